This is an optimization exercise on Yosys and OpenROAD, whose aim is small area, not a production implementation.
Function was checked by simulation only, so behaviour that the tests miss may differ from the original.
The runs stand in the order in which they began. Some may have run side by side, so a run need not build on the results above it, and the first need not be the original design.
Some runs may be left out. An edit can pass the tests and still lose a function that they never use.
Power figures rest on the tool's default switching activity, not on a simulated workload.

<file path="flow/design.v">
module ALU
(
    srcA_i,
    srcB_i,
    ALUctrl_i,
    ALUresult_o,
    NZCV_o
);
    input  [32-1:0] srcA_i;       
    input  [32-1:0] srcB_i;       
    input  [ 4-1:0] ALUctrl_i;    
    output [32-1:0] ALUresult_o;  
    output [ 4-1:0] NZCV_o;       
    reg    [33-1:0] result;  
    assign ALUresult_o = result[31:0];  
    assign NZCV_o[3]   = result[31];  
    assign NZCV_o[2]   = ~|result[31:0];  
    assign NZCV_o[1]   = (ALUctrl_i == 4'b0010 || ALUctrl_i == 4'b0110) ? result[32] : 1'b0;  
    assign NZCV_o[0]   = (srcA_i[31] ^ (srcA_i[31] + srcB_i[31])) & (srcB_i[31] ^ (srcA_i[31] + srcB_i[31]));  
    always @(*)
    begin
        case(ALUctrl_i) 
            4'b0000: result = srcA_i & srcB_i;                                    
            4'b0001: result = srcA_i | srcB_i;                                    
            4'b0010: result = srcA_i + srcB_i;                  
            4'b0110: result = srcA_i -{1'b1, srcB_i};                  
            4'b0111: result = ($signed(srcA_i) < $signed(srcB_i)) ? 33'd1:33'd0 ;  
            4'b1100: result = ~(srcA_i | srcB_i);                                    
            4'b1101: result = ~(srcA_i & srcB_i);                                    
            default: result = 33'd0;                               
        endcase
    end
endmodule
module ALU_Conrtoller
(
    funct_i,
    ALUop_i,
    ALUctrl_o
);
    input  [3:0] funct_i;    
    input  [1:0] ALUop_i;    
    output [3:0] ALUctrl_o;  
    reg    [2:0] ALUopcode;  
    assign ALUctrl_o = {1'b0 , ALUopcode};  
    always @(*)
    begin
        case(ALUop_i)  
            2'b00  : ALUopcode = 3'b010;  
            2'b01  : ALUopcode = 3'b110;  
            2'b10  :  
                begin
                    case(funct_i[2:0])
                        3'b000:  ALUopcode = (funct_i[3]) ? 3'b110 : 3'b010;  
                        3'b010:  ALUopcode = 3'b111;  
                        3'b110:  ALUopcode = 3'b001;  
                        3'b111:  ALUopcode = 3'b000;  
                        default: ALUopcode = 3'b000;  
                    endcase
                end
            2'b11  : ALUopcode = 3'b000;        
            default: ALUopcode = 3'b000;  
        endcase
    end
endmodule
module Controller
(
    instr_op_i,
    ALUop_o,
    RegWrite_o,
    MemWrite_o,
    MemtoReg_o,
    MemRead_o,
    ALUSrc_o,
    Branch_o,
    Jal_o,
    Jalr_o
);
    localparam OPC_OP     = 5'b01100;  
    localparam OPC_OP_IMM = 5'b00100;  
    localparam OPC_LOAD   = 5'b00000;  
    localparam OPC_STORE  = 5'b01000;  
    localparam OPC_BRANCH = 5'b11000;  
    localparam OPC_JAL    = 5'b11011;  
    localparam OPC_JALR   = 5'b11001;  
    localparam OPC_LUI    = 5'b01101;  
    localparam OPC_AUIPC  = 5'b00101;  
    localparam F3_ADDSUB = 3'b000;  
    localparam F3_SLT    = 3'b010;  
    localparam F3_SLTU   = 3'b011;  
    localparam F3_XOR    = 3'b100;  
    localparam F3_OR     = 3'b110;  
    localparam F3_AND    = 3'b111;  
    localparam F3_SLL    = 3'b001;  
    localparam F3_SR     = 3'b101;  
    input  wire [7-1:0] instr_op_i;  
    output  reg [2-1:0] ALUop_o;     
    output  reg         RegWrite_o;  
    output  reg         MemWrite_o;  
    output  reg [2-1:0] MemtoReg_o;  
    output  reg         MemRead_o;   
    output  reg         ALUSrc_o;    
    output  reg         Branch_o;    
    output  reg         Jal_o;       
    output  reg         Jalr_o;      
    always @(*)
    begin
        case (instr_op_i[6:2])  
            OPC_LOAD:  
                begin
                    RegWrite_o = 1'b1;
                    ALUSrc_o   = 1'b1;
                    MemWrite_o = 1'b0;
                    MemtoReg_o = 2'b01;
                    MemRead_o  = 1'b1;
                    Branch_o   = 1'b0;
                    Jal_o      = 1'b0;
                    Jalr_o     = 1'b0;
                    ALUop_o    = 2'b00;
                end
            OPC_STORE:  
                begin
                    RegWrite_o = 1'b0;
                    ALUSrc_o   = 1'b1;
                    MemWrite_o = 1'b1;
                    MemtoReg_o = 2'b00;
                    MemRead_o  = 1'b0;
                    Branch_o   = 1'b0;
                    Jal_o      = 1'b0;
                    Jalr_o     = 1'b0;
                    ALUop_o    = 2'b00;
                end
            OPC_BRANCH:  
                begin
                    RegWrite_o = 1'b0;
                    ALUSrc_o   = 1'b0;
                    MemWrite_o = 1'b0;
                    MemtoReg_o = 2'b00;
                    MemRead_o  = 1'b0;
                    Branch_o   = 1'b1;
                    Jal_o      = 1'b0;
                    Jalr_o     = 1'b0;
                    ALUop_o    = 2'b01;
                end
            OPC_OP:  
                begin
                    RegWrite_o = 1'b1;
                    ALUSrc_o   = 1'b0;
                    MemWrite_o = 1'b0;
                    MemtoReg_o = 2'b00;
                    MemRead_o  = 1'b0;
                    Branch_o   = 1'b0;
                    Jal_o      = 1'b0;
                    Jalr_o     = 1'b0;
                    ALUop_o    = 2'b10;
                end
            OPC_OP_IMM:  
                begin
                    RegWrite_o = 1'b1;
                    ALUSrc_o   = 1'b1;
                    MemWrite_o = 1'b0;
                    MemtoReg_o = 2'b00;
                    MemRead_o  = 1'b0;
                    Branch_o   = 1'b0;
                    Jal_o      = 1'b0;
                    Jalr_o     = 1'b0;
                    ALUop_o    = 2'b10;
                end
            OPC_JAL:  
                begin
                    RegWrite_o = 1'b1;
                    ALUSrc_o   = 1'b0;
                    MemWrite_o = 1'b0;
                    MemtoReg_o = 2'b10;
                    MemRead_o  = 1'b0;
                    Branch_o   = 1'b0;
                    Jal_o      = 1'b1;
                    Jalr_o     = 1'b0;
                    ALUop_o    = 2'b00;
                end
            OPC_JALR:  
                begin
                    RegWrite_o = 1'b1;
                    ALUSrc_o   = 1'b0;
                    MemWrite_o = 1'b0;
                    MemtoReg_o = 2'b10;
                    MemRead_o  = 1'b0;
                    Branch_o   = 1'b0;
                    Jal_o      = 1'b0;
                    Jalr_o     = 1'b1;
                    ALUop_o    = 2'b00;
                end
            OPC_AUIPC:  
                begin
                    RegWrite_o = 1'b1;
                    ALUSrc_o   = 1'b0;
                    MemWrite_o = 1'b0;
                    MemtoReg_o = 2'b11;
                    MemRead_o  = 1'b0;
                    Branch_o   = 1'b0;
                    Jal_o      = 1'b0;
                    Jalr_o     = 1'b0;
                    ALUop_o    = 2'b00;
                end
            default:  
                begin
                    RegWrite_o = 1'b0;
                    ALUSrc_o   = 1'b0;
                    MemWrite_o = 1'b0;
                    MemtoReg_o = 2'b00;
                    MemRead_o  = 1'b0;
                    Branch_o   = 1'b0;
                    Jal_o      = 1'b0;
                    Jalr_o     = 1'b0;
                    ALUop_o    = 2'b00;
                end
        endcase
    end
endmodule
module Imm_Gen
(
    instr_data_i,  
    imm_data_o     
);
    localparam OPC_OP_IMM = 5'b00100;  
    localparam OPC_LOAD   = 5'b00000;  
    localparam OPC_STORE  = 5'b01000;  
    localparam OPC_BRANCH = 5'b11000;  
    localparam OPC_JAL    = 5'b11011;  
    localparam OPC_JALR   = 5'b11001;  
    localparam OPC_LUI    = 5'b01101;  
    localparam OPC_AUIPC  = 5'b00101;  
    input      [32-1:0] instr_data_i;  
    output reg [32-1:0] imm_data_o;    
    always @(*)
    begin
        case (instr_data_i[6:2])  
            OPC_LOAD, OPC_OP_IMM, OPC_JALR:  
                imm_data_o = {{20{instr_data_i[31]}}, instr_data_i[31:20]};
            OPC_STORE:  
                imm_data_o = {{20{instr_data_i[31]}}, instr_data_i[31:25], instr_data_i[11:7]};
            OPC_BRANCH:  
                imm_data_o = {{19{instr_data_i[31]}}, instr_data_i[31], instr_data_i[7],
                              instr_data_i[30:25], instr_data_i[11:8], 1'b0};
            OPC_JAL:  
                imm_data_o = {{11{instr_data_i[31]}}, instr_data_i[31], instr_data_i[19:12],
                              instr_data_i[20], instr_data_i[30:21], 1'b0};
            OPC_LUI, OPC_AUIPC:  
                imm_data_o = {instr_data_i[31:12], 12'd0};
            default:  
                imm_data_o = 32'd0;
        endcase
    end
endmodule
module MUX_2to1
(
    select_i,  
    data0_i,   
    data1_i,   
    data_o     
);
    input           select_i;  
    input  [32-1:0] data0_i;   
    input  [32-1:0] data1_i;   
    output [32-1:0] data_o;    
    assign data_o = (select_i) ? data1_i: data0_i;
endmodule
module MUX_4to1
(
    select_i,
    data0_i,
    data1_i,
    data2_i,
    data3_i,
    data_o
);
    input  wire [ 2-1:0] select_i;  
    input  wire [32-1:0] data0_i;   
    input  wire [32-1:0] data1_i;   
    input  wire [32-1:0] data2_i;   
    input  wire [32-1:0] data3_i;   
    output reg  [32-1:0] data_o;    
    always @(*)
    begin
        case (select_i)
            2'b00:   data_o = data0_i;
            2'b01:   data_o = data1_i;
            2'b10:   data_o = data2_i;
            2'b11:   data_o = data3_i;
            default: data_o = 32'd0;  
        endcase 
    end
endmodule
module ProgramCounter
(
    clk_i,   
    rst_n,   
    load_i,  
    count_o  
);
    input  wire          clk_i;    
    input  wire          rst_n;    
    input  wire [32-1:0] load_i;   
    output reg  [32-1:0] count_o;  
    always @(posedge clk_i or negedge rst_n) 
    begin
        if(~rst_n)
            count_o <= 0;
        else
            count_o <= load_i;
    end
endmodule
module Reg_File
(
    clk_i,
    rst_n,
    RegWrite_i,
    rs1_addr_i,
    rs2_addr_i,
    rd_addr_i,
    rd_data_i,
    rs1_data_o,
    rs2_data_o
);
    input           clk_i;       
    input           rst_n;       
    input           RegWrite_i;  
    input  [ 5-1:0] rs1_addr_i;  
    input  [ 5-1:0] rs2_addr_i;  
    input  [ 5-1:0] rd_addr_i;   
    input  [32-1:0] rd_data_i;   
    output [32-1:0] rs1_data_o;  
    output [32-1:0] rs2_data_o;  
    reg signed [31:0] register [0:31];  
    assign rs1_data_o = register[rs1_addr_i];
    assign rs2_data_o = register[rs2_addr_i];
    always @(negedge rst_n or posedge clk_i) 
    begin
        if (~rst_n)  
        begin  
            register[ 0] <= 0; register[ 1] <= 0; register[ 2] <= 0; register[ 3] <= 0;
            register[ 4] <= 0; register[ 5] <= 0; register[ 6] <= 0; register[ 7] <= 0;
            register[ 8] <= 0; register[ 9] <= 0; register[10] <= 0; register[11] <= 0;
            register[12] <= 0; register[13] <= 0; register[14] <= 0; register[15] <= 0;
            register[16] <= 0; register[17] <= 0; register[18] <= 0; register[19] <= 0;
            register[20] <= 0; register[21] <= 0; register[22] <= 0; register[23] <= 0;
            register[24] <= 0; register[25] <= 0; register[26] <= 0; register[27] <= 0;
            register[28] <= 0; register[29] <= 128; register[30] <= 0; register[31] <= 0;
        end
        else
        begin
            if (RegWrite_i)  
            begin
                if(rd_addr_i != 5'd0)  
                    register[rd_addr_i] <= rd_data_i;
            end
            else 
                register[rd_addr_i] <= register[rd_addr_i];
        end
    end
endmodule
module adder
(
    srcA_i,  
    srcB_i,  
    sum_o    
);
    input  [32-1:0] srcA_i;
    input  [32-1:0] srcB_i;
    output [32-1:0] sum_o;
    assign sum_o = srcA_i + srcB_i;
endmodule
module Simple_Single_CPU
(
    clk_i,
    rst_n,
    imem_addr_o,
    imem_rdata_i,
    dmem_addr_o,
    dmem_wdata_o,
    dmem_we_o,
    dmem_re_o,
    dmem_rdata_i
);
    input         clk_i;          
    input         rst_n;          
    output [32-1:0] imem_addr_o;    
    input  [32-1:0] imem_rdata_i;   
    output [32-1:0] dmem_addr_o;    
    output [32-1:0] dmem_wdata_o;   
    output          dmem_we_o;      
    output          dmem_re_o;      
    input  [32-1:0] dmem_rdata_i;   
    wire [32-1:0] PC_next;        
    wire [32-1:0] PC_pres;        
    wire [32-1:0] instr;          
    wire [32-1:0] imm_out;        
    wire [   3:0] funct;          
    wire [   6:0] opcode;         
    wire [ 2-1:0] ALUop;          
    wire          RegWrite;       
    wire          MemWrite;       
    wire [ 2-1:0] MemtoReg;       
    wire          MemRead;        
    wire          ALUSrc;         
    wire          Branch;         
    wire          Jal;            
    wire          Jalr;           
    wire [ 5-1:0] rs1_addr;       
    wire [ 5-1:0] rs2_addr;       
    wire [ 5-1:0] rd_addr;        
    wire [32-1:0] rs1_data;       
    wire [32-1:0] rs2_data;       
    wire [32-1:0] rd_data;        
    wire [32-1:0] ALUsrcA;        
    wire [32-1:0] ALUsrcB;        
    wire [32-1:0] ALUresult;      
    wire [ 4-1:0] NZCV;           
    wire [32-1:0] PC_plusfour;    
    wire [32-1:0] PC_branch;      
    wire [32-1:0] PC_jump;        
    wire [ 4-1:0] ALUctrl;        
    wire [32-1:0] mem_data_wr;    
    wire [32-1:0] mem_data_rd;    
    wire [32-1:0] PC_target;      
    wire          target_sel;     
    ProgramCounter PC
    (
        .clk_i(clk_i),
        .rst_n(rst_n),
        .load_i(PC_next),          
        .count_o(PC_pres)          
    );
    assign imem_addr_o = PC_pres;       
    assign instr       = imem_rdata_i;  
    Imm_Gen ImmGen
    (
        .instr_data_i(instr),    
        .imm_data_o(imm_out)       
    );
    assign opcode = instr[6:0];
    Controller Control
    (
        .instr_op_i(opcode),     
        .ALUop_o(ALUop),        
        .RegWrite_o(RegWrite),     
        .MemWrite_o(MemWrite),     
        .MemtoReg_o(MemtoReg),     
        .MemRead_o(MemRead),      
        .ALUSrc_o(ALUSrc),       
        .Branch_o(Branch),       
        .Jal_o(Jal),          
        .Jalr_o(Jalr)          
    );
    assign rs1_addr = instr[19:15];
    assign rs2_addr = instr[24:20];
    assign rd_addr  = instr[11: 7];
    Reg_File RF
    (
        .clk_i(clk_i),
        .rst_n(rst_n),
        .RegWrite_i(RegWrite),     
        .rs1_addr_i(rs1_addr),     
        .rs2_addr_i(rs2_addr),     
        .rd_addr_i(rd_addr),      
        .rd_data_i(rd_data),      
        .rs1_data_o(rs1_data),     
        .rs2_data_o(rs2_data)      
    );
    MUX_2to1 MUX_ALUSrc
    (
        .data0_i(rs2_data),        
        .data1_i(imm_out),        
        .select_i(ALUSrc),      
        .data_o(ALUsrcB)          
    );
    assign ALUsrcA = rs1_data;
    ALU ALU
    (
        .srcA_i(ALUsrcA),         
        .srcB_i(ALUsrcB),         
        .ALUctrl_i(ALUctrl),      
        .ALUresult_o(ALUresult),    
        .NZCV_o(NZCV)          
    );
    assign funct = {instr[30], instr[14:12]};
    ALU_Conrtoller ALU_Conrtoller
    (
        .funct_i(funct),       
        .ALUop_i(ALUop),       
        .ALUctrl_o(ALUctrl)      
    );
    adder adder_PC_plusfour
    (
        .srcA_i(PC_pres),        
        .srcB_i(32'd4),
        .sum_o(PC_plusfour)          
    );
    assign mem_data_wr = rs2_data;
    assign dmem_addr_o  = ALUresult;     
    assign dmem_wdata_o = mem_data_wr;   
    assign dmem_re_o    = MemRead;       
    assign dmem_we_o    = MemWrite;      
    assign mem_data_rd  = dmem_rdata_i;  
    adder adder_branch_addr
    (
        .srcA_i(PC_pres),        
        .srcB_i(imm_out),        
        .sum_o(PC_branch)          
    );
    MUX_4to1 MUX_Mem_Reg
    (
        .data0_i(ALUresult),       
        .data1_i(mem_data_rd),       
        .data2_i(PC_plusfour),       
        .data3_i(PC_branch),  
        .select_i(MemtoReg),      
        .data_o(rd_data)         
    );
    assign target_sel = (Branch & NZCV[2]) | Jal;
    MUX_2to1 MUX_PC_Source
    (
        .data0_i(PC_plusfour),       
        .data1_i(PC_branch),       
        .select_i(target_sel),      
        .data_o(PC_target)         
    );
    adder adder_jalr_addr
    (
        .srcA_i(rs1_data),        
        .srcB_i(imm_out),        
        .sum_o(PC_jump)          
    );
    MUX_2to1 MUX_PC_Branch
    (
        .data0_i(PC_target),       
        .data1_i(PC_jump),       
        .select_i(Jalr),      
        .data_o(PC_next)         
    );
endmodule
</file>
<file path="flow/run.sh">
#!/bin/bash
# synth_recipe.tcl (not shown) runs the flow's synth.tcl, then flattens the netlist and writes it again
# the make line also repeats each setting of config.mk as NAME=value (left out here)
make -C /OpenROAD-flow-scripts/flow DESIGN_CONFIG=/design/flow/config.mk WORK_HOME=/design/flow/orfs CLKGATE_MAP_FILE= SYNTH_SCRIPT=/design/flow/synth_recipe.tcl finish
</file>
<file path="flow/config.mk">
export PLATFORM = sky130hd
export DESIGN_NAME = Simple_Single_CPU
export DESIGN_NICKNAME = Simple_Single_CPU
export VERILOG_FILES = /design/flow/design.v
export SDC_FILE = /design/flow/constraint.sdc
export NUM_CORES = 8
export LEC_CHECK = 0
export CAP_MARGIN = 20
export CORE_MARGIN = 2
export CORE_UTILIZATION = 25
export PLACE_DENSITY = 0.45
export SLEW_MARGIN = 20
</file>
<file path="flow/constraint.sdc">
create_clock -name core_clock -period 20.0 [get_ports {clk_i}]
set_input_delay 4.0000 -clock core_clock [delete_from_list [all_inputs] [get_ports {clk_i}]]
set_output_delay 4.0000 -clock core_clock [all_outputs]
set_load 0.01 [all_outputs]
</file>
==> results of run 1 <==
## placed cells by master, fill, tap and decap left out, types with 36 or more instances in the layout
cell type	count
a21o_1	36
inv_1	156
a21oi_1	264
clkbuf_16	132
nand2_1	1389
xor2_1	37
nand3_1	120
nand4_1	176
nor2_1	233
a22oi_1	840
o21ai_0	1146
buf_4	282
xnor2_1	40
nor3_1	97
clkdlybuf4s50_1	159
a22o_1	304
a221oi_1	302
dfrtp_1	1055
nor2_4	96
ha_1	159
nor4_1	50
diode_2	51
o21a_1	53
## synth_stat cells, types with 9 or more instances
library cell,n
and3_1,23
nor3_1,99
o32a_1,12
a211oi_1,26
a22o_1,304
o22ai_1,27
a31oi_1,25
nor4_1,50
or3_1,21
o32ai_1,12
o21bai_1,13
a22oi_1,840
o221ai_1,33
nand2b_1,35
nor2_1,330
o31ai_1,13
o21ai_0,1155
nand3_1,121
nand3b_1,9
nand2_1,1421
a221oi_1,302
ha_1,159
xnor2_1,40
dfrtp_1,1055
buf_2,23
nand4_1,176
mux2i_1,27
a21o_1,36
inv_1,156
clkbuf_1,677
o21a_1,53
a21oi_1,280
or4b_2,18
and2_1,16
o211ai_1,25
nor2b_1,25
buf_1,42
a222oi_1,32
or2_2,16
xor2_1,37
## logic make-up (layout without fill, tap and decap cells)
kind of cell    count (synthesis)  in the layout  synth area share, %
compound gates               3310           3310                 33.9
buf+inv                       908            838                 5.31
flops                        1056           1056                 40.1
simple gates                 2400           2400                 16.0
mux                            32             32                0.512
other cells                     0             51                    0
fa+ha+maj                     163            163                 3.14
xor+xnor                       77             77                 1.02
## state kept, by name, indices dropped and copies added (netlist names)
| signal | cells |
|---|---|
| PC.count_o | 32 |
| RF.register | 1024 |
## area by class of cell
cell class | count | share of cell area [%]
diodes | 51 | 0.165
clock buffers | 175 | 4.70
clock inverters | 54 | 1.06
inverters | 157 | 0.764
multi-input cells | 5982 | 48.3
flip-flops and latches | 1056 | 34.3
well taps | 3515 | 5.70
repair buffers | 452 | 5.10
## layer usage
metal  share of wire, %  wire [um]
met5              0.094        458
met4                8.9      43300
met3                 14      68200
met2                 40     193000
met1                 37     181000
## path summary, 6_finish.rpt
check / endpoint / slack [ps] / cells after the start
setup / recovery: dmem_addr_o[27] / 3020 / 23
hold reg to reg: RF.register[0][26] / 420 / 0
hold / removal: RF.register[0][26] / 420 / 0
min in group asynchronous: RF.register[20][19] / 3090 / 1
setup reg to reg: PC.count_o[13] / 12200 / 21
max in group asynchronous: PC.count_o[31] / 14100 / 4
## power breakdown
part | switching (mW) | internal, mW
clock network | 1.09 | 1.47
logic | 1.67 | 0.807
registers | 0.665 | 2.55
total | 3.43 | 4.83
## critical path, stage by stage
cell	delay, ps
clkdlybuf4s50_1	880
nand2b_1	660
nor2_4	910
buf_4	720
a22oi_1	150
nand3_1	150
nor3_1	90
a21oi_1	980
nand2_1	100
a21boi_0	220
ha_1	370
a211oi_1	410
o311ai_1	180
buf_4	200
a31oi_1	350
o21ai_0	320
a41oi_1	460
and2_1	230
o32ai_1	110
a221oi_1	320
nor2b_1	490
inv_1	80
clkdlybuf4s50_1	490
## stage by stage
step | total power, mW | hold WS, ps | setup slack (ps)
floorplan | 4.30 | 462 | 7410
global route | 8.54 | 432 | 3110
finish | 8.26 | 418 | 3020
detailed placement | 5.59 | 407 | 3540
global placement | 5.57 | 402 | 3520
CTS | 8.14 | 421 | 3500
==> run notes, run 1 <==
H-tree depth 4; Arrival @ worst endpoint 12980 ps; Netlist Area Pre-Place 0.0659 mm^2; post-synthesis sequential area ratio 40.1%; antenna violations before repair 49; Inst Count DP 11158; reg-to-reg critical path startpoint RF.register[10][1]; hold_buf cts 0; core area 0.262 mm^2; Clock Latency Late Sink 860 ps; CTS tree built; Slew @ Worst Pin 1310 ps; NumNets Final 8009; FF+latch area 0.0264 mm^2; syn_nets 8175; Detail Route Antenna Nets 0; post-DP HPWL 299 mm; EDFF count, synth 0; Post-route DRC 0; max-slew violation count 0; crit path kind in -> out; Via density 6.76; Syn. warnings 8; All-Layer GR Usage 34.9%; Req. time, crit path 16000 ps; # rows 188; top_reg_cell synth dfrtp_1; Fin Setup TNS 0 ps; PwrDens 107 mW/mm^2; fin crit share 84.9%; Initial Utilization 25.1%; Synth area leader dfrtp_1; skew final 43.7 ps; placed cell areas 0.0724 mm^2; synth top area cells dfrtp_1, a22oi_1, o21ai_0; MaxCap Viol Count 0; endpoints failing setup 0; Placer Congestion 1.00; Port Buf Inserts 161; Yosys reg bits 1056; Die W 518 um; Tmin final 16980 ps; Die ar. 0.268 mm^2; leakage power 31.9 nW; worst hold path type reg -> reg; TritonCTS buffer count 131; CTS Buffer Depth 3; Peak VDD IR 0.000112 V; share of the synthesized area in the top cell type 40.0%; final std cells w/o fill 11442; vias in the first global route 70259; first-pass GRT wire length 646 mm; DRT iter0 DRCs 14387; share of cells above drive strength 1 9.46%; Max FO, Critical Path 20; Area growth syn-to-layout 17.0%; TritonCTS Sinks 1056; startpoint types primary input; met3 Track Usage GR 15.3%; fraction of registers with async set/reset 100%; DR WL/cell 42.4 um; drt first pass iters 11; Worst-path clk slew 50 ps; final hold violation count 0; post_cts resized 0; total grt overflow 0; I/O pin count 164; largest net degree at the start of global routing 150; Mapped Avg Cell Area 8.30 um^2; CTS root buffer clkbuf_16; hold_sp RF.register[0][26]; die height 518 um; unrepaired setup endpoints after global routing false; Fillers 27857; relative slew slack 11.9%; Most Crowded Layer GR met2; status finished clean; Total Routed Length 485 mm; met2 Usage GRT 48.4%; CP endpoint kind primary output; number of distinct library cells after synthesis 100; Finished Core Util 29.4%; design area 0.0771 mm^2; Post-CTS Setup Bufs 0; met1 Track Usage GR 42.5%; footprint of the multi-input gates 0.0372 mm^2; routed via count 77309; Max Clk Rate 58.9 MHz; Syn Inst Count 7946; CP startpoint imem_rdata_i[23]
==> inputs of run 2 (changes only) <==
==> flow/design.v (replaced) <==
module Simple_Single_CPU
(
    clk_i,
    rst_n,
    imem_addr_o,
    imem_rdata_i,
    dmem_addr_o,
    dmem_wdata_o,
    dmem_we_o,
    dmem_re_o,
    dmem_rdata_i
);
    input           clk_i;
    input           rst_n;
    output [32-1:0] imem_addr_o;
    input  [32-1:0] imem_rdata_i;
    output [32-1:0] dmem_addr_o;
    output [32-1:0] dmem_wdata_o;
    output          dmem_we_o;
    output          dmem_re_o;
    input  [32-1:0] dmem_rdata_i;
    reg  [2:0] ph;       
    reg        init;     
    reg        pass2;    
    reg        flag;     
    reg        cm;       
    reg        cp;       
    reg [31:0] pc;
    reg [31:0] A;        
    reg [31:0] W;        
    wire p0   = (ph == 3'd0);
    wire last = (ph == 3'd7);
    wire [31:0] I  = imem_rdata_i;
    wire [4:0]  op = I[6:2];
    wire [2:0]  f3 = I[14:12];
    wire is_load  = (op == 5'b00000);
    wire is_opimm = (op == 5'b00100);
    wire is_auipc = (op == 5'b00101);
    wire is_store = (op == 5'b01000);
    wire is_op    = (op == 5'b01100);
    wire is_br    = (op == 5'b11000);
    wire is_jalr  = (op == 5'b11001);
    wire is_jal   = (op == 5'b11011);
    wire is_alu   = is_op | is_opimm;
    wire is_slt   = is_alu & (f3 == 3'b010);
    wire two_pass = is_load | is_store | is_br | is_slt;
    wire fin      = init | pass2 | ~two_pass;    
    reg [31:0] imm;
    always @(*) begin
        case (op)
            5'b01000: imm = {{20{I[31]}}, I[31:25], I[11:7]};
            5'b11000: imm = {{20{I[31]}}, I[7], I[30:25], I[11:8], 1'b0};
            5'b11011: imm = {{12{I[31]}}, I[19:12], I[20], I[30:21], 1'b0};
            5'b00101: imm = {I[31:12], 12'd0};
            default:  imm = {{20{I[31]}}, I[31:20]};
        endcase
    end
    wire [3:0] imm_d = imm[{ph, 2'b00} +: 4];
    wire [3:0] pc_d  = pc[{ph, 2'b00} +: 4];
    wire [3:0] rdig [0:31];
    assign rdig[0] = 4'd0;
    wire [3:0] r1 = rdig[I[19:15]];
    wire [3:0] r2 = rdig[I[24:20]];
    wire       inv   = is_alu & (((f3 == 3'b000) & I[30]) | (f3 == 3'b010));
    wire [3:0] x     = (is_auipc | is_jal | is_br) ? pc_d : r1;
    wire [3:0] b     = is_op ? r2 : imm_d;
    wire [3:0] y     = b ^ {4{inv}};
    wire       cin   = p0 ? inv : cm;
    wire [4:0] msum  = {1'b0, x} + {1'b0, y} + {4'd0, cin};
    wire       lt    = (x[3] ^ b[3]) ? x[3] : msum[3];
    wire [4:0] psum  = {1'b0, pc_d} + {2'd0, p0, 2'd0} + {4'd0, cp & ~p0};
    reg  [3:0] alu_d;
    always @(*) begin
        case (f3)
            3'b000:  alu_d = msum[3:0];
            3'b110:  alu_d = r1 | b;
            default: alu_d = r1 & b;
        endcase
    end
    wire wr1 = ~pass2 & ((is_alu & ~is_slt) | is_auipc | is_jal | is_jalr);
    wire wr2 =  pass2 & (is_load | is_slt);
    wire wr  = ~init & (wr1 | wr2);
    reg  [3:0] wd;
    always @(*) begin
        if (init)
            wd = 4'd0;
        else if (pass2)
            wd = is_load ? (p0 ? dmem_rdata_i[3:0] : W[3:0]) : {3'd0, flag & p0};
        else if (is_jal | is_jalr)
            wd = psum[3:0];
        else if (is_auipc)
            wd = msum[3:0];
        else
            wd = alu_d;
    end
    wire [3:0] wd29 = init ? {(ph == 3'd1), 3'd0} : wd;
    wire [4:0] rd   = I[11:7];
    genvar g;
    generate
        for (g = 1; g < 32; g = g + 1) begin : R
            reg  [31:0] q;
            wire        wen = init | (wr & (rd == g));
            wire [3:0]  din = (g == 29) ? wd29 : wd;
            always @(posedge clk_i)
                q <= {wen ? din : q[3:0], q[31:4]};
            assign rdig[g] = q[3:0];
        end
    endgenerate
    wire       a_m  = (~pass2 & (is_load | is_store | is_jal | is_jalr)) | (pass2 & is_br & flag);
    wire [3:0] a_in = init ? 4'd0 : (a_m ? msum[3:0] : psum[3:0]);
    wire [31:0] a_next = {a_in, A[31:4]};
    wire cap = pass2 & p0;
    always @(posedge clk_i) begin
        A  <= a_next;
        W  <= cap ? {dmem_rdata_i[3:0], dmem_rdata_i[31:4]} : {r2, W[31:4]};
        cm <= msum[4];
        cp <= psum[4];
        if (last & fin)
            pc <= a_next;
        if (~pass2) begin
            if (is_slt)
                flag <= lt;
            else
                flag <= (p0 | flag) & (r1 == r2);
        end
    end
    always @(posedge clk_i or negedge rst_n) begin
        if (~rst_n) begin
            ph    <= 3'd0;
            init  <= 1'b1;
            pass2 <= 1'b0;
        end else begin
            ph <= ph + 3'd1;
            if (last) begin
                init  <= 1'b0;
                pass2 <= ~init & ~pass2 & two_pass;
            end
        end
    end
    assign imem_addr_o  = pc;
    assign dmem_addr_o  = A;
    assign dmem_wdata_o = W;
    assign dmem_we_o    = cap & is_store;
    assign dmem_re_o    = cap & is_load;
endmodule
==> run notes, run 2 <==
status finished clean; hold_buf cts 0; Int Pwr 3.50 mW; Synth Area in Adders 0.598%; placed cell areas 0.0325 mm^2; max-slew violation count 0; All-Layer GR Usage 13.6%; # rows 125; Peak VDD IR 0.0000689 V; H-tree depth 3; post-synthesis sequential area ratio 76.1%; CP endpoint kind primary output; startpoint types primary input; reg-to-reg critical path startpoint ph[0]; Port Buf Inserts 161; Detail Route Antenna Nets 0; skew final 24.6 ps; Initial Utilization 25.2%; top_reg_cell synth dfxtp_1; PwrDens 123 mW/mm^2; Yosys reg bits 1096; Tmin final 10550 ps; slowest library cell on the worst path or4b_2; Area growth syn-to-layout 23.2%; syn_nets 2278; mux contribution to synthesized area 3.65%; sequential power share 51.0%; hold_sp R[6].q[14]; share of the synthesized area in the top cell type 72.3%; Via density 4.28; core area 0.116 mm^2; Switching Share 21.2%; number of distinct library cells after synthesis 100; synth top area cells dfxtp_1, edfxtp_1, nand3_1; Clock Power Share 45.0%; EDFF count, synth 33; Netlist Area Pre-Place 0.0293 mm^2; area share of and/or/nand/nor cells after synthesis 9.32%; relative slew slack 26.6%; Placer Congestion 0.888; share of cells above drive strength 1 11.9%; CP startpoint imem_rdata_i[2]; Req. time, crit path 16000 ps; post_cts resized 0; unrepaired setup endpoints after global routing false; first-pass GRT wire length 120 mm; DRT iter0 DRCs 1373; TritonCTS buffer count 104; endpoints failing setup 0; Overall Power 4.45 mW; Max Clk Rate 94.8 MHz; commonest non-fill, non-tap cell in the layout dfxtp_1; Max FO, Critical Path 19; largest net degree at the start of global routing 64; CTS tree built; routed via count 17169; top-count cell post-synth dfxtp_1; post-DP HPWL 57.3 mm; Post-CTS Setup Bufs 0; worst hold path type reg -> reg; most frequent CP cell clkdlybuf4s50_1; Mapped Avg Cell Area 13.3 um^2; vias in the first global route 16951; largest family of logic cells by synthesized area simple AND/OR/NAND/NOR gates; xor/xnor share of the synthesized area 0.359%; fraction of registers with async set/reset 0.456%; Slew @ Worst Pin 1100 ps; Finished Core Util 31.1%; Commonest cells post-synth dfxtp_1, nand3_1, o21ai_0; most frequent cells in the layout dfxtp_1, clkdlybuf4s50_1, nand3_1, o21ai_0, clkbuf_16; max reg flops 992; MaxCap Viol Count 0; Post-route DRC 0; leakage power 13.5 nW; CTS root buffer clkbuf_16; Compound-Gate Fraction of Synth Area 8.05%; Arrival @ worst endpoint 6550 ps; crit path kind in -> out; die height 346 um; DR WL/cell 20.7 um; Syn Inst Count 2200; NumNets Final 2476; I/O pin count 164; Comb power frac 4.0%; fin crit share 52.7%; Worst-path clk slew 60 ps; Syn. warnings 1; Die ar. 0.120 mm^2; Synth area leader dfxtp_1; crit-path cells clkdlybuf4s50_1, or4b_2, nor3_1, clkdlybuf4s50_1; total grt overflow 0; TritonCTS Sinks 1096; Clock Latency Late Sink 670 ps; Psw 0.945 mW; antenna violations before repair 8; Total Routed Length 83.0 mm; CTS Buffer Depth 3; drt first pass iters 5; Largest Register R.q; Fin Setup TNS 0 ps; final hold violation count 0; Die W 346 um; design area 0.0361 mm^2; Worst path max stage delay 900 ps
-- run 2: cell types whose count changed after synthesis, moves of 164 or more --
cell,delta
o21ai_0,-1051
nor2_1,-238
a21oi_1,-235
a22o_1,-297
a221oi_1,-300
nand2_1,-1322
nand4_1,-164
dfrtp_1,-1051
a22oi_1,-822
clkbuf_1,-643
dfxtp_1,+1058
-- run 2: cell type report --
type	instances	area [um^2]
diodes	2	5.00
fillers	11631	80100
flip-flops and latches	1096	22300
multi-input cells	984	6460
inverters	24	90.1
clock inverters	43	569
well taps	1524	1910
repair buffers	188	1780
clock buffers	146	3000
-- run 2: cell families after synthesis --
logic type	count (synthesis)
xor+xnor	12
fa+ha+maj	13
buf+inv	120
mux	89
simple gates	514
flops	1096
compound gates	356
-- run 2: final timing paths --
path                                     to  slack [ps]  cells after the start
worst max-delay path              dmem_we_o        9450                      4
worst min-delay path             R[6].q[10]         310                      0
worst max register to register  R[10].q[30]       14870                     15
worst min register to register   R[6].q[10]         310                      0
max in group asynchronous              init       16160                      1
min in group asynchronous             ph[0]        3580                      1
-- run 2: power by group through the flow --
stage / clock, mW / sequential [mW] / combinational, mW
after floorplan: 0 / 2.31 / 0.0806
after detailed placement: 0 / 2.32 / 0.179
after global routing: 2.15 / 2.27 / 0.189
after global placement: 0 / 2.32 / 0.180
after CTS: 2.06 / 2.27 / 0.179
final: 2.00 / 2.27 / 0.178
-- run 2: routing by layer --
layer	up-vias	GRT usage [%]	wire [um]	share of wire, %
met2	592	20.9	36400	44
met1	8334	18.4	38600	46
met3	149	3.84	5610	6.8
met4	10	4.51	2340	2.8
met5	-	0	72	0.087
li1	8084	-	-	-
-- run 2: worst max-delay path: cells and delay by family --
| kind | cells | cell delay [ps] |
|---|---|---|
| buf+inv | 2 | 1380 |
| simple gates | 2 | 1170 |
-- run 2: metrics by stage --
stage	setup slack [ps]	cells	hold slack, ps
after floorplan	10790	2200	310
after global placement	9480	3816	310
after detailed placement	9430	3816	312
after CTS	9440	4005	310
after global routing	9280	4005	325
final	9450	4007	314
==> inputs of run 3 (changes only) <==
--- a/flow/config.mk
+++ b/flow/config.mk
@@ -6,7 +6,9 @@
 export NUM_CORES = 8
 export LEC_CHECK = 0
+export ABC_AREA = 1
 export CAP_MARGIN = 20
 export CORE_MARGIN = 2
 export CORE_UTILIZATION = 25
+export CTS_BUF_LIST = sky130_fd_sc_hd__clkbuf_4
 export PLACE_DENSITY = 0.45
 export SLEW_MARGIN = 20
==> run notes, run 3 <==
status finished clean; post-synthesis sequential area ratio 76.1%; largest net degree at the start of global routing 41; Fin Setup TNS 0 ps; Slew @ Worst Pin 1020 ps; number of distinct library cells after synthesis 51; core area 0.116 mm^2; leakage power 15.4 nW; All-Layer GR Usage 14.2%; Overall Power 4.14 mW; H-tree depth 5; commonest non-fill, non-tap cell in the layout dfxtp_1; crit path kind in -> out; PwrDens 115 mW/mm^2; xor/xnor share of the synthesized area 0.269%; area share of and/or/nand/nor cells after synthesis 15.6%; Largest Register R.q; skew final 134 ps; hold_buf cts 0; Via density 4.04; worst hold path type reg -> reg; pre-CTS setup slack 9750 ps; fin crit share 51.1%; routed via count 19251; Req. time, crit path 16000 ps; Yosys reg bits 1096; Max FO, Critical Path 6; Hold Path Stages 0; Compound-Gate Fraction of Synth Area 2.81%; Total Routed Length 85.4 mm; Max Clk Rate 97.9 MHz; most frequent cells in the layout dfxtp_1, nand2_1, clkbuf_4, nor2_1, inv_1; Tmin final 10220 ps; Die W 346 um; vias in the first global route 19154; endpoints failing setup 0; DR WL/cell 17.9 um; Netlist Area Pre-Place 0.0293 mm^2; largest family of logic cells by synthesized area simple AND/OR/NAND/NOR gates; relative slew slack 32.0%; TritonCTS buffer count 292; NumNets Final 3162; fraction of registers with async set/reset 0.456%; Placer Congestion 0.951; Peak VDD IR 0.0000310 V; met1 WL 39.8 mm; Detail Route Antenna Nets 0; max reg flops 992; Die ar. 0.120 mm^2; setup ws final 9780 ps; top-count cell post-synth dfxtp_1; Fillers 12118; MaxCap Viol Count 0; Commonest cells post-synth dfxtp_1, nand2_1, nor2_1; CTS root buffer clkbuf_4; Mapped Avg Cell Area 11.0 um^2; top_reg_cell synth dfxtp_1; first-pass GRT wire length 124 mm; Synth Area in Adders 0.564%; Clock Latency Late Sink 1170 ps; Post-CTS Setup Bufs 0; syn_nets 2740; Post-route DRC 0; worst-case reg-to-reg path depth 18; CTS Buffer Depth 4; met3 routed WL 5.90 mm; share of cells above drive strength 1 15.1%; synth top area cells dfxtp_1, nand2_1, edfxtp_1; DR WL met2 37.3 mm; TritonCTS Sinks 1096; antenna violations before repair 2; placed cell areas 0.0327 mm^2; Synth area leader dfxtp_1; Arrival @ worst endpoint 6220 ps; CP endpoint kind primary output; EDFF count, synth 33; total grt overflow 0; drt first pass iters 5; CTS tree built; Syn. warnings 1; design area 0.0359 mm^2; # rows 125; Worst-path clk slew 60 ps; Port Buf Inserts 161; die height 346 um; DRT iter0 DRCs 1162; post-DP HPWL 59.2 mm; I/O pin count 164; Max Used Layer met4; mux contribution to synthesized area 1.08%; max-slew violation count 0; Area growth syn-to-layout 22.7%; post_cts resized 0; startpoint types primary input; share of the synthesized area in the top cell type 72.3%; unrepaired setup endpoints after global routing false; final hold violation count 0; Syn Inst Count 2662; Initial Utilization 25.2%
-- run 3: power breakdown --
| group | internal (mW) | switching (mW) |
|---|---|---|
| Combinational | 0.0502 | 0.0922 |
| Sequential | 2.24 | 0.0188 |
| Clock | 0.932 | 0.806 |
| Total | 3.22 | 0.917 |
-- run 3: worst paths after layout --
path	from	to	slack, ps
worst max-delay path	imem_rdata_i[3]	dmem_re_o	9780
max in group asynchronous	rst_n	init	16600
worst min-delay path	R[29].q[16]	R[29].q[12]	230
worst max register to register	ph[1]	R[9].q[30]	14870
worst min register to register	R[29].q[16]	R[29].q[12]	230
min in group asynchronous	rst_n	ph[1]	3050
-- run 3: cell type report --
cell class | instances | area (um^2) | area share [%]
flip-flops and latches | 1096 | 22300 | 62.0
diodes | 4 | 10.0 | 0.0278
repair buffers | 175 | 1740 | 4.83
clock inverters | 52 | 290 | 0.808
well taps | 1524 | 1910 | 5.30
clock buffers | 391 | 2940 | 8.17
inverters | 205 | 769 | 2.14
multi-input cells | 1314 | 6000 | 16.7
-- run 3: worst max-delay path, stage by stage --
cell	delay [ps]
clkdlybuf4s50_1	490
nor2_1	220
nand2_1	120
nor2_1	110
inv_1	60
nor2_1	260
inv_1	210
nor2_1	130
clkdlybuf4s50_1	600
-- run 3: cell families (layout without fill, tap and decap cells) --
logic type	Yosys count	after routing
compound gates	139	139
xor+xnor	9	9
fa+ha+maj	12	12
buf+inv	252	823
flops	1096	1096
mux	28	28
other cells	0	4
simple gates	1126	1126
-- run 3: per-layer routing --
layer,track usage (%),up-vias
met4,5.92,0
met3,4.27,141
met2,21.5,714
met5,0,-
met1,18.7,9054
li1,-,9342
-- run 3: through the flow --
stage / hold slack [ps] / instances / util (%)
after floorplan: 310 / 2662 / -
after detailed placement: 312 / 4314 / 28.1
after global placement: 310 / 4313 / 28.1
final: 235 / 4761 / 30.9
after CTS: 227 / 4757 / 30.9
after global routing: 228 / 4761 / 30.9
==> inputs of run 4 (changes only) <==
--- a/flow/config.mk
+++ b/flow/config.mk
@@ -10,5 +10,5 @@
 export CORE_MARGIN = 2
 export CORE_UTILIZATION = 25
-export CTS_BUF_LIST = sky130_fd_sc_hd__clkbuf_4
+export CTS_BUF_LIST = sky130_fd_sc_hd__clkbuf_8
 export PLACE_DENSITY = 0.45
 export SLEW_MARGIN = 20
==> run notes, run 4 <==
die height 346 um; TritonCTS Sinks 1096; core area 0.116 mm^2; Die W 346 um; CTS tree built; CTS Buffer Depth 3; flop2flop setup slack 14930 ps; share of the synthesized area in the top cell type 72.3%; most frequent CP cell nor2_1; Worst path max stage delay 590 ps; Worst path depth 9; Hold Path Stages 0; cell family with most CP delay buffers and inverters; startpoint types primary input; hold_buf cts 0; commonest non-fill, non-tap cell in the layout dfxtp_1; leakage power 15.4 nW; number of distinct library cells after synthesis 51; status finished clean; Total Routed Length 84.9 mm; Mapped Avg Cell Area 11.0 um^2; fraction of registers with async set/reset 0.456%; Fin Setup TNS 0 ps; Netlist Area Pre-Place 0.0293 mm^2; I/O pin count 164; footprint of the multi-input gates 0.00600 mm^2; drt first pass iters 5; CTS root buffer clkbuf_8; Tmin final 10230 ps; post_cts resized 0; relative slew slack 33.9%; Req. time, crit path 16000 ps; antenna violations before repair 2; CP endpoint kind primary output; sequential power share 53.6%; Clock Power Share 43.1%; Slew @ Worst Pin 990 ps; Post-CTS Setup Bufs 0; post-DP HPWL 59.2 mm; max reg flops 992; EDFF count, synth 33; crit-path cells clkdlybuf4s50_1, nor2_1, nand2_1, nor2_1, inv_1, nor2_1, inv_1, nor2_1, clkdlybuf4s50_1; Max FO, Critical Path 6; Overall Power 4.21 mW; Detail Route Antenna Nets 0; Fillers 12022; H-tree depth 4; Arrival @ worst endpoint 6230 ps; PwrDens 117 mW/mm^2; most frequent cells in the layout dfxtp_1, nand2_1, inv_1, nor2_1, clkbuf_8; syn_nets 2740; MaxCap Viol Count 0; Via density 4.02; placed cell areas 0.0327 mm^2; DR WL/cell 18.4 um; largest net degree at the start of global routing 41; # rows 125; Yosys reg bits 1096; Comb power frac 3.4%; design area 0.0361 mm^2; Critical path buffers and inverters 4; synth top area cells dfxtp_1, nand2_1, edfxtp_1; Hold WS 283 ps; top_reg_cell synth dfxtp_1; Peak VDD IR 0.0000463 V; worst hold path type reg -> reg; Psw 0.941 mW; vias in the first global route 17959; unrepaired setup endpoints after global routing false; NumNets Final 3040; Initial Utilization 25.2%; Area growth syn-to-layout 23.3%; Clock Latency Late Sink 840 ps; total grt overflow 0; routed via count 18566; post-synthesis sequential area ratio 76.1%; top-count cell post-synth dfxtp_1; max-slew violation count 0; Placer Congestion 0.951; crit path kind in -> out; Port Buf Inserts 161; DRT iter0 DRCs 1283; final hold violation count 0; share of cells above drive strength 1 10.4%; first-pass GRT wire length 122 mm; Syn. warnings 1; skew final 64.0 ps; All-Layer GR Usage 14.0%; Synth area leader dfxtp_1; Commonest cells post-synth dfxtp_1, nand2_1, nor2_1; slowest library cell on the worst path clkdlybuf4s50_1; worst-case reg-to-reg path depth 18; FF+latch area 0.0223 mm^2; endpoints failing setup 0; Switching Share 22.3%; TritonCTS buffer count 170; Max Clk Rate 97.8 MHz; Die ar. 0.120 mm^2; Worst-path clk slew 60 ps; Post-route DRC 0; Syn Inst Count 2662; Int Pwr 3.27 mW; Largest Register R.q; fin crit share 51.1%
[run 4: cell counts after synthesis]
Identical to the previous run, type by type.
[run 4: path summary, 6_finish.rpt]
| kind | start | to |
|---|---|---|
| min in group asynchronous | rst_n | ph[0] |
| worst min-delay path | R[30].q[9] | R[30].q[5] |
| max in group asynchronous | rst_n | init |
| worst max register to register | ph[1] | R[9].q[30] |
| worst min register to register | R[30].q[9] | R[30].q[5] |
| worst max-delay path | imem_rdata_i[3] | dmem_re_o |
[run 4: area by class of cell]
cell class | count | share of cell area, %
Clock buffer | 205 | 7.81
Timing Repair Buffer | 175 | 4.81
Sequential cell | 1096 | 61.7
Tap cell | 1524 | 5.28
Inverter | 205 | 2.13
Antenna cell | 1 | 0.00693
Clock inverter | 96 | 1.61
Multi-Input combinational cell | 1314 | 16.6
[run 4: power by group through the flow]
stage / clock network (mW) / registers (mW) / logic, mW
floorplan: 0 / 2.30 / 0.0555
global placement: 0 / 2.30 / 0.143
global route: 1.98 / 2.26 / 0.151
detailed placement: 0 / 2.31 / 0.142
CTS: 1.89 / 2.26 / 0.142
finish: 1.81 / 2.26 / 0.142
[run 4: metrics by stage]
step	std cells	setup WS (ps)	utilization [%]
final	4616	9770	31.1
after global routing	4616	9620	31.1
after CTS	4615	9750	31.1
after detailed placement	4314	9750	28.1
after global placement	4313	9720	28.1
after floorplan	2662	11210	-
[run 4: cells by family after synthesis]
family / share of synthesized area (%)
muxes: 1.08
AOI/OAI and AO/OA: 2.81
DFF: 76.1
buffers and inverters: 3.53
and+or+nand+nor: 15.6
xor gates and xnor gates: 0.269
adders and majority gates: 0.564
[run 4: worst reg2reg max path, stage by stage (launching register included)]
cell and delay (ps):
dfrtp_1 790, inv_1 440, ha_1 310, nand2_1 170, inv_1 290, nand2_1 140
o21ai_0 130, fa_1 500, fa_1 480, xnor2_1 370, a21oi_1 130, nand2_1 80
nand2_1 70, nand2_1 70, nand2_1 60, nand2_2 50, buf_4 580, nand3_1 180
nand2_1 130
[run 4: routing by layer]
metal	share of wire, %	track usage, %	wire length (um)	vias to the layer above
met5	0.0082	0	7	-
met4	2.9	5.28	2430	2
met3	6.9	3.67	5850	151
met2	43	21.3	36800	665
met1	47	19.0	39700	8751
li1	-	-	-	8997
==> inputs of run 5 (changes only) <==
--- a/flow/config.mk
+++ b/flow/config.mk
@@ -6,9 +6,10 @@
 export NUM_CORES = 8
 export LEC_CHECK = 0
-export ABC_AREA = 1
 export CAP_MARGIN = 20
 export CORE_MARGIN = 2
 export CORE_UTILIZATION = 25
-export CTS_BUF_LIST = sky130_fd_sc_hd__clkbuf_8
+export CTS_BUF_LIST = sky130_fd_sc_hd__clkbuf_16 sky130_fd_sc_hd__clkbuf_8 sky130_fd_sc_hd__clkbuf_4
+export CTS_CLUSTER_DIAMETER = 100
+export CTS_CLUSTER_SIZE = 24
 export PLACE_DENSITY = 0.45
 export SLEW_MARGIN = 20
==> run notes, run 5 <==
I/O pin count 164; setup ws final 9440 ps; Fillers 11770; All-Layer GR Usage 13.3%; EDFF count, synth 33; CP endpoint kind primary output; Req. time, crit path 16000 ps; routed via count 16818; fin crit share 52.8%; DR WL/cell 21.0 um; synth top area cells dfxtp_1, edfxtp_1, nand3_1; total grt overflow 0; TritonCTS Sinks 1096; Post-CTS Setup Bufs 0; worst hold path type reg -> reg; MaxCap Viol Count 0; antenna violations before repair 8; Syn Inst Count 2200; top_reg_cell synth dfxtp_1; Port Buf Inserts 161; Largest Register R.q; most frequent cells in the layout dfxtp_1, clkdlybuf4s50_1, nand3_1, o21ai_0, nand2_1; Fin Setup TNS 0 ps; Commonest cells post-synth dfxtp_1, nand3_1, o21ai_0; Slew @ Worst Pin 1100 ps; Total Routed Length 81.7 mm; PwrDens 107 mW/mm^2; CP startpoint imem_rdata_i[2]; Clock Latency Late Sink 660 ps; crit path to dmem_we_o; leakage power 12.5 nW; Placer Congestion 0.888; Max Clk Rate 94.7 MHz; vias in the first global route 16472; Mapped Avg Cell Area 13.3 um^2; Post-route DRC 0; Overall Power 3.64 mW; Initial Utilization 25.2%; Syn. warnings 1; FF+latch area 0.0223 mm^2; Tmin final 10560 ps; first-pass GRT wire length 118 mm; drt first pass iters 5; largest net degree at the start of global routing 64; max-slew violation count 0; fraction of registers with async set/reset 0.456%; footprint of the multi-input gates 0.00646 mm^2; max reg flops 992; post-synthesis sequential area ratio 76.1%; share of the synthesized area in the top cell type 72.3%; core area 0.116 mm^2; startpoint types primary input; CTS Buffer Depth 3; Crit Reg-Reg Endpoint R[10].q[30]; Synth area leader dfxtp_1; Via density 4.33; crit path kind in -> out; worst-case reg-to-reg path depth 15; Area growth syn-to-layout 16.4%; flop2flop setup slack 14840 ps; Arrival @ worst endpoint 6560 ps; reg-to-reg critical path startpoint ph[0]; DRT iter0 DRCs 1428; Peak VDD IR 0.0000765 V; CTS tree built; share of cells above drive strength 1 8.14%; top-count cell post-synth dfxtp_1; post-DP HPWL 57.3 mm; CTS root buffer clkbuf_16; hold_buf cts 0; number of distinct library cells after synthesis 100; post_cts resized 0; pre-CTS setup slack 9430 ps; Netlist Area Pre-Place 0.0293 mm^2; # rows 125; commonest non-fill, non-tap cell in the layout dfxtp_1; NumNets Final 2426; relative slew slack 26.2%; Hold WS 320 ps; final hold violation count 0; Worst-path clk slew 90 ps; die height 346 um; skew final 36.9 ps; syn_nets 2278; hold_sp R[31].q[18]; unrepaired setup endpoints after global routing false; Die ar. 0.120 mm^2; status finished clean; Max FO, Critical Path 19; TritonCTS buffer count 54; Yosys reg bits 1096; endpoints failing setup 0; H-tree depth 2; Detail Route Antenna Nets 0; Die W 346 um
[run 5: changes by cell type after synthesis, moves of 16 or more]
cell      change
a211oi_1     +32
a32oi_1      +18
and3_1       +16
buf_2        +30
inv_1       -175
mux2_2       +22
mux2i_1      +28
nand2_1     -563
nor2_1      -147
nor2b_1      +23
o21ai_0      +46
o21ai_1      +21
[run 5: area by class of cell]
cell class	instances	share of cell area [%]
flip-flops and latches	1096	65.4
multi-input cells	984	18.9
well taps	1524	5.59
repair buffers	188	5.23
clock buffers	58	4.10
clock inverters	10	0.488
inverters	24	0.264
diodes	3	0.0220
[run 5: worst min path at each step]
stage	end	cells past startpoint
final	R[31].q[14]	0
after global routing	R[24].q[12]	0
after CTS	R[6].q[10]	0
after detailed placement	R[1].q[3]	0
after global placement	R[9].q[6]	0
after floorplan	R[10].q[0]	0
[run 5: through the flow]
stage	cells	instance area [um^2]	utilization, %
global placement	3816	32500	28.0
detailed placement	3816	32500	28.0
finish	3887	34100	29.4
CTS	3884	34100	29.4
floorplan	2200	29300	-
global route	3884	34100	29.4
[run 5: kinds of logic after synthesis]
family	after synthesis	synth area share [%]
AOI/OAI and AO/OA	356	8.05
xor gates and xnor gates	12	0.359
adders and majority gates	13	0.598
buffers and inverters	120	1.96
DFF	1096	76.1
muxes	89	3.65
and+or+nand+nor	514	9.32
[run 5: routing by layer]
| metal | part of all wire (%) | vias to the layer above | wire length, um | GRT usage (%) |
|---|---|---|---|---|
| met5 | 0.19 | - | 158 | 0.520 |
| met4 | 3.4 | 12 | 2780 | 4.76 |
| met3 | 6.6 | 130 | 5400 | 3.30 |
| met2 | 43 | 544 | 35500 | 20.5 |
| met1 | 46 | 8216 | 37900 | 18.1 |
| li1 | - | 7916 | - | - |
[run 5: critical path, cell delays in order]
cell and delay [ps]:
clkdlybuf4s50_1 770, or4b_2 900, nor3_1 270, clkdlybuf4s50_1 620
[run 5: power breakdown]
part	switching (mW)	leakage, nW	internal, mW
Clock	0.670	0.764	0.524
Combinational	0.112	2.80	0.0668
Sequential	0.0234	8.92	2.24
Total	0.805	12.5	2.83
==> inputs of run 6 (changes only) <==
--- a/flow/config.mk
+++ b/flow/config.mk
@@ -11,5 +11,5 @@
 export CTS_BUF_LIST = sky130_fd_sc_hd__clkbuf_16 sky130_fd_sc_hd__clkbuf_8 sky130_fd_sc_hd__clkbuf_4
 export CTS_CLUSTER_DIAMETER = 100
-export CTS_CLUSTER_SIZE = 24
+export CTS_CLUSTER_SIZE = 30
 export PLACE_DENSITY = 0.45
 export SLEW_MARGIN = 20
==> run notes, run 6 <==
status finished clean; endpoints failing setup 0; Initial Utilization 25.2%; pre-CTS setup slack 9430 ps; Syn. warnings 1; commonest non-fill, non-tap cell in the layout dfxtp_1; fraction of registers with async set/reset 0.456%; sequential power share 64.3%; antenna violations before repair 8; Clock Latency Late Sink 670 ps; PwrDens 104 mW/mm^2; Max FO, Critical Path 19; Die W 346 um; FF+latch area 0.0223 mm^2; flop2flop setup slack 14830 ps; leakage power 12.3 nW; Post-CTS Setup Bufs 0; All-Layer GR Usage 13.3%; final hold violation count 0; top-count cell post-synth dfxtp_1; footprint of the multi-input gates 0.00646 mm^2; post-synthesis sequential area ratio 76.1%; crit path kind in -> out; max reg flops 992; Yosys reg bits 1096; # rows 125; Arrival @ worst endpoint 6560 ps; Switching Share 22.4%; vias in the first global route 16358; Synth area leader dfxtp_1; Post-route DRC 0; Placer Congestion 0.888; CTS tree built; hold endpoint R[31].q[14]; Worst-path clk slew 100 ps; top_reg_cell synth dfxtp_1; Slew @ Worst Pin 1150 ps; routed via count 16729; total grt overflow 0; hold_buf cts 0; hold_sp R[31].q[18]; CTS Buffer Depth 3; Via density 4.32; share of cells above drive strength 1 7.67%; NumNets Final 2416; CTS root buffer clkbuf_16; post-DP HPWL 57.3 mm; worst-case reg-to-reg path depth 15; reg-to-reg critical path startpoint ph[0]; synth top area cells dfxtp_1, edfxtp_1, nand3_1; number of distinct library cells after synthesis 100; drt first pass iters 5; worst hold path type reg -> reg; Fillers 11785; TritonCTS buffer count 44; unrepaired setup endpoints after global routing false; setup ws final 9440 ps; Netlist Area Pre-Place 0.0293 mm^2; Mapped Avg Cell Area 13.3 um^2; fin crit share 52.8%; startpoint types primary input; Total Routed Length 81.7 mm; EDFF count, synth 33; H-tree depth 2; relative slew slack 23.3%; max-slew violation count 0; Max Clk Rate 94.7 MHz; skew final 36.4 ps; syn_nets 2278; post_cts resized 0; first-pass GRT wire length 117 mm; Psw 0.791 mW; Largest Register R.q; most frequent cells in the layout dfxtp_1, clkdlybuf4s50_1, nand3_1, o21ai_0, nand2_1; Comb power frac 5.1%; Port Buf Inserts 161; die height 346 um; largest net degree at the start of global routing 64; CP endpoint kind primary output; Detail Route Antenna Nets 0; Int Pwr 2.73 mW; Syn Inst Count 2200; DR WL/cell 21.1 um; TritonCTS Sinks 1096; MaxCap Viol Count 0; Req. time, crit path 16000 ps; core area 0.116 mm^2; Overall Power 3.52 mW; Tmin final 10560 ps; Hold Path Stages 0; share of the synthesized area in the top cell type 72.3%; Commonest cells post-synth dfxtp_1, nand3_1, o21ai_0; Fin Setup TNS 0 ps; Die ar. 0.120 mm^2; Crit Reg-Reg Endpoint R[10].q[30]; Clock Power Share 30.6%; Hold WS 304 ps; I/O pin count 164; DRT iter0 DRCs 1292; Peak VDD IR 0.0000620 V; Area growth syn-to-layout 15.5%
run 6: metrics by stage:
| step | cells | cell area (um^2) | utilization, % |
|---|---|---|---|
| floorplan | 2200 | 29300 | - |
| global placement | 3816 | 32500 | 28.0 |
| detailed placement | 3816 | 32500 | 28.0 |
| CTS | 3872 | 33800 | 29.1 |
| global route | 3872 | 33800 | 29.1 |
| finish | 3873 | 33900 | 29.1 |
run 6: cells by family after synthesis:
family | count (synthesis) | synth area share, %
xor+xnor | 12 | 0.359
simple gates | 514 | 9.32
mux | 89 | 3.65
fa+ha+maj | 13 | 0.598
flops | 1096 | 76.1
buf+inv | 120 | 1.96
compound gates | 356 | 8.05
run 6: power groups by stage:
stage	registers (mW)	logic (mW)	clock network [mW]
global route	2.27	0.190	1.21
detailed placement	2.32	0.179	0
floorplan	2.31	0.0806	0
finish	2.27	0.178	1.08
CTS	2.27	0.179	1.13
global placement	2.32	0.180	0
run 6: how the worst max path moves through the flow:
stage	endpoint	slack (ps)	start
after floorplan	dmem_we_o	10790	imem_rdata_i[2]
final	dmem_we_o	9440	imem_rdata_i[2]
after detailed placement	dmem_we_o	9430	imem_rdata_i[2]
after CTS	dmem_we_o	9440	imem_rdata_i[2]
after global routing	dmem_we_o	9280	imem_rdata_i[2]
after global placement	dmem_we_o	9480	imem_rdata_i[2]
run 6: final cells by class:
| cell class | instances | area share [%] |
|---|---|---|
| Sequential cell | 1096 | 65.9 |
| Clock buffer | 47 | 3.36 |
| Clock inverter | 9 | 0.503 |
| Timing Repair Buffer | 188 | 5.27 |
| Inverter | 24 | 0.266 |
| Antenna cell | 1 | 0.00739 |
| Multi-Input combinational cell | 984 | 19.1 |
| Tap cell | 1524 | 5.63 |
run 6: critical path, stage by stage:
cell and delay [ps]:
clkdlybuf4s50_1 770, or4b_2 900, nor3_1 270, clkdlybuf4s50_1 620
run 6: routing by layer:
metal | wire [um] | track usage [%] | vias up
met2 | 35500 | 20.5 | 565
met4 | 2460 | 4.29 | 10
met5 | 72 | 0 | -
met1 | 37900 | 18.1 | 8151
met3 | 5760 | 3.67 | 126
li1 | - | - | 7877
==> inputs of run 7 (changes only) <==
--- a/flow/config.mk
+++ b/flow/config.mk
@@ -11,5 +11,5 @@
 export CTS_BUF_LIST = sky130_fd_sc_hd__clkbuf_16 sky130_fd_sc_hd__clkbuf_8 sky130_fd_sc_hd__clkbuf_4
 export CTS_CLUSTER_DIAMETER = 100
-export CTS_CLUSTER_SIZE = 30
+export CTS_CLUSTER_SIZE = 34
 export PLACE_DENSITY = 0.45
 export SLEW_MARGIN = 20
==> run notes, run 7 <==
commonest non-fill, non-tap cell in the layout dfxtp_1; slowest library cell on the worst path or4b_2; Placer Congestion 0.888; startpoint types primary input; DR WL/cell 21.0 um; Commonest cells post-synth dfxtp_1, nand3_1, o21ai_0; Comb power frac 5.1%; Post-route DRC 0; Die W 346 um; Detail Route Antenna Nets 0; post_cts resized 0; Synth area leader dfxtp_1; Via density 4.30; Worst path max stage delay 900 ps; Arrival @ worst endpoint 6560 ps; EDFF count, synth 33; Area growth syn-to-layout 15.1%; # rows 125; CTS tree built; All-Layer GR Usage 13.3%; DRT iter0 DRCs 1283; routed via count 16637; leakage power 12.3 nW; die height 346 um; top_reg_cell synth dfxtp_1; fraction of registers with async set/reset 0.456%; Syn Inst Count 2200; Psw 0.782 mW; relative slew slack 23.2%; Hold Path Stages 0; Syn. warnings 1; final hold violation count 0; unrepaired setup endpoints after global routing false; Total Routed Length 81.1 mm; most frequent cells in the layout dfxtp_1, clkdlybuf4s50_1, nand3_1, o21ai_0, nand2_1; status finished clean; post-synthesis sequential area ratio 76.1%; worst-case reg-to-reg path depth 15; TritonCTS Sinks 1096; CTS Buffer Depth 3; Yosys reg bits 1096; I/O pin count 164; core area 0.116 mm^2; crit-path cells clkdlybuf4s50_1, or4b_2, nor3_1, clkdlybuf4s50_1; NumNets Final 2413; first-pass GRT wire length 117 mm; Req. time, crit path 16000 ps; Max Clk Rate 94.7 MHz; sequential power share 65.0%; MaxCap Viol Count 0; Initial Utilization 25.2%; Netlist Area Pre-Place 0.0293 mm^2; fin crit share 52.8%; Peak VDD IR 0.0000629 V; total grt overflow 0; number of distinct library cells after synthesis 100; PwrDens 103 mW/mm^2; vias in the first global route 16290; setup ws final 9440 ps; Slew @ Worst Pin 1150 ps; hold_buf cts 0; top-count cell post-synth dfxtp_1; Fin Setup TNS 0 ps; Switching Share 22.4%; endpoints failing setup 0; CP endpoint kind primary output; Clock Power Share 29.9%; Tmin final 10560 ps; skew final 47.8 ps; Die ar. 0.120 mm^2; Int Pwr 2.71 mW; CTS root buffer clkbuf_16; flop2flop setup slack 14830 ps; crit path kind in -> out; max-slew violation count 0; Clock Latency Late Sink 640 ps; max reg flops 992; Worst-path clk slew 120 ps; post-DP HPWL 57.3 mm; largest net degree at the start of global routing 64; synth top area cells dfxtp_1, edfxtp_1, nand3_1; Port Buf Inserts 161; Post-CTS Setup Bufs 0; drt first pass iters 7; H-tree depth 2; pre-CTS setup slack 9430 ps; TritonCTS buffer count 41; share of cells above drive strength 1 7.55%; Max FO, Critical Path 19; share of the synthesized area in the top cell type 72.3%; Largest Register R.q; most frequent CP cell clkdlybuf4s50_1; syn_nets 2278; worst hold path type reg -> reg; Mapped Avg Cell Area 13.3 um^2; antenna violations before repair 8
[run 7: layout make-up]
cell class	instances	area, um^2
sequential	1096	22300
clock buffer	43	1040
clock inverter	10	156
tap	1524	1910
multi-input combinational	984	6460
timing repair buffer	188	1780
inverter	24	90.1
fill	11789	82500
antenna	1	2.50
[run 7: logic make-up after synthesis]
kind of cell / synth area share (%)
mux: 3.65
compound gates: 8.05
simple gates: 9.32
fa+ha+maj: 0.598
buf+inv: 1.96
xor+xnor: 0.359
flops: 76.1
[run 7: final timing paths]
path / endpoint / from
worst max-delay path: dmem_we_o / imem_rdata_i[2]
worst min-delay path: R[5].q[11] / R[5].q[15]
worst max register to register: R[24].q[30] / ph[0]
worst min register to register: R[5].q[11] / R[5].q[15]
max in group asynchronous: init / rst_n
min in group asynchronous: pass2 / rst_n
[run 7: power groups by stage]
stage	logic [mW]	clock network [mW]	registers, mW
after floorplan	0.0806	0	2.31
after global placement	0.180	0	2.32
after detailed placement	0.179	0	2.32
after CTS	0.179	1.10	2.27
after global routing	0.190	1.17	2.27
final	0.178	1.05	2.27
[run 7: stage by stage]
step	utilization [%]	area [um^2]	total power, mW	cells	hold slack [ps]
final	29.0	33700	3.49	3870	313
after global routing	29.0	33700	3.63	3869	316
after CTS	29.0	33700	3.55	3869	312
after detailed placement	28.0	32500	2.50	3816	312
after global placement	28.0	32500	2.50	3816	310
after floorplan	-	29300	2.39	2200	310
[run 7: worst max-delay path, delay by kind of cell]
kind,cells,cell delay (ps)
buffers and inverters,2,1390
and+or+nand+nor,2,1170
[run 7: metal layers]
layer | wire length [um] | share of wire, % | track usage, % | vias to the layer above
met5 | 76 | 0.094 | 0 | -
met4 | 2610 | 3.2 | 4.75 | 10
met3 | 5400 | 6.7 | 3.25 | 119
met2 | 35300 | 43 | 20.4 | 545
met1 | 37800 | 47 | 18.1 | 8086
li1 | - | - | - | 7877
==> inputs of run 8 (changes only) <==
==> flow/flow/run.sh (new file) <==
#!/bin/bash
# Standard ORFS flow (standard.sh), with two changes:
#  - the port buffers that global placement inserts are buf_1 cells;
#  - clock tree synthesis clusters up to 30 sinks within 100 um.
# Each ORFS step writes its own log under orfs/logs/; make's output is in flow.log.
set -euo pipefail
bash standard.sh \
  "BUFFER_PORTS_ARGS=-buffer_cell sky130_fd_sc_hd__buf_1" \
  "CTS_ARGS=-sink_clustering_enable -repair_clock_nets -sink_clustering_size 30 -sink_clustering_max_diameter 100 -buf_list {sky130_fd_sc_hd__clkbuf_16 sky130_fd_sc_hd__clkbuf_8 sky130_fd_sc_hd__clkbuf_4}" \
  finish > flow.log 2>&1
==> flow/standard.sh (new file) <==
#!/bin/bash
# synth_recipe.tcl (not shown) runs the flow's synth.tcl, then flattens the netlist and writes it again
# the make line also repeats each setting of config.mk as NAME=value (left out here)
make -C /OpenROAD-flow-scripts/flow DESIGN_CONFIG=/design/flow/config.mk WORK_HOME=/design/flow/orfs CLKGATE_MAP_FILE= SYNTH_SCRIPT=/design/flow/synth_recipe.tcl "${@:-finish}"
--- a/flow/config.mk
+++ b/flow/config.mk
@@ -9,7 +9,4 @@
 export CORE_MARGIN = 2
 export CORE_UTILIZATION = 25
-export CTS_BUF_LIST = sky130_fd_sc_hd__clkbuf_16 sky130_fd_sc_hd__clkbuf_8 sky130_fd_sc_hd__clkbuf_4
-export CTS_CLUSTER_DIAMETER = 100
-export CTS_CLUSTER_SIZE = 34
 export PLACE_DENSITY = 0.45
 export SLEW_MARGIN = 20
removed: flow/run.sh
==> run notes, run 8 <==
Hold WS 317 ps; unrepaired setup endpoints after global routing false; met3 routed WL 3.70 mm; Syn Inst Count 2200; footprint of the multi-input gates 0.00648 mm^2; Area growth syn-to-layout 12.0%; Mapped Avg Cell Area 13.3 um^2; H-tree depth 2; Die W 346 um; pre-CTS setup slack 10240 ps; worst hold path type reg -> reg; Post-CTS Setup Bufs 0; Port Buf Inserts 161; MaxCap Viol Count 0; synth top area cells dfxtp_1, edfxtp_1, nand3_1; # rows 125; top_reg_cell synth dfxtp_1; Yosys reg bits 1096; drt first pass iters 6; DR WL met2 35.4 mm; Initial Utilization 25.2%; reg-to-reg critical path startpoint ph[0]; top-count cell post-synth dfxtp_1; NumNets Final 2417; startpoint types primary input; core area 0.116 mm^2; Peak VDD IR 0.0000596 V; FF+latch area 0.0223 mm^2; Die ar. 0.120 mm^2; max-slew violation count 0; vias in the first global route 16205; TritonCTS buffer count 44; Arrival @ worst endpoint 5740 ps; Placer Congestion 0.864; skew final 22.5 ps; CTS root buffer clkbuf_16; hold endpoint R[7].q[11]; CP endpoint kind primary output; hold_sp R[7].q[15]; Overall Power 3.48 mW; post_cts resized 0; crit path kind in -> out; Largest Register R.q; commonest non-fill, non-tap cell in the layout dfxtp_1; Finished Core Util 28.3%; EDFF count, synth 33; Synth area leader dfxtp_1; status finished clean; first-pass GRT wire length 116 mm; final hold violation count 0; share of the synthesized area in the top cell type 72.3%; largest net degree at the start of global routing 70; antenna violations before repair 1; PwrDens 106 mW/mm^2; Clock Latency Late Sink 640 ps; relative slew slack 26.3%; syn_nets 2278; Fin Setup TNS 0 ps; Netlist Area Pre-Place 0.0293 mm^2; max reg flops 992; hold_buf cts 0; I/O pin count 164; TritonCTS Sinks 1096; Max Used Layer met4; post-DP HPWL 56.6 mm; setup ws final 10260 ps; Req. time, crit path 16000 ps; Max FO, Critical Path 14; Commonest cells post-synth dfxtp_1, nand3_1, o21ai_0; number of distinct library cells after synthesis 100; Via density 4.26; CTS Buffer Depth 3; Tmin final 9740 ps; flop2flop setup slack 14850 ps; Fillers 11911; All-Layer GR Usage 13.1%; share of cells above drive strength 1 7.88%; Crit Reg-Reg Endpoint R[10].q[30]; met1 WL 39.0 mm; DR WL/cell 20.7 um; DRT iter0 DRCs 1096; fraction of registers with async set/reset 0.456%; endpoints failing setup 0; post-synthesis sequential area ratio 76.1%; Total Routed Length 80.0 mm; Worst-path clk slew 110 ps; leakage power 11.9 nW; Slew @ Worst Pin 1100 ps; Syn. warnings 1; Max Clk Rate 103 MHz; die height 346 um; total grt overflow 0; Post-route DRC 0; Detail Route Antenna Nets 0; CTS tree built; Hold Path Stages 0; ant diodes 0; most frequent cells in the layout dfxtp_1, buf_1, nand3_1, o21ai_0, nand2_1; routed via count 16478; worst-case reg-to-reg path depth 15; fin crit share 48.7%
-- run 8: cell counts after synthesis --
No cell type changed its count.
-- run 8: cell type report --
| cell class | count | share of cell area, % |
|---|---|---|
| multi-input cells | 984 | 19.7 |
| clock inverters | 8 | 0.324 |
| flip-flops and latches | 1096 | 67.9 |
| clock buffers | 47 | 3.47 |
| repair buffers | 189 | 2.51 |
| inverters | 24 | 0.274 |
| well taps | 1524 | 5.81 |
-- run 8: layer usage --
| metal | up-vias | GRT usage, % |
|---|---|---|
| met5 | - | 0 |
| met4 | 0 | 3.81 |
| met3 | 92 | 2.22 |
| met2 | 450 | 20.6 |
| met1 | 8059 | 18.3 |
| li1 | 7877 | - |
-- run 8: how the worst max path moves through the flow --
| stage | from | to | slack (ps) | cells past startpoint |
|---|---|---|---|---|
| finish | imem_rdata_i[3] | dmem_re_o | 10260 | 5 |
| CTS | imem_rdata_i[3] | dmem_re_o | 10260 | 5 |
| floorplan | imem_rdata_i[2] | dmem_we_o | 10790 | 4 |
| detailed placement | imem_rdata_i[4] | R[27].q[30] | 10240 | 15 |
| global route | imem_rdata_i[3] | dmem_re_o | 10170 | 5 |
| global placement | imem_rdata_i[4] | R[23].q[30] | 10250 | 15 |
-- run 8: cells by family after synthesis --
logic type,share of synthesized area [%]
AOI/OAI and AO/OA,8.05
DFF,76.1
adders and majority gates,0.598
xor gates and xnor gates,0.359
and+or+nand+nor,9.32
muxes,3.65
buffers and inverters,1.96
-- run 8: where the power goes --
| part | switching (mW) | total [mW] | internal (mW) | leakage [nW] |
|---|---|---|---|---|
| Combinational | 0.111 | 0.155 | 0.0436 | 2.40 |
| Clock | 0.641 | 1.06 | 0.423 | 0.612 |
| Sequential | 0.0230 | 2.27 | 2.24 | 8.92 |
| Total | 0.775 | 3.48 | 2.71 | 11.9 |
-- run 8: metrics by stage --
step | cell area, um^2 | cells
4_1_cts | 32800 | 3872
3_5_place_dp | 31600 | 3817
6_report | 32800 | 3872
3_3_place_gp | 31600 | 3817
2_1_floorplan | 29300 | 2200
5_1_grt | 32800 | 3872
-- run 8: worst max-delay path, cell delays in order --
cell,delay [ps]
buf_1,320
or2_1,360
or4_1,670
nor2_1,190
buf_1,210
==> inputs of run 9 (changes only) <==
--- a/flow/flow/run.sh
+++ b/flow/flow/run.sh
@@ -1,8 +1,17 @@
 #!/bin/bash
-# Standard ORFS flow (standard.sh), with two changes:
+# The standard ORFS flow (standard.sh), with three changes:
+#  - synthesis maps logic with an area-only ABC script (flow/abc_area.script:
+#    strash; dch; map -a), everything else in synthesis as standard;
 #  - the port buffers that global placement inserts are buf_1 cells;
 #  - clock tree synthesis clusters up to 30 sinks within 100 um.
-# Each ORFS step writes its own log under orfs/logs/; make's output is in flow.log.
+# Each ORFS step writes its own log under orfs/logs/; make's output goes to
+# synth.log and flow.log in this folder.
 set -euo pipefail
+HERE=$(pwd)
+# ORFS scripts, with only the ABC area script replaced
+rm -rf scripts_abc
+cp -r "$FLOW_HOME/scripts" scripts_abc
+cp flow/abc_area.script scripts_abc/abc_area.script
+bash standard.sh ABC_AREA=1 "SCRIPTS_DIR=$HERE/scripts_abc" synth > synth.log 2>&1
 bash standard.sh \
   "BUFFER_PORTS_ARGS=-buffer_cell sky130_fd_sc_hd__buf_1" \
==> flow/flow/abc_area.script (new file) <==
strash
dch
map -a
topo
==> run notes, run 9 <==
I/O pin count 164; Die W 335 um; Req. time, crit path 20490 ps; max reg flops 992; Netlist Area Pre-Place 0.0275 mm^2; EDFF count, synth 33; setup ws final 9690 ps; DR WL/cell 19.3 um; final hold violation count 0; top_reg_cell synth dfxtp_1; vias in the first global route 14697; leakage power 11.5 nW; share of the synthesized area in the top cell type 77.1%; PwrDens 109 mW/mm^2; H-tree depth 2; post_cts resized 0; placed cell areas 0.0299 mm^2; most frequent cells in the layout dfxtp_1, nand2_1, nor2_1, o21ai_0, buf_1; worst hold path type reg -> reg; Via density 4.14; Placer Congestion 0.867; Finished Core Util 28.6%; antenna violations before repair 3; Hold Path Stages 0; Max FO, Critical Path 31; Port Buf Inserts 161; share of cells above drive strength 1 4.91%; worst-case reg-to-reg path depth 18; relative slew slack 30.6%; DRT iter0 DRCs 1185; slowest library cell on the worst path nand2_2; Syn Inst Count 2076; TritonCTS buffer count 43; TritonCTS Sinks 1096; Commonest cells post-synth dfxtp_1, nand2_1, nor2_1; first-pass GRT wire length 103 mm; Total Routed Length 71.9 mm; CTS Buffer Depth 3; largest net degree at the start of global routing 34; CP endpoint kind flop; Crit Reg-Reg Endpoint R[10].q[30]; fraction of registers with async set/reset 0.456%; status finished clean; Initial Utilization 25.2%; routed via count 15382; reg-to-reg critical path startpoint ph[0]; flop2flop setup slack 13430 ps; Largest Register R.q; crit-path cells buf_1, nor2_1, nand2_1, clkinv_1, nor2_1, clkinv_1, nor2_1, clkinv_1, nor2_1, o311ai_0, nand3_1, o311ai_0, nand2_1, xor2_1, fa_1, fa_1, xnor2_1, a21oi_1, a211oi_1, a211oi_1, o21ai_0, nand2_2, o21ai_0; drt first pass iters 5; fin crit share 51.5%; MaxCap Viol Count 0; CTS root buffer clkbuf_16; Tmin final 10310 ps; Syn. warnings 1; commonest non-fill, non-tap cell in the layout dfxtp_1; design area 0.0312 mm^2; crit path to R[10].q[30]; Peak VDD IR 0.0000490 V; endpoints failing setup 0; Slew @ Worst Pin 1040 ps; syn_nets 2154; Post-CTS Setup Bufs 0; crit path kind in -> reg; Detail Route Antenna Nets 0; Area growth syn-to-layout 13.5%; die height 335 um; Post-route DRC 0; post-synthesis sequential area ratio 81.2%; Die ar. 0.112 mm^2; core area 0.109 mm^2; Max Clk Rate 97.0 MHz; startpoint types primary input; Clock Latency Late Sink 600 ps; Mapped Avg Cell Area 13.2 um^2; Yosys reg bits 1096; Synth area leader dfxtp_1; pre-CTS setup slack 9140 ps; All-Layer GR Usage 12.5%; most frequent CP cell nor2_1; hold_buf cts 0; max-slew violation count 0; # rows 121; Worst-path clk slew 110 ps; Fin Setup TNS 0 ps; total grt overflow 0; Hold WS 322 ps; Worst path max stage delay 680 ps; NumNets Final 2372; top-count cell post-synth dfxtp_1; number of distinct library cells after synthesis 37; unrepaired setup endpoints after global routing false; skew final 22.8 ps; CTS tree built; Arrival @ worst endpoint 10800 ps; synth top area cells dfxtp_1, edfxtp_1, o21ai_0; post-DP HPWL 53.1 mm; CP startpoint imem_rdata_i[3]
## run 9: cell count changes after synthesis, moves of 20 or more
cell,previous run,this run
a21oi_1,45,65
inv_1,20,0
nand3_1,139,23
o21ai_1,26,0
mux2i_1,28,1
o21ai_0,104,169
a211oi_1,36,6
clkinv_1,3,81
clkbuf_1,34,0
a22oi_1,18,105
nor2_1,92,175
buf_2,42,0
nand2_1,99,213
nor2b_1,23,0
## run 9: critical path: cells and delay by family
family	cells	cell delay, ps
compound gates	7	1640
simple gates	8	2630
buf+inv	4	1090
xor+xnor	2	470
fa+ha+maj	2	910
## run 9: worst min-delay path by stage
stage / start / end
global placement: R[1].q[27] / R[1].q[23]
CTS: R[29].q[12] / R[29].q[8]
detailed placement: R[22].q[24] / R[22].q[20]
global route: R[18].q[11] / R[18].q[7]
finish: R[31].q[16] / R[31].q[12]
floorplan: R[10].q[4] / R[10].q[0]
## run 9: final cells by class
class | count | area [um^2]
sequential | 1096 | 22300
inverter | 81 | 304
clock buffer | 48 | 1110
multi-input combinational | 899 | 4880
timing repair buffer | 173 | 714
tap | 1414 | 1770
fill | 11037 | 77700
antenna | 1 | 2.50
clock inverter | 5 | 83.8
## run 9: per-stage QoR
step | std cells | total power, mW
4_1_cts | 3715 | 3.44
5_1_grt | 3717 | 3.53
6_report | 3717 | 3.39
3_5_place_dp | 3662 | 2.41
2_1_floorplan | 2076 | 2.34
3_3_place_gp | 3662 | 2.41
## run 9: logic make-up (layout without fill, tap and decap cells)
kind of cell / count (synthesis) / count (layout) / share of synthesized area, %
flip-flops: 1096 / 1096 / 81.2
AND/OR/NAND/NOR: 446 / 446 / 6.49
AO/OA/AOI/OAI: 399 / 399 / 8.96
buffers and inverters: 81 / 307 / 1.11
multiplexers: 32 / 32 / 1.31
adder cells (fa/ha/maj): 12 / 12 / 0.602
XOR/XNOR: 10 / 10 / 0.319
other: 0 / 1 / 0
## run 9: layer usage
layer | vias to the layer above | global-route usage, % | part of all wire (%)
li1 | 7392 | - | -
met1 | 7408 | 17.6 | 48
met2 | 471 | 19.9 | 44
met3 | 107 | 1.86 | 5.1
met4 | 4 | 3.73 | 2.6
met5 | - | 0 | 0.038
## run 9: power breakdown
| part | total [mW] | internal, mW | switching, mW |
|---|---|---|---|
| combinational | 0.0994 | 0.0247 | 0.0748 |
| clock | 1.04 | 0.420 | 0.620 |
| sequential | 2.26 | 2.24 | 0.0196 |
| total | 3.39 | 2.68 | 0.714 |
==> inputs of run 10 (changes only) <==
--- a/flow/config.mk
+++ b/flow/config.mk
@@ -8,5 +8,5 @@
 export CAP_MARGIN = 20
 export CORE_MARGIN = 2
-export CORE_UTILIZATION = 25
-export PLACE_DENSITY = 0.45
+export CORE_UTILIZATION = 55
+export PLACE_DENSITY = 0.7
 export SLEW_MARGIN = 20
==> run notes, run 10 <==
status finished clean; Tmin final 10300 ps; Int Pwr 2.67 mW; post_cts resized 0; NumNets Final 2369; skew final 19.3 ps; Commonest cells post-synth dfxtp_1, nand2_1, nor2_1; fin crit share 51.5%; most frequent cells in the layout dfxtp_1, nand2_1, nor2_1, o21ai_0, buf_1; core area 0.0492 mm^2; Fin Setup TNS 0 ps; # rows 81; Inst Count DP 2911; CP endpoint kind flop; Netlist Area Pre-Place 0.0275 mm^2; endpoints failing setup 0; hold_buf cts 0; drt first pass iters 7; Psw 0.684 mW; Area growth syn-to-layout 9.77%; Peak VDD IR 0.0000841 V; Switching Share 20.4%; Yosys reg bits 1096; final hold violation count 0; Placer Congestion 0.964; synth top area cells dfxtp_1, edfxtp_1, o21ai_0; vias in the first global route 14739; PwrDens 111 mW/mm^2; max reg flops 992; startpoint types primary input; commonest non-fill, non-tap cell in the layout dfxtp_1; Max FO, Critical Path 31; Die ar. 0.0517 mm^2; Hold Path Stages 0; CTS Buffer Depth 3; Die W 227 um; Slew @ Worst Pin 1160 ps; CTS tree built; fraction of registers with async set/reset 0.456%; first-pass GRT wire length 92.8 mm; top_reg_cell synth dfxtp_1; DRT iter0 DRCs 1248; leakage power 11.4 nW; post-synthesis sequential area ratio 81.2%; Finished Core Util 61.3%; EDFF count, synth 33; Syn. warnings 1; CTS root buffer clkbuf_16; total grt overflow 0; top-count cell post-synth dfxtp_1; All-Layer GR Usage 24.9%; worst-case reg-to-reg path depth 15; final std cells w/o fill 2962; Post-route DRC 0; Max Clk Rate 97.1 MHz; Total Routed Length 64.5 mm; Clock Latency Late Sink 610 ps; Comb power frac 2.7%; I/O pin count 164; post-DP HPWL 46.8 mm; Arrival @ worst endpoint 10760 ps; crit path kind in -> reg; worst hold path type reg -> reg; setup ws final 9700 ps; Overall Power 3.35 mW; share of cells above drive strength 1 4.70%; Via density 5.22; die height 227 um; unrepaired setup endpoints after global routing false; share of the synthesized area in the top cell type 77.1%; MaxCap Viol Count 0; Worst-path clk slew 110 ps; Synth area leader dfxtp_1; sequential power share 67.3%; Largest Register R.q; Initial Utilization 55.9%; Req. time, crit path 20470 ps; Post-CTS Setup Bufs 0; relative slew slack 22.6%; antenna violations before repair 2; Mapped Avg Cell Area 13.2 um^2; largest net degree at the start of global routing 36; syn_nets 2154; H-tree depth 2; Detail Route Antenna Nets 0; TritonCTS Sinks 1096; Syn Inst Count 2076; Clock Power Share 30.0%; pre-CTS setup slack 9350 ps; number of distinct library cells after synthesis 37; TritonCTS buffer count 42; DR WL/cell 21.8 um; flop2flop setup slack 14090 ps; max-slew violation count 0; routed via count 15471; Port Buf Inserts 161
## run 10: cell types whose count changed in the layout (fill, tap and decap cells not counted)
| cell | before | now |
|---|---|---|
| a21oi_2 | 0 | 1 |
| a21oi_4 | 2 | 1 |
| buf_16 | 1 | 0 |
| buf_4 | 11 | 10 |
| clkbuf_16 | 43 | 42 |
| clkinv_8 | 0 | 1 |
| inv_12 | 1 | 0 |
| inv_16 | 1 | 0 |
| inv_6 | 2 | 0 |
| inv_8 | 0 | 1 |
## run 10: per-layer routing
metal  wire (um)  global-route usage [%]
met5          12                       0
met1       29800                    34.5
met3        3490                    4.17
met4        2500                    9.26
met2       28700                    39.5
## run 10: cell families (layout without fill, tap and decap cells)
logic type	after synthesis	count (layout)	share of synthesized area (%)
xor gates and xnor gates	10	10	0.319
and+or+nand+nor	446	446	6.49
muxes	32	32	1.31
adders and majority gates	12	12	0.602
other	0	1	0
buffers and inverters	81	302	1.11
DFF	1096	1096	81.2
AOI/OAI and AO/OA	399	399	8.96
## run 10: stage by stage
stage | instance area, um^2 | hold WS (ps)
after floorplan | 27500 | 310
after detailed placement | 29000 | 312
final | 30100 | 326
after global placement | 29000 | 310
after CTS | 30100 | 328
after global routing | 30100 | 334
## run 10: worst paths after layout
path,start,to
setup / recovery,imem_rdata_i[3],R[18].q[30]
hold / removal,R[14].q[5],R[14].q[1]
setup reg to reg,R[18].q[1],R[18].q[30]
hold reg to reg,R[14].q[5],R[14].q[1]
max in group asynchronous,rst_n,init
min in group asynchronous,rst_n,ph[0]
## run 10: area by class of cell
type	count	area [um^2]
Multi-Input combinational cell	899	4880
Fill cell	3798	19000
Timing Repair Buffer	171	679
Tap cell	664	831
Inverter	81	304
Clock inverter	3	57.6
Sequential cell	1096	22300
Clock buffer	47	1090
Antenna cell	1	2.50
## run 10: power by group through the flow
stage	Sequential (mW)	Combinational (mW)	Clock (mW)
after detailed placement	2.31	0.0902	0
final	2.26	0.0917	1.00
after global placement	2.30	0.0900	0
after CTS	2.26	0.0909	1.03
after floorplan	2.30	0.0391	0
after global routing	2.26	0.101	1.10
## run 10: worst max-delay path, stage by stage
cell and delay [ps]:
buf_1 160, nor2_1 80, nand2_1 330, clkinv_1 370, nor2_1 570, clkinv_1 350
nor2_1 250, a21oi_1 120, clkinv_1 140, a21oi_1 50, o311ai_0 430, nand3_1 110
o311ai_0 170, nand2_1 210, xor2_1 200, fa_1 430, fa_1 460, xnor2_1 380
a21oi_1 130, a211oi_1 250, a211oi_1 80, o21ai_0 280, nand2_2 610, o21ai_0 580
==> inputs of run 11 (changes only) <==
--- a/flow/flow/run.sh
+++ b/flow/flow/run.sh
@@ -16,4 +16,4 @@
 bash standard.sh \
   "BUFFER_PORTS_ARGS=-buffer_cell sky130_fd_sc_hd__buf_1" \
-  "CTS_ARGS=-sink_clustering_enable -repair_clock_nets -sink_clustering_size 30 -sink_clustering_max_diameter 100 -buf_list {sky130_fd_sc_hd__clkbuf_16 sky130_fd_sc_hd__clkbuf_8 sky130_fd_sc_hd__clkbuf_4}" \
+  "CTS_ARGS=-sink_clustering_enable -repair_clock_nets -sink_clustering_size 18 -sink_clustering_max_diameter 60 -buf_list {sky130_fd_sc_hd__clkbuf_8}" \
   finish > flow.log 2>&1
==> run notes, run 11 <==
Fin Setup TNS 0 ps; core area 0.0492 mm^2; fraction of registers with async set/reset 0.456%; TritonCTS buffer count 72; antenna violations before repair 2; Syn Inst Count 2076; DR WL/cell 21.4 um; CP endpoint kind flop; drt first pass iters 7; post-synthesis sequential area ratio 81.2%; Comb power frac 2.7%; FF+latch area 0.0223 mm^2; Mapped Avg Cell Area 13.2 um^2; die height 227 um; vias in the first global route 14809; PwrDens 111 mW/mm^2; Worst-path clk slew 100 ps; final std cells w/o fill 3003; share of the synthesized area in the top cell type 77.1%; Netlist Area Pre-Place 0.0275 mm^2; CTS root buffer clkbuf_8; Finished Core Util 61.5%; Hold WS 320 ps; Port Buf Inserts 161; final hold violation count 0; Arrival @ worst endpoint 10630 ps; unrepaired setup endpoints after global routing false; Fillers 3824; Placer Congestion 0.964; Total Routed Length 64.3 mm; All-Layer GR Usage 25.0%; skew final 27.1 ps; leakage power 11.5 nW; Hold Path Stages 0; commonest non-fill, non-tap cell in the layout dfxtp_1; CTS tree built; H-tree depth 3; share of cells above drive strength 1 6.12%; footprint of the multi-input gates 0.00488 mm^2; synth top area cells dfxtp_1, edfxtp_1, o21ai_0; Post-route DRC 0; routed via count 15557; Commonest cells post-synth dfxtp_1, nand2_1, nor2_1; Tmin final 10060 ps; Via density 5.18; worst-case reg-to-reg path depth 15; sequential power share 67.2%; top_reg_cell synth dfxtp_1; first-pass GRT wire length 92.9 mm; Initial Utilization 55.9%; Post-CTS Setup Bufs 0; Yosys reg bits 1096; max-slew violation count 0; Clock Power Share 30.0%; Worst path max stage delay 620 ps; worst hold path type reg -> reg; hold_buf cts 0; Detail Route Antenna Nets 0; Switching Share 21.1%; most frequent cells in the layout dfxtp_1, nand2_1, nor2_1, o21ai_0, buf_1; crit-path cells buf_1, nor2_1, nand2_1, clkinv_1, nor2_1, clkinv_1, nor2_1, a21oi_1, clkinv_1, a21oi_1, o311ai_0, nand3_1, o311ai_0, nand2_1, xor2_1, fa_1, fa_1, xnor2_1, a21oi_1, a211oi_1, a211oi_1, o21ai_0, nand2_2, o21ai_0; Max FO, Critical Path 31; largest net degree at the start of global routing 36; Inst Count DP 2911; TritonCTS Sinks 1096; Area growth syn-to-layout 10.0%; MaxCap Viol Count 0; top-count cell post-synth dfxtp_1; startpoint types primary input; # rows 81; syn_nets 2154; post-DP HPWL 46.8 mm; post_cts resized 0; crit path kind in -> reg; NumNets Final 2399; CTS Buffer Depth 3; DRT iter0 DRCs 1353; relative slew slack 23.8%; Max Clk Rate 99.4 MHz; Die W 227 um; Psw 0.707 mW; Int Pwr 2.65 mW; Slew @ Worst Pin 1140 ps; EDFF count, synth 33; endpoints failing setup 0; I/O pin count 164; Synth area leader dfxtp_1; max reg flops 992; Req. time, crit path 20570 ps; Largest Register R.q; number of distinct library cells after synthesis 37; status finished clean; Die ar. 0.0517 mm^2; Peak VDD IR 0.0000973 V; Clock Latency Late Sink 710 ps; fin crit share 50.3%; total grt overflow 0; Syn. warnings 1; slowest library cell on the worst path nand2_2
==> run 11: metal layers <==
metal  vias to the layer above  routed length (um)  part of all wire (%)  global-route usage [%]
met5                         -                   0                     0                       0
li1                       7468                   -                     -                       -
met1                      7421               29600                    46                    34.4
met2                       533               28700                    45                    39.3
met4                         0                2360                   3.7                    10.2
met3                       135                3620                   5.6                    4.80
==> run 11: power by group through the flow <==
stage | logic, mW | clock network [mW] | registers [mW]
3_5_place_dp | 0.0902 | 0 | 2.31
2_1_floorplan | 0.0391 | 0 | 2.30
5_1_grt | 0.100 | 1.11 | 2.26
6_report | 0.0915 | 1.01 | 2.25
3_3_place_gp | 0.0900 | 0 | 2.30
4_1_cts | 0.0906 | 1.04 | 2.26
==> run 11: logic make-up (layout without fill, tap and decap cells) <==
kind of cell | after synthesis | in the layout | share of synthesized area [%]
flops | 1096 | 1096 | 81.2
simple gates | 446 | 446 | 6.49
compound gates | 399 | 399 | 8.96
buf+inv | 81 | 342 | 1.11
mux | 32 | 32 | 1.31
fa+ha+maj | 12 | 12 | 0.602
xor+xnor | 10 | 10 | 0.319
other cells | 0 | 2 | 0
==> run 11: per-stage QoR <==
| step | setup WS (ps) | total power [mW] | instance area, um^2 |
|---|---|---|---|
| after global routing | 9420 | 3.47 | 30200 |
| after CTS | 10080 | 3.38 | 30200 |
| final | 9940 | 3.35 | 30200 |
| after global placement | 9320 | 2.39 | 29000 |
| after floorplan | 11210 | 2.34 | 27500 |
| after detailed placement | 9350 | 2.40 | 29000 |
==> run 11: critical path: cells and delay by family <==
kind / cells / cell delay, ps
XOR/XNOR: 2 / 530
buffers and inverters: 4 / 1000
adder cells (fa/ha/maj): 2 / 890
AND/OR/NAND/NOR: 7 / 2120
AO/OA/AOI/OAI: 9 / 2040
==> run 11: final cells by class <==
| cell class | instances | share of cell area (%) |
|---|---|---|
| repair buffers | 171 | 2.25 |
| clock buffers | 75 | 3.42 |
| well taps | 664 | 2.75 |
| diodes | 2 | 0.0166 |
| inverters | 81 | 1.01 |
| multi-input cells | 899 | 16.1 |
| clock inverters | 15 | 0.605 |
| flip-flops and latches | 1096 | 73.8 |
==> run 11: path summary, 6_finish.rpt <==
kind                            startpoint         end  slack (ps)
setup reg to reg                R[18].q[1]  R[3].q[30]       14170
max in group asynchronous            rst_n        init       16600
setup / recovery           imem_rdata_i[3]  R[3].q[30]        9940
hold reg to reg                 R[4].q[16]  R[4].q[12]         320
hold / removal                  R[4].q[16]  R[4].q[12]         320
min in group asynchronous            rst_n       ph[2]        3130
==> inputs of run 12 (changes only) <==
--- a/flow/design.v
+++ b/flow/design.v
@@ -113,5 +113,5 @@
     always @(posedge clk_i) begin
         A  <= a_next;
-        W  <= cap ? {dmem_rdata_i[3:0], dmem_rdata_i[31:4]} : {r2, W[31:4]};
+        W  <= {r2, cap ? dmem_rdata_i[31:4] : W[31:4]};
         cm <= msum[4];
         cp <= psum[4];
--- a/flow/flow/run.sh
+++ b/flow/flow/run.sh
@@ -16,4 +16,4 @@
 bash standard.sh \
   "BUFFER_PORTS_ARGS=-buffer_cell sky130_fd_sc_hd__buf_1" \
-  "CTS_ARGS=-sink_clustering_enable -repair_clock_nets -sink_clustering_size 18 -sink_clustering_max_diameter 60 -buf_list {sky130_fd_sc_hd__clkbuf_8}" \
+  "CTS_ARGS=-sink_clustering_enable -repair_clock_nets -sink_clustering_size 30 -sink_clustering_max_diameter 100 -buf_list {sky130_fd_sc_hd__clkbuf_16 sky130_fd_sc_hd__clkbuf_8 sky130_fd_sc_hd__clkbuf_4}" \
   finish > flow.log 2>&1
==> run notes, run 12 <==
Via density 5.19; Total Routed Length 61.8 mm; first-pass GRT wire length 89.9 mm; unrepaired setup endpoints after global routing false; max-slew violation count 0; reg-to-reg critical path startpoint ph[1]; NumNets Final 2348; CP endpoint kind flop; Initial Utilization 55.8%; CTS tree built; Die W 227 um; most frequent cells in the layout dfxtp_1, nand2_1, nor2_1, o21ai_0, buf_1; placed cell areas 0.0289 mm^2; Req. time, crit path 20480 ps; hold_buf cts 0; total grt overflow 0; CTS root buffer clkbuf_16; Switching Share 20.2%; Placer Congestion 1.00; flop2flop setup slack 13870 ps; Crit Reg-Reg Endpoint R[2].q[30]; antenna violations before repair 4; Syn. warnings 1; Psw 0.677 mW; H-tree depth 2; crit path kind in -> reg; status finished clean; # rows 81; Commonest cells post-synth dfxtp_1, nand2_1, nor2_1; CTS Buffer Depth 3; number of distinct library cells after synthesis 35; design area 0.0300 mm^2; Worst-path clk slew 100 ps; footprint of the multi-input gates 0.00476 mm^2; worst-case reg-to-reg path depth 18; skew final 29.1 ps; hold endpoint R[10].q[24]; Int Pwr 2.67 mW; top_reg_cell synth dfxtp_1; top-count cell post-synth dfxtp_1; post_cts resized 0; synth top area cells dfxtp_1, edfxtp_1, o21ai_0; vias in the first global route 14546; share of cells above drive strength 1 4.39%; Tmin final 9620 ps; Largest Register R.q; fraction of registers with async set/reset 0.456%; Peak VDD IR 0.0000846 V; Slew @ Worst Pin 1150 ps; Synth area leader dfxtp_1; All-Layer GR Usage 24.0%; worst hold path type reg -> reg; EDFF count, synth 33; leakage power 11.3 nW; post-DP HPWL 45.2 mm; Max FO, Critical Path 31; met1 Track Usage GR 33.0%; I/O pin count 164; TritonCTS buffer count 42; endpoints failing setup 0; Netlist Area Pre-Place 0.0273 mm^2; largest net degree at the start of global routing 38; Yosys reg bits 1096; die height 227 um; syn_nets 2135; FF+latch area 0.0223 mm^2; met3 Track Usage GR 4.67%; Fin Setup TNS 0 ps; Post-CTS Setup Bufs 0; core area 0.0490 mm^2; Post-route DRC 0; TritonCTS Sinks 1096; fin crit share 48.1%; share of the synthesized area in the top cell type 77.5%; PwrDens 111 mW/mm^2; commonest non-fill, non-tap cell in the layout dfxtp_1; Syn Inst Count 2057; Fillers 3904; final hold violation count 0; MaxCap Viol Count 0; post-synthesis sequential area ratio 81.6%; Max Clk Rate 104 MHz; Clock Power Share 30.0%; drt first pass iters 9; DRT iter0 DRCs 1410; hold_sp R[10].q[28]; DR WL/cell 21.0 um; Most Crowded Layer GR met2; max reg flops 992; Area growth syn-to-layout 9.88%; met2 Usage GRT 37.6%; Clock Latency Late Sink 610 ps; relative slew slack 23.2%; Port Buf Inserts 161; Hold Path Stages 0; startpoint types primary input; sequential power share 67.3%; routed via count 15286; Arrival @ worst endpoint 10100 ps; Comb power frac 2.7%; Mapped Avg Cell Area 13.3 um^2; Detail Route Antenna Nets 0; Die ar. 0.0515 mm^2
[run 12: changes by cell type in the layout (fill, tap and decap cells not counted), sizes merged, moves of 4 or more]
| cell | before | now |
|---|---|---|
| nand4 | 22 | 29 |
| inv | 11 | 0 |
| a22o | 9 | 3 |
| a21oi | 65 | 58 |
| o311ai | 4 | 0 |
| a211oi | 6 | 2 |
| nor3 | 9 | 5 |
| clkbuf | 75 | 48 |
| nand3 | 23 | 13 |
| a22oi | 105 | 109 |
[run 12: cell type report]
cell class | instances | area share, %
clock buffers | 48 | 3.82
clock inverters | 2 | 0.0708
flip-flops and latches | 1096 | 74.3
repair buffers | 169 | 2.21
diodes | 3 | 0.0250
inverters | 80 | 1.00
well taps | 664 | 2.77
multi-input cells | 881 | 15.8
[run 12: routing by layer]
metal / wire length [um] / share of wire (%) / vias up
met4: 2240 / 3.6 / 2
met3: 4380 / 7.1 / 133
li1: - / - / 7329
met2: 27100 / 44 / 592
met1: 28000 / 45 / 7230
met5: 13 / 0.021 / -
[run 12: metrics by stage]
stage | instances | power, mW | util, % | hold WS [ps] | setup WS, ps
final | 2943 | 3.34 | 61.3 | 319 | 10380
after global routing | 2942 | 3.46 | 61.3 | 329 | 10020
after CTS | 2940 | 3.37 | 61.3 | 316 | 10490
after detailed placement | 2890 | 2.39 | 58.9 | 312 | 9880
after global placement | 2890 | 2.39 | 58.9 | 310 | 9910
after floorplan | 2057 | 2.34 | - | 310 | 10940
[run 12: worst max path at each step]
| stage | from | endpoint |
|---|---|---|
| after floorplan | imem_rdata_i[6] | R[10].q[30] |
| after global placement | imem_rdata_i[24] | R[9].q[31] |
| after detailed placement | imem_rdata_i[6] | R[31].q[30] |
| after CTS | imem_rdata_i[6] | R[24].q[30] |
| after global routing | imem_rdata_i[6] | R[31].q[30] |
| final | imem_rdata_i[6] | R[2].q[30] |
[run 12: power by group through the flow]
stage | Combinational [mW] | Sequential, mW | Clock [mW]
global placement | 0.0881 | 2.30 | 0
finish | 0.0897 | 2.25 | 1.01
CTS | 0.0884 | 2.25 | 1.03
floorplan | 0.0368 | 2.30 | 0
global route | 0.0971 | 2.25 | 1.11
detailed placement | 0.0882 | 2.30 | 0
[run 12: critical path, stage by stage]
cell,delay (ps)
buf_1,170
clkinv_1,140
nand4_1,280
clkinv_1,440
nor2_1,510
clkinv_1,320
nor2_1,260
nor2_1,120
o221a_2,240
o21ai_0,260
a31oi_1,130
o31ai_1,470
xnor2_1,160
fa_1,450
fa_1,470
xnor2_1,370
a21oi_1,130
o21ai_0,90
nand3_1,110
a21oi_1,200
o21ai_2,70
buf_4,320
o21ai_0,350
[run 12: kinds of logic after synthesis]
family / Yosys count / share of synthesized area [%]
adder cells (fa/ha/maj): 12 / 0.604
XOR/XNOR: 10 / 0.320
AND/OR/NAND/NOR: 439 / 6.46
multiplexers: 30 / 1.23
flip-flops: 1096 / 81.6
AO/OA/AOI/OAI: 390 / 8.70
buffers and inverters: 80 / 1.10
==> inputs of run 13 (changes only) <==
--- a/flow/config.mk
+++ b/flow/config.mk
@@ -6,7 +6,9 @@
 export NUM_CORES = 8
 export LEC_CHECK = 0
-export CAP_MARGIN = 20
+export CAP_MARGIN = 0
 export CORE_MARGIN = 2
 export CORE_UTILIZATION = 55
+export GPL_ROUTABILITY_DRIVEN = 0
+export GPL_TIMING_DRIVEN = 0
 export PLACE_DENSITY = 0.7
-export SLEW_MARGIN = 20
+export SLEW_MARGIN = 0
==> run notes, run 13 <==
status finished clean; hold_buf cts 0; Post-CTS Setup Bufs 0; Largest Register R.q; DR WL/cell 20.3 um; All-Layer GR Usage 23.0%; Commonest cells post-synth dfxtp_1, nand2_1, nor2_1; max reg flops 992; CTS Buffer Depth 3; cell family with most CP delay compound AO/OA/AOI/OAI gates; CTS root buffer clkbuf_16; Syn Inst Count 2057; top_reg_cell synth dfxtp_1; reg-to-reg critical path startpoint ph[0]; Synth area leader dfxtp_1; Max FO, Critical Path 18; post-DP HPWL 42.2 mm; Post-route DRC 0; Mapped Avg Cell Area 13.3 um^2; endpoints failing setup 0; hold_sp R[25].q[17]; Clock Latency Late Sink 620 ps; share of the synthesized area in the top cell type 77.5%; Fin Setup TNS 0 ps; worst-case reg-to-reg path depth 18; max-slew violation count 0; crit path kind in -> reg; Die ar. 0.0515 mm^2; relative slew slack 5.05%; Hold Path Stages 0; slowest library cell on the worst path a2111oi_0; TritonCTS Sinks 1096; top-count cell post-synth dfxtp_1; Worst-path clk slew 100 ps; Req. time, crit path 20450 ps; commonest non-fill, non-tap cell in the layout dfxtp_1; Area growth syn-to-layout 9.98%; antenna violations before repair 8; Peak VDD IR 0.0000647 V; fraction of registers with async set/reset 0.456%; Via density 5.39; post_cts resized 0; syn_nets 2135; unrepaired setup endpoints after global routing false; Crit Reg-Reg Endpoint R[11].q[30]; flop2flop setup slack 13420 ps; post-synthesis sequential area ratio 81.6%; Netlist Area Pre-Place 0.0273 mm^2; CTS tree built; Max Clk Rate 100 MHz; fin crit share 49.8%; Total Routed Length 59.7 mm; hold endpoint R[25].q[13]; Fillers 3774; Detail Route Antenna Nets 0; DRT iter0 DRCs 2086; H-tree depth 2; Critical path buffers and inverters 3; EDFF count, synth 33; number of distinct library cells after synthesis 35; I/O pin count 164; startpoint types primary input; first-pass GRT wire length 87.5 mm; leakage power 11.3 nW; TritonCTS buffer count 42; NumNets Final 2344; synth top area cells dfxtp_1, edfxtp_1, o21ai_0; Arrival @ worst endpoint 10410 ps; CP endpoint kind flop; most frequent cells in the layout dfxtp_1, nand2_1, nor2_1, o21ai_0, buf_1; Yosys reg bits 1096; worst hold path type reg -> reg; routed via count 15870; PwrDens 111 mW/mm^2; core area 0.0490 mm^2; Tmin final 9950 ps; Syn. warnings 1; final std cells w/o fill 2942; Inst Count DP 2886; drt first pass iters 14; die height 227 um; Port Buf Inserts 161; Die W 227 um; final hold violation count 0; Initial Utilization 55.8%; total grt overflow 0; crit-path cells buf_1, clkinv_1, nand2_1, nor2_1, a22oi_1, nand4_1, a2111oi_0, nand4_1, mux2i_1, fa_1, fa_1, xnor2_1, a21oi_1, o21ai_0, nand3_1, a21oi_1, o21ai_4, buf_16, o21ai_0; share of cells above drive strength 1 4.23%; Worst path max stage delay 1160 ps; # rows 81; skew final 28.5 ps; largest net degree at the start of global routing 38; Slew @ Worst Pin 1390 ps; vias in the first global route 14691; MaxCap Viol Count 0
==> run 13: cell counts after synthesis <==
Identical to the previous run, type by type.
==> run 13: report_power, final <==
part           total, mW  leakage, nW  switching [mW]  internal [mW]
Sequential          2.25         8.90          0.0185           2.23
Clock              0.995        0.558           0.603          0.392
Combinational     0.0917         1.85          0.0658         0.0258
==> run 13: per-layer routing <==
metal | track usage [%] | up-vias | part of all wire [%]
met5 | 0 | - | 0.14
met4 | 10.2 | 10 | 4.6
met3 | 6.52 | 249 | 10
met2 | 35.6 | 922 | 43
met1 | 30.2 | 7351 | 42
li1 | - | 7338 | -
==> run 13: cell type report <==
class / count / area, um^2 / area share, %
clock inverter: 5 / 55.1 / 0.183
sequential: 1096 / 22300 / 74.2
timing repair buffer: 165 / 707 / 2.35
inverter: 80 / 300 / 0.999
clock buffer: 45 / 1070 / 3.57
antenna: 6 / 15.0 / 0.0500
tap: 664 / 831 / 2.76
multi-input combinational: 881 / 4780 / 15.9
==> run 13: metrics by stage <==
step	power (mW)	area, um^2	hold WS (ps)	setup WS, ps	utilization [%]
final	3.34	30100	323	10050	61.4
after floorplan	2.34	27300	310	10940	-
after global routing	3.44	30000	324	9980	61.4
after CTS	3.36	30000	315	10610	61.4
after global placement	2.38	28800	310	6020	58.8
after detailed placement	2.39	28900	312	9990	59.1
==> run 13: worst max-delay path by stage <==
stage	from	endpoint	slack, ps	cells after the start
after floorplan	imem_rdata_i[6]	R[10].q[30]	10940	21
after global placement	imem_rdata_i[19]	R[14].q[30]	6020	18
after detailed placement	imem_rdata_i[6]	R[14].q[30]	9990	23
after CTS	imem_rdata_i[3]	dmem_re_o	10610	9
after global routing	imem_rdata_i[19]	R[14].q[30]	9980	19
final	imem_rdata_i[19]	R[11].q[30]	10050	19
==> run 13: cells by family after synthesis <==
logic type	Yosys count	share of synthesized area (%)
mux	30	1.23
xor+xnor	10	0.320
buf+inv	80	1.10
simple gates	439	6.46
flops	1096	81.6
compound gates	390	8.70
fa+ha+maj	12	0.604
==> inputs of run 14 (changes only) <==
--- a/flow/flow/run.sh
+++ b/flow/flow/run.sh
@@ -2,5 +2,6 @@
 # The standard ORFS flow (standard.sh), with three changes:
 #  - synthesis maps logic with an area-only ABC script (flow/abc_area.script:
-#    strash; dch; map -a), everything else in synthesis as standard;
+#    strash; &deepsyn -I 2 -J 100; dch; map -a), everything else in synthesis
+#    as standard;
 #  - the port buffers that global placement inserts are buf_1 cells;
 #  - clock tree synthesis clusters up to 30 sinks within 100 um.
==> flow/flow/abc_area.script (replaced) <==
strash
&get -n
&deepsyn -I 2 -J 100
&put
dch
map -a
topo
--- a/flow/config.mk
+++ b/flow/config.mk
@@ -6,9 +6,7 @@
 export NUM_CORES = 8
 export LEC_CHECK = 0
-export CAP_MARGIN = 0
+export CAP_MARGIN = 20
 export CORE_MARGIN = 2
 export CORE_UTILIZATION = 55
-export GPL_ROUTABILITY_DRIVEN = 0
-export GPL_TIMING_DRIVEN = 0
 export PLACE_DENSITY = 0.7
-export SLEW_MARGIN = 0
+export SLEW_MARGIN = 20
==> run notes, run 14 <==
NumNets Final 2358; # rows 81; die height 226 um; commonest non-fill, non-tap cell in the layout dfxtp_1; Largest Register R.q; DRT iter0 DRCs 1643; first-pass GRT wire length 93.3 mm; All-Layer GR Usage 25.0%; Peak VDD IR 0.000106 V; fraction of registers with async set/reset 0.456%; share of cells above drive strength 1 4.02%; final hold violation count 0; CTS tree built; Syn. warnings 1; top_reg_cell synth dfxtp_1; Fin Setup TNS 0 ps; Synth area leader dfxtp_1; Overall Power 3.39 mW; Clock Latency Late Sink 610 ps; startpoint types primary input; Arrival @ worst endpoint 10210 ps; Fillers 3779; fin crit share 49.0%; Slew @ Worst Pin 1090 ps; Post-CTS Setup Bufs 0; post_cts resized 0; Req. time, crit path 20410 ps; MaxCap Viol Count 0; CTS Buffer Depth 3; max-slew violation count 0; CP endpoint kind flop; Via density 5.20; unrepaired setup endpoints after global routing false; Commonest cells post-synth dfxtp_1, nand2_1, o21ai_0; DR WL/cell 21.7 um; Die ar. 0.0511 mm^2; crit path kind in -> reg; Detail Route Antenna Nets 0; Initial Utilization 55.6%; H-tree depth 2; vias in the first global route 14814; TritonCTS Sinks 1096; relative slew slack 25.5%; I/O pin count 164; post-synthesis sequential area ratio 82.3%; antenna violations before repair 1; worst hold path type reg -> reg; Total Routed Length 64.1 mm; core area 0.0487 mm^2; Area growth syn-to-layout 10.5%; Post-route DRC 0; post-DP HPWL 45.1 mm; TritonCTS buffer count 43; syn_nets 2134; Mapped Avg Cell Area 13.2 um^2; number of distinct library cells after synthesis 40; Netlist Area Pre-Place 0.0271 mm^2; EDFF count, synth 33; total grt overflow 0; Die W 226 um; Max FO, Critical Path 31; skew final 26.4 ps; endpoints failing setup 0; drt first pass iters 7; Port Buf Inserts 161; Syn Inst Count 2056; ant diodes 0; Placer Congestion 0.913; PwrDens 113 mW/mm^2; Worst-path clk slew 100 ps; routed via count 15352; Tmin final 9800 ps; largest net degree at the start of global routing 34; Yosys reg bits 1096; leakage power 11.2 nW; hold_buf cts 0; most frequent cells in the layout dfxtp_1, nand2_1, o21ai_0, buf_1, clkinv_1; synth top area cells dfxtp_1, nand2_1, edfxtp_1; max reg flops 992; share of the synthesized area in the top cell type 78.2%; top-count cell post-synth dfxtp_1; CTS root buffer clkbuf_16; Max Clk Rate 102 MHz; status finished clean
-- run 14: cell count changes after synthesis, moves of 6 or more --
cell / change
a21oi_1: -20
nand3_1: +22
nand4_1: -23
o22ai_1: +15
nor3_1: +18
nor2_1: -109
mux2_2: -28
nand2_1: +113
a31o_2: +6
a22oi_1: -24
clkinv_1: +16
-- run 14: logic make-up (layout without fill, tap and decap cells) --
family	after synthesis	in the layout	synth area share [%]
AND/OR/NAND/NOR	457	457	6.69
buffers and inverters	96	326	1.33
flip-flops	1096	1096	82.3
XOR/XNOR	10	10	0.323
AO/OA/AOI/OAI	385	385	8.78
adder cells (fa/ha/maj)	12	12	0.609
-- run 14: worst paths after layout --
check,from,endpoint,slack [ps],cells after the start
worst min register to register,R[3].q[6],R[3].q[2],320,0
max in group asynchronous,rst_n,init,16480,1
worst min-delay path,R[3].q[6],R[3].q[2],320,0
worst max-delay path,imem_rdata_i[23],R[28].q[30],10200,21
worst max register to register,ph[0],R[28].q[30],13890,18
min in group asynchronous,rst_n,ph[2],3230,1
-- run 14: final cells by class --
| cell class | count | area, um^2 | area share [%] |
|---|---|---|---|
| Multi-Input combinational cell | 864 | 4510 | 15.1 |
| Timing Repair Buffer | 179 | 739 | 2.47 |
| Sequential cell | 1096 | 22300 | 74.5 |
| Inverter | 96 | 360 | 1.20 |
| Clock inverter | 3 | 52.6 | 0.176 |
| Tap cell | 664 | 831 | 2.78 |
| Clock buffer | 48 | 1150 | 3.84 |
-- run 14: where the power goes --
group          total [mW]  internal (mW)  switching (mW)
combinational      0.0986         0.0247          0.0739
sequential           2.26           2.24          0.0225
clock                1.03          0.419           0.611
total                3.39           2.68           0.707
-- run 14: per-layer routing --
metal / routed length (um) / GRT usage, % / vias up
li1: - / - / 7297
met1: 29000 / 34.2 / 7324
met2: 28700 / 40.4 / 600
met3: 4210 / 4.36 / 129
met4: 2190 / 8.78 / 2
met5: 13 / 0 / -
-- run 14: metrics by stage --
stage	utilization (%)	area, um^2	cells	setup slack (ps)	hold WS [ps]
6_report	61.4	29900	2950	10200	322
5_1_grt	61.4	29900	2950	9760	323
4_1_cts	61.4	29900	2950	10400	323
3_5_place_dp	58.9	28700	2899	9780	312
3_3_place_gp	58.9	28700	2899	9880	310
2_1_floorplan	-	27100	2056	11110	310
-- run 14: critical path, cell delays in order --
cell	delay [ps]
buf_1	340
clkinv_1	290
nand2_1	280
clkinv_1	410
a22oi_1	270
nand2_1	70
o21ai_0	360
nand3_1	120
a2111oi_0	870
clkinv_1	400
nand2_1	130
nand2_1	100
xor2_1	220
clkinv_1	110
fa_1	410
xor2_1	240
o22ai_1	110
a211oi_1	220
o21ai_0	140
nand2_2	740
o21ai_0	320

port drivers added, routing unchanged:
The results above use ideal ports. As a check the final layouts listed here were re-extracted and re-timed, cells and wires unchanged. Step 1, drivers: a clkbuf_16 drives clk_i and a buf_2 each remaining input, both assumed. Step 2 times the ports against the registers' clock, not the clock port: input delays grow and output delays shrink by t, the midpoint of the rising clock arrivals with the driver on. Three values: ideal ports, drivers, drivers and shift; two values: the first two.
run	t, ns	setup slack, ns	worst slew at a driven data input, ns
run 1	0.952	3.016 / 2.835 / 2.835	0.27
run 2	0.722	9.454 / 9.411 / 9.411	0.12
run 3	1.170	9.781 / 9.733 / 9.733	0.12
run 4	0.874	9.771 / 9.721 / 9.721	0.12
run 5	0.705	9.443 / 9.400 / 9.400	0.11
run 6	0.720	9.445 / 9.402 / 9.402	0.12
run 7	0.679	9.440 / 9.395 / 9.395	0.09
run 8	0.700	10.258 / 10.219 / 10.094	0.12
run 9	0.661	9.690 / 9.689 / 9.028	0.13
run 10	0.655	9.704 / 9.722 / 9.067	0.09
run 11	0.748	9.938 / 9.913 / 9.165	0.09
run 12	0.653	10.378 / 10.381 / 9.728	0.12
run 13	0.663	10.048 / 10.022 / 9.359	0.13
run 14	0.653	10.202 / 10.236 / 9.584	0.12
After both steps setup and hold are still met in every run listed. For run 11, which loses most, drivers alone change the setup slack by -0.025 ns; drivers and shift together by -0.773 ns.
